What follows belongs to an exercise in optimizing a design on an open flow for small area and a short achievable clock period; a production flow would make more cautious choices. Function was checked by simulation only, so behaviour that the tests miss may differ from the original. Order is by start time. A run may have started before the one above it ended, and the first run may already hold edits. Not every run is shown, and edits may drop behaviour that the tests do not exercise.

===== flow/config.mk =====
export PLATFORM = sky130hd
export DESIGN_NAME = metronome_top
export DESIGN_NICKNAME = metronome_top
export VERILOG_FILES = /design/flow/design.v
export SDC_FILE = /design/flow/constraint.sdc
export NUM_CORES = 4
export LEC_CHECK = 0
export CAP_MARGIN = 20
export CORE_MARGIN = 2
export CORE_UTILIZATION = 45
export SLEW_MARGIN = 20

===== flow/constraint.sdc =====
create_clock -name core_clock -period 140.0 [get_ports {i_clk}]
set_input_delay 28.0000 -clock core_clock [delete_from_list [all_inputs] [get_ports {i_clk}]]
set_output_delay 28.0000 -clock core_clock [all_outputs]
set_load 0.01 [all_outputs]

===== flow/design.v =====
module metronome_top #(
	parameter BTN_WAIT_WIDTH	= 10,	 
	parameter BTN_HOLD_WIDTH	= 12,	 
	parameter LED_HOLD_WIDTH	= 8,	 
	parameter LIFE_LED_WIDTH	= 10,	 
	parameter SSI_TIMER_WIDTH	= 6		 
)(
	input 			i_clk,
	input 			i_reset,
	input 			i_uart_rx,
	input	[3:0]	i_control_btns,
	output	[3:0]	o_led_n,
	output reg [6:0] o_ssi_segments,
	output reg [3:0] o_ssi_code
);
	localparam GW0 = (BTN_WAIT_WIDTH > LIFE_LED_WIDTH) ? BTN_WAIT_WIDTH : LIFE_LED_WIDTH;
	localparam GW  = (GW0 > SSI_TIMER_WIDTH + 2) ? GW0 : SSI_TIMER_WIDTH + 2;
	localparam [34:0] BEAT_N = 35'd12000000000;
	reg [GW-1:0] timer;
	always @(posedge i_clk, posedge i_reset)
		if (i_reset)	timer <= 0;
		else			timer <= timer + 1'b1;
	wire		btn_wait_end	= &timer[BTN_WAIT_WIDTH-1:0];
	wire		life_end		= &timer[LIFE_LED_WIDTH-1:0];
	wire [1:0]	ssi_sel			= timer[SSI_TIMER_WIDTH+1:SSI_TIMER_WIDTH];
	reg life_led_n;
	always @(posedge i_clk, posedge i_reset)
		if (i_reset)	life_led_n <= 1'b1;
		else			life_led_n <= life_led_n ^ life_end;
	reg [3:0] btn_d1, btn_d2, btn_lock, btn_act;
	wire [3:0] btn_edge = btn_d1 & ~btn_d2;
	always @(posedge i_clk, posedge i_reset)
		if (i_reset) begin
			btn_d1		<= 0;
			btn_d2		<= 0;
			btn_lock	<= 0;
			btn_act		<= 0;
		end else begin
			btn_d1		<= i_control_btns;
			btn_d2		<= btn_d1;
			btn_act		<= btn_edge & ~btn_lock;
			btn_lock	<= btn_wait_end ? 4'b0 : (btn_lock | btn_edge);
		end
	wire [1:0] hold_btn		= {btn_d1[3], btn_d1[1]};
	wire [1:0] hold_press	= {btn_act[3], btn_act[1]};
	reg  [1:0] hold_arm, hold_hit;
	reg  [BTN_HOLD_WIDTH-1:0] hold_cnt0, hold_cnt1;
	wire [1:0] hold_on		= hold_btn & hold_arm;
	wire [1:0] hold			= hold_btn & hold_hit;
	always @(posedge i_clk, posedge i_reset)
		if (i_reset) begin
			hold_arm	<= 0;
			hold_hit	<= 0;
		end else begin
			hold_arm	<= hold_press | hold_on;
			hold_hit	<= hold_on & {&hold_cnt1, &hold_cnt0};
		end
	always @(posedge i_clk) begin
		hold_cnt0	<= hold_on[0] ? hold_cnt0 + 1'b1 : {BTN_HOLD_WIDTH{1'b0}};
		hold_cnt1	<= hold_on[1] ? hold_cnt1 + 1'b1 : {BTN_HOLD_WIDTH{1'b0}};
	end
	localparam RX_IDLE = 3'd0, RX_START = 3'd1, RX_DATA = 3'd2, RX_STOP = 3'd3, RX_DONE = 3'd4;
	reg			rx_meta, rx_sync;
	reg [2:0]	rx_state;
	reg [6:0]	rx_cnt;
	reg [2:0]	rx_bit;
	reg [39:0]	rx_shift;	 
	wire rx_half	= rx_cnt == 7'd43;
	wire rx_full	= rx_cnt == 7'd86;
	wire rx_dv		= rx_state == RX_DONE;
	always @(posedge i_clk, posedge i_reset)
		if (i_reset) begin
			rx_meta		<= 1'b1;
			rx_sync		<= 1'b1;
			rx_state	<= RX_IDLE;
		end else begin
			rx_meta		<= i_uart_rx;
			rx_sync		<= rx_meta;
			case (rx_state)
				RX_IDLE:	if (~rx_sync) rx_state <= RX_START;
				RX_START:	if (rx_half) rx_state <= rx_sync ? RX_IDLE : RX_DATA;
				RX_DATA:	if (rx_full & (&rx_bit)) rx_state <= RX_STOP;
				RX_STOP:	if (rx_full) rx_state <= RX_DONE;
				default:	rx_state <= RX_IDLE;
			endcase
		end
	always @(posedge i_clk) begin
		rx_cnt	<= (((rx_state == RX_START) & ~rx_half) |
					(((rx_state == RX_DATA) | (rx_state == RX_STOP)) & ~rx_full)) ? rx_cnt + 1'b1 : 7'd0;
		rx_bit	<= (rx_state == RX_DATA) ? rx_bit + rx_full : 3'd0;
		if ((rx_state == RX_DATA) & rx_full)
			rx_shift <= {rx_sync, rx_shift[39:1]};
	end
	reg [2:0] msg_state;	 
	wire [7:0] rx_byte = rx_shift[39:32];
	always @(posedge i_clk, posedge i_reset)
		if (i_reset)
			msg_state <= 3'd0;
		else if (msg_state == 3'd0 || msg_state == 3'd2)
			msg_state <= 3'd1;
		else if (rx_dv)
			case (msg_state)
				3'd1:		msg_state <= (rx_byte == 8'h73) ? 3'd3 : 3'd0;
				3'd7:		msg_state <= (rx_byte == 8'h65) ? 3'd2 : 3'd0;
				default:	msg_state <= msg_state + 1'b1;
			endcase
	wire		uart_msg	= msg_state == 3'd2;
	wire [31:0]	uart_value	= {rx_shift[7:0], rx_shift[15:8], rx_shift[23:16], rx_shift[31:24]};
	reg [33:0]	bpm;
	reg			bpm_changed;
	wire p1 = btn_act[0], p5 = btn_act[1], p10 = hold[0];
	wire m1 = btn_act[2], m5 = btn_act[3], m10 = hold[1];
	wire		btn_any	= p1 | p5 | p10 | m1 | m5 | m10;
	wire		btn_sub	= ~(p1 | p5 | p10);
	wire [3:0]	step	= p1 ? 4'd1 : p5 ? 4'd5 : p10 ? 4'd10 : m1 ? 4'd1 : m5 ? 4'd5 : 4'd10;
	wire [34:0]	addend	= btn_sub ? {31'h7fffffff, ~step} : {31'd0, step};
	wire [34:0]	sum		= {1'b0, bpm} + addend + btn_sub;
	wire [33:0]	bpm_btn	= (btn_sub & sum[34]) ? 34'd0 : sum[33:0];
	always @(posedge i_clk, posedge i_reset)
		if (i_reset)			bpm <= 0;
		else if (uart_msg)		bpm <= {2'b00, uart_value};
		else if (btn_any)		bpm <= bpm_btn;
	always @(posedge i_clk)
		bpm_changed <= uart_msg | btn_any;
	reg [34:0]	beat_s;
	reg			beat_z, trig;
	wire		beat_hit	= beat_z ? ~beat_s[34] : beat_s[34];
	wire		zn			= (bpm == 34'd0) | (bpm > BEAT_N[33:0]);
	wire		reload		= beat_hit | bpm_changed;
	wire [34:0]	beat_a		= reload ? (zn ? (beat_hit ? 35'h400000000 : {35{1'b1}}) : BEAT_N) : beat_s;
	wire [34:0]	beat_t		= (reload & beat_hit) ? {bpm, 1'b0} : {1'b0, bpm};
	wire [34:0]	beat_b		= zn ? 35'd0 : ~beat_t;
	always @(posedge i_clk, posedge i_reset)
		if (i_reset) begin
			beat_s	<= 0;
			beat_z	<= 1'b1;
			trig	<= 1'b0;
		end else begin
			beat_s	<= beat_a + beat_b + 1'b1;
			beat_z	<= zn;
			trig	<= beat_hit;
		end
	reg							led_on, beat_led_n;
	reg [LED_HOLD_WIDTH-1:0]	led_cnt;
	wire						led_end = &led_cnt;
	always @(posedge i_clk, posedge i_reset)
		if (i_reset) begin
			led_on		<= 1'b0;
			beat_led_n	<= 1'b1;
		end else begin
			led_on		<= led_on ? ~led_end : trig;
			beat_led_n	<= ~(led_on & ~led_end);
		end
	always @(posedge i_clk)
		led_cnt <= led_on ? led_cnt + 1'b1 : {LED_HOLD_WIDTH{1'b0}};
	assign o_led_n = {beat_led_n, ~(bpm >= 34'd9999), ~(bpm >= 34'd600), life_led_n};
	reg [13:0]	d_n1;	 
	reg [10:0]	d_q1;	 
	reg [7:0]	d_q2;	 
	always @(posedge i_clk, posedge i_reset)
		if (i_reset) begin
			d_n1	<= 0;
			d_q1	<= 0;
			d_q2	<= 0;
		end else begin
			d_n1	<= bpm[13:0];
			d_q1	<= d_n1 / 4'd10;
			d_q2	<= d_q1 / 4'd10;
		end
	wire [3:0]	dig_1		= d_n1 % 4'd10;
	wire [3:0]	dig_10		= d_q1 % 4'd10;
	wire [3:0]	dig_100		= d_q2 % 4'd10;
	wire [3:0]	dig_1000	= d_q2 / 4'd10;
	wire		dig_big		= d_q2 >= 8'd100;
	reg [3:0] ssi_digit;
	reg [3:0] dig_sel;
	always @(*)
		case (ssi_sel)
			2'd0:		dig_sel = dig_1;
			2'd1:		dig_sel = dig_10;
			2'd2:		dig_sel = dig_100;
			default:	dig_sel = dig_1000;
		endcase
	always @(posedge i_clk, posedge i_reset)
		if (i_reset) begin
			o_ssi_code		<= 4'b0000;
			ssi_digit		<= 4'd0;
			o_ssi_segments	<= 7'b1000000;
		end else begin
			case (ssi_sel)
				2'd0:		o_ssi_code <= 4'b1110;
				2'd1:		o_ssi_code <= 4'b1101;
				2'd2:		o_ssi_code <= 4'b1011;
				default:	o_ssi_code <= 4'b0111;
			endcase
			ssi_digit <= dig_big ? 4'd9 : dig_sel;
			case (ssi_digit)
				4'd1:		o_ssi_segments <= 7'b1111001;
				4'd2:		o_ssi_segments <= 7'b0100100;
				4'd3:		o_ssi_segments <= 7'b0110000;
				4'd4:		o_ssi_segments <= 7'b0011001;
				4'd5:		o_ssi_segments <= 7'b0010010;
				4'd6:		o_ssi_segments <= 7'b0000010;
				4'd7:		o_ssi_segments <= 7'b1111000;
				4'd8:		o_ssi_segments <= 7'b0000000;
				4'd9:		o_ssi_segments <= 7'b0010000;
				default:	o_ssi_segments <= 7'b1000000;
			endcase
		end
endmodule

===== flow/run.sh =====
#!/bin/bash
# synth_recipe.tcl (not shown) runs the flow's synth.tcl, then flattens the netlist and writes it again
# the make line also repeats each setting of config.mk as NAME=value (left out here)
make -C /OpenROAD-flow-scripts/flow DESIGN_CONFIG=/design/flow/config.mk WORK_HOME=/design/flow/orfs CLKGATE_MAP_FILE= SYNTH_SCRIPT=/design/flow/synth_recipe.tcl finish

==> flow_summary.json, run 1 <==
{
  "status": "complete, no violations",
  "port_buffers": 21,
  "top_usage_layer": "met2",
  "layout_commonest_cell": "nor2_1",
  "n_antenna_cell": 0,
  "mostFrequentLayoutCells": "nor2_1 (181), nand2_1 (163), dfrtp_1 (154), o21ai_0 (116), a21oi_1 (101)",
  "drt_pass1_iterations": 5,
  "ctsResizeCount": 0,
  "fillCellCount": 3225,
  "worstPathRequired_ns": 112.00,
  "synthFlopType": "dfrtp_1",
  "fp-row-count": 68,
  "ctsHoldBuffers": 0,
  "seq_area_frac_synth": 0.3885,
  "critPathKind": "reg2out",
  "finalSetupViolCount": 0,
  "clk_pin_slew_ns": 0.06,
  "syn_area_um2": 15630,
  "fin_setup_tns_ns": 0,
  "use_met3": 0.02374,
  "drive_gt1_frac": 0.06162,
  "grt_first_pass_wirelength_um": 62000,
  "path_cells": "or4_1 > nor2_1 > and3_1 > and3_1 > and2_1 > a21boi_0 > clkdlybuf4s50_1",
  "yosysTopAreaCellShare": 0.2465,
  "worst_pin_slew_ns": 0.8737,
  "synth_top_cell_by_area": "dfrtp_1",
  "viasPerCell": 5.758,
  "core_um2": 34370,
  "route.detailed.drc": 0,
  "post-route-min-period_ns": 31.30,
  "critPathMaxStageDelay_ns": 0.62,
  "routed_wl_um": 37100,
  "gr-usage-met2": 0.3594,
  "crit_fanout": 5,
  "cp-start-kind": "flop",
  "gp_congestion": 0.8546,
  "chipWidth_um": 190.4,
  "worstHoldPathType": "reg2reg",
  "cts-root-buf": "clkbuf_16",
  "drt_iter0_markers": 915,
  "grt_overflow": 0,
  "synth_edf_count": 40,
  "yosys-top-cells-area": "dfrtp_1 (25%), edfxtp_1 (7.7%), ha_1 (7.4%)",
  "fin_skew_ns": 0.01553,
  "htree_levels": 1,
  "postSynthAreaPerCell_um2": 8.807,
  "cts_sinks": 243,
  "slowest_stage": "clkdlybuf4s50_1",
  "cp_common_cell": "and3_1",
  "final_max_slew_viol_count": 0,
  "first_global_vias": 12400,
  "cts_buffer_depth": 3,
  "grt_util_met1": 0.2674,
  "die-area_um2": 36250,
  "dr_total_vias": 12900,
  "netlist-cell-type-count": 97,
  "numCtsBuffers": 29,
  "boundaryPins": 22,
  "hold_viol_final": 0,
  "post-cts-setup-buffers": 0,
  "rsz0062_at_grt": "false",
  "finalNetCount": 1863,
  "period_share": 0.2235,
  "fmax_mhz": 31.95,
  "hpwlAfterDp_um": 25810,
  "grt_start_max_net_pins": 103,
  "max_cap_violations": 0,
  "ys_ff_latch": 243,
  "area_delta_synth_final_pct": 10.00,
  "wire_per_inst_um": 16.56,
  "worst_ep_arrival_time_ns": 3.30,
  "yosysWarnings": 1,
  "synth_cells": 1775,
  "insertion_delay_ns": 0.57,
  "cp_top_family": "simple AND/OR/NAND/NOR gates",
  "path_buf_inv": 1,
  "synth_nets": 1876,
  "grt_antenna_before_repair": 0,
  "fp.dieH_um": 190.4,
  "detail-route-antenna-nets": 0,
  "start_util": 0.4548,
  "slew_headroom": 0.4163,
  "synthArstFlopShare": 0.6584,
  "grt_usage": 0.2071,
  "setup.worst_path.end_class": "primary output",
  "cts_tree": "yes"
}
-- layout make-up --
| cell class | count | area (um^2) | area share |
|---|---|---|---|
| clock inverters | 16 | 160.2 | 0.009313 |
| inverters | 68 | 260.3 | 0.01513 |
| flip-flops and latches | 243 | 6073 | 0.3532 |
| well taps | 455 | 569.3 | 0.03311 |
| clock buffers | 38 | 802.0 | 0.04664 |
| multi-input cells | 1386 | 9006 | 0.5237 |
| repair buffers | 34 | 325.3 | 0.01892 |
-- per-stage QoR --
stage                     std cells  hold WS (ns)  utilization  worst slack (ns)  instance area, um^2
final                          2240        0.3576       0.5003            108.71                17200
after global routing           2240        0.3674       0.5003            108.62                17200
after CTS                      2238        0.3598       0.4993            108.68                17160
after detailed placement       2184        0.3507       0.4714            109.30                16200
after global placement         2184        0.3475       0.4714            109.25                16200
after floorplan                1775        0.3452            -            107.69                15630
-- synthesized netlist by cell type (all sizes together), types with 21 or more instances --
| cell type | count |
|---|---|
| a211oi | 21 |
| a21o | 29 |
| a21oi | 103 |
| a22oi | 34 |
| a31oi | 23 |
| and2 | 23 |
| and3 | 57 |
| clkbuf | 63 |
| dfrtp | 154 |
| dfxtp | 43 |
| edfxtp | 40 |
| ha | 92 |
| inv | 66 |
| nand2 | 163 |
| nand2b | 28 |
| nand3 | 51 |
| nor2 | 184 |
| nor2b | 31 |
| nor3 | 35 |
| o21a | 33 |
| o21ai | 123 |
| xnor2 | 72 |
| xor2 | 38 |
-- final timing paths --
kind / start / to / slack, ns / cells past startpoint
max: bpm[18] / o_led_n[1] / 108.71 / 7
min: rx_meta / rx_sync / 0.36 / 0
max reg2reg: bpm[18] / beat_s[33] / 131.66 / 30
min reg2reg: rx_meta / rx_sync / 0.36 / 0
max in group asynchronous: i_reset / beat_s[23] / 110.74 / 4
min in group asynchronous: i_reset / btn_d1[0] / 27.76 / 2
-- per-layer routing --
metal	part of all wire	routed length (um)
met1	0.45	16800
met4	0.030	1109
met5	0	0
met3	0.036	1347
met2	0.48	17850
-- cells by family after synthesis --
family                     Yosys count  synth area share
AOI/OAI and AO/OA                  497            0.2131
muxes                               19           0.01353
and+or+nand+nor                    664            0.2089
xor gates and xnor gates           110           0.06163
buffers and inverters              146           0.03682
adders and majority gates           96           0.07748
DFF                                243            0.3885
-- flip-flops by register name, summed over array words and instances (netlist names), 4 cells and up --
register        flops
beat_s             35
bpm                34
btn_act             4
btn_d1              4
btn_d2              4
btn_lock            4
d_n1               14
d_q1               11
d_q2                8
hold_cnt0          12
hold_cnt1          12
led_cnt             8
o_ssi_code          4
o_ssi_segments      7
rx_cnt              7
rx_shift           40
ssi_digit           4
timer              10
Power of run 1 is not shown: default switching activity piles up to over one toggle a cycle in this logic, so the estimate is an artifact.
==> inputs of run 2 (changes only) <==
==> flow/design.v (replaced) <==
module metronome_top #(
	parameter BTN_WAIT_WIDTH	= 10,	 
	parameter BTN_HOLD_WIDTH	= 12,	 
	parameter LED_HOLD_WIDTH	= 8,	 
	parameter LIFE_LED_WIDTH	= 10,	 
	parameter SSI_TIMER_WIDTH	= 6		 
)(
	input 			i_clk,
	input 			i_reset,
	input 			i_uart_rx,
	input	[3:0]	i_control_btns,
	output	[3:0]	o_led_n,
	output reg [6:0] o_ssi_segments,
	output reg [3:0] o_ssi_code
);
	localparam GW0 = (BTN_WAIT_WIDTH > LIFE_LED_WIDTH) ? BTN_WAIT_WIDTH : LIFE_LED_WIDTH;
	localparam GW  = (GW0 > SSI_TIMER_WIDTH + 2) ? GW0 : SSI_TIMER_WIDTH + 2;
	localparam [34:0] BEAT_N = 35'd12000000000;
	localparam [34:0] BEAT_K = 35'h7_FFFF_FFFF - BEAT_N;	 
	wire first = ~o_ssi_code[0] & ~o_ssi_code[1];
	reg [GW-1:0] timer;
	always @(posedge i_clk, posedge i_reset)
		if (i_reset)	timer <= 0;
		else			timer <= timer + 1'b1;
	wire		btn_wait_end	= &timer[BTN_WAIT_WIDTH-1:0];
	wire		life_end		= &timer[LIFE_LED_WIDTH-1:0];
	wire [1:0]	ssi_sel			= timer[SSI_TIMER_WIDTH+1:SSI_TIMER_WIDTH];
	reg life_led_n;
	always @(posedge i_clk, posedge i_reset)
		if (i_reset)	life_led_n <= 1'b1;
		else			life_led_n <= life_led_n ^ life_end;
	reg [3:0] btn_d1, btn_lock;
	reg [3:0] btn_d2, btn_act;
	wire [3:0] btn_edge = btn_d1 & ~btn_d2;
	always @(posedge i_clk, posedge i_reset)
		if (i_reset) begin
			btn_d1		<= 0;
			btn_lock	<= 0;
		end else begin
			btn_d1		<= i_control_btns;
			btn_lock	<= btn_wait_end ? 4'b0 : (btn_lock | btn_edge);
		end
	always @(posedge i_clk) begin
		btn_d2		<= btn_d1;
		btn_act		<= btn_edge & ~btn_lock;
	end
	wire [1:0] hold_btn		= {btn_d1[3], btn_d1[1]};
	wire [1:0] hold_press	= {btn_act[3], btn_act[1]};
	reg  [1:0] hold_arm;
	reg  [1:0] hold_hit;
	reg  [BTN_HOLD_WIDTH-1:0] hold_cnt0, hold_cnt1;
	wire [1:0] hold_on		= hold_btn & hold_arm;
	wire [1:0] hold			= hold_btn & hold_hit;
	always @(posedge i_clk, posedge i_reset)
		if (i_reset)	hold_arm <= 0;
		else			hold_arm <= hold_press | hold_on;
	always @(posedge i_clk) begin
		hold_hit	<= hold_on & {&hold_cnt1, &hold_cnt0};
		hold_cnt0	<= hold_on[0] ? hold_cnt0 + 1'b1 : {BTN_HOLD_WIDTH{1'b0}};
		hold_cnt1	<= hold_on[1] ? hold_cnt1 + 1'b1 : {BTN_HOLD_WIDTH{1'b0}};
	end
	localparam RX_IDLE = 3'd0, RX_START = 3'd1, RX_DATA = 3'd2, RX_STOP = 3'd3, RX_DONE = 3'd4;
	reg			rx_meta, rx_sync;
	reg [2:0]	rx_state;
	reg [6:0]	rx_cnt;
	reg [2:0]	rx_bit;
	wire rx_half	= rx_cnt == 7'd43;
	wire rx_full	= rx_cnt == 7'd86;
	wire rx_dv		= rx_state == RX_DONE;
	wire rx_sample	= (rx_state == RX_DATA) & rx_full;
	always @(posedge i_clk, posedge i_reset)
		if (i_reset) begin
			rx_meta		<= 1'b1;
			rx_state	<= RX_IDLE;
		end else begin
			rx_meta		<= i_uart_rx;
			case (rx_state)
				RX_IDLE:	if (~rx_sync) rx_state <= RX_START;
				RX_START:	if (rx_half) rx_state <= rx_sync ? RX_IDLE : RX_DATA;
				RX_DATA:	if (rx_full & (&rx_bit)) rx_state <= RX_STOP;
				RX_STOP:	if (rx_full) rx_state <= RX_DONE;
				default:	rx_state <= RX_IDLE;
			endcase
		end
	always @(posedge i_clk) begin
		rx_sync	<= rx_meta;
		rx_cnt	<= (((rx_state == RX_START) & ~rx_half) |
					(((rx_state == RX_DATA) | (rx_state == RX_STOP)) & ~rx_full)) ? rx_cnt + 1'b1 : 7'd0;
		rx_bit	<= (rx_state == RX_DATA) ? rx_bit + rx_full : 3'd0;
	end
	reg [2:0]	msg_state;	 
	reg			rx_match;	 
	reg [31:0]	rx_data;	 
	wire [7:0]	rx_expect	= (msg_state == 3'd1) ? 8'h73 : 8'h65;
	wire		msg_data	= msg_state[2] ? ~(msg_state[1] & msg_state[0]) : (msg_state[1] & msg_state[0]);
	always @(posedge i_clk) begin
		if (rx_sample)
			rx_match <= ((rx_bit == 3'd0) | rx_match) & (rx_sync == rx_expect[rx_bit]);
		if (rx_sample & msg_data)
			rx_data <= {rx_sync, rx_data[31:1]};
	end
	always @(posedge i_clk, posedge i_reset)
		if (i_reset)
			msg_state <= 3'd0;
		else if (msg_state == 3'd0 || msg_state == 3'd2)
			msg_state <= 3'd1;
		else if (rx_dv)
			case (msg_state)
				3'd1:		msg_state <= rx_match ? 3'd3 : 3'd0;
				3'd7:		msg_state <= rx_match ? 3'd2 : 3'd0;
				default:	msg_state <= msg_state + 1'b1;
			endcase
	wire		uart_msg	= msg_state == 3'd2;
	wire [31:0]	uart_value	= {rx_data[7:0], rx_data[15:8], rx_data[23:16], rx_data[31:24]};
	reg [33:0]	bpm;
	reg			bpm_changed;
	reg			led_600_n, led_9999_n;
	wire p1 = btn_act[0], p5 = btn_act[1], p10 = hold[0];
	wire m1 = btn_act[2], m5 = btn_act[3], m10 = hold[1];
	wire		btn_any	= p1 | p5 | p10 | m1 | m5 | m10;
	wire [4:0]	delta	= p1 ? 5'd1 : p5 ? 5'd5 : p10 ? 5'd10 : m1 ? 5'h1f : m5 ? 5'h1b : 5'h16;
	wire [33:0]	addend	= {{29{delta[4]}}, delta};
	wire [34:0]	bc;
	wire [33:0]	bsum;
	assign bc[0] = 1'b0;
	genvar i;
	generate for (i = 0; i < 34; i = i + 1) begin : bpm_add
		assign bsum[i]	= bpm[i] ^ addend[i] ^ bc[i];
		assign bc[i+1]	= (bpm[i] & addend[i]) | (bc[i] & (bpm[i] ^ addend[i]));
	end endgenerate
	wire [33:0]	bpm_btn		= (delta[4] & ~bc[34]) ? 34'd0 : bsum;
	wire [33:0]	bpm_next	= uart_msg ? {2'b00, uart_value} : btn_any ? bpm_btn : bpm;
	always @(posedge i_clk, posedge i_reset)
		if (i_reset) begin
			bpm			<= 0;
			led_600_n	<= 1'b1;
			led_9999_n	<= 1'b1;
		end else begin
			bpm			<= bpm_next;
			led_600_n	<= ~(bpm_next >= 34'd600);
			led_9999_n	<= ~(bpm_next >= 34'd9999);
		end
	always @(posedge i_clk)
		bpm_changed <= uart_msg | btn_any;
	reg [34:0]	beat_p;
	reg			trig;
	wire		beat_hit	= first | ~beat_p[34];
	wire		zn			= (bpm == 34'd0) | (bpm > BEAT_N[33:0]);
	wire		reload		= beat_hit | bpm_changed;
	wire [34:0]	beat_a		= reload ? (zn ? {beat_hit, 34'd0} : BEAT_K) : beat_p;
	wire [34:0]	beat_b		= zn ? 35'd0 : beat_hit ? {bpm, 1'b0} : {1'b0, bpm};
	wire [35:0]	pc;
	wire [34:0]	psum;
	assign pc[0] = zn & (beat_hit | ~bpm_changed);
	generate for (i = 0; i < 35; i = i + 1) begin : beat_add
		assign psum[i]	= beat_a[i] ^ beat_b[i] ^ pc[i];
		assign pc[i+1]	= (beat_a[i] & beat_b[i]) | (pc[i] & (beat_a[i] ^ beat_b[i]));
	end endgenerate
	always @(posedge i_clk)
		beat_p <= psum;
	always @(posedge i_clk, posedge i_reset)
		if (i_reset)	trig <= 1'b0;
		else			trig <= beat_hit;
	reg							led_on, beat_led_n;
	reg [LED_HOLD_WIDTH-1:0]	led_cnt;
	wire						led_end = &led_cnt;
	always @(posedge i_clk, posedge i_reset)
		if (i_reset) begin
			led_on		<= 1'b0;
			beat_led_n	<= 1'b1;
		end else begin
			led_on		<= led_on ? ~led_end : trig;
			beat_led_n	<= ~(led_on & ~led_end);
		end
	always @(posedge i_clk)
		led_cnt <= led_on ? led_cnt + 1'b1 : {LED_HOLD_WIDTH{1'b0}};
	assign o_led_n = {beat_led_n, led_9999_n, led_600_n, life_led_n};
	function [3:0] div10_step;
		input [3:0] r;
		reg q;
		begin
			q = r[3] | (r[2] & (r[1] | r[0]));
			div10_step = {q, (r[3] & r[0]) | (r[2] & ~r[1] & ~r[0]),
			                 (r[1] & (~r[2] | r[0])) | (r[3] & ~r[0]),
			                 r[0] ^ q};
		end
	endfunction
	function [17:0] div10;
		input [13:0] n;
		integer k;
		reg [3:0] r, t;
		reg [13:0] q;
		begin
			r = {1'b0, n[13:11]};
			q[13:11] = 3'd0;
			for (k = 10; k >= 0; k = k - 1) begin
				t = div10_step(r);
				q[k] = t[3];
				r = {t[2:0], n[k]};
			end
			div10 = {q, r};
		end
	endfunction
	reg  [13:0]	d_n1;	 
	reg  [10:0]	d_q1;	 
	reg  [7:0]	d_q2;	 
	wire [17:0]	d_s1 = div10(d_n1);
	wire [17:0]	d_s2 = div10({3'd0, d_q1});
	wire [17:0]	d_s3 = div10({6'd0, d_q2});
	always @(posedge i_clk) begin
		d_n1	<= bpm[13:0];
		d_q2	<= d_s2[11:4];
	end
	always @(posedge i_clk, posedge i_reset)
		if (i_reset)	d_q1 <= 0;
		else			d_q1 <= d_s1[14:4];
	wire		dig_big	= d_q2 >= 8'd100;
	reg  [3:0]	dig_sel;
	always @(*)
		case (ssi_sel)
			2'd0:		dig_sel = d_s1[3:0];
			2'd1:		dig_sel = d_s2[3:0];
			2'd2:		dig_sel = d_s3[3:0];
			default:	dig_sel = d_s3[7:4];
		endcase
	reg [3:0] ssi_digit;
	always @(posedge i_clk, posedge i_reset)
		if (i_reset) begin
			o_ssi_code		<= 4'b0000;
			ssi_digit		<= 4'd0;
			o_ssi_segments	<= 7'b1000000;
		end else begin
			case (ssi_sel)
				2'd0:		o_ssi_code <= 4'b1110;
				2'd1:		o_ssi_code <= 4'b1101;
				2'd2:		o_ssi_code <= 4'b1011;
				default:	o_ssi_code <= 4'b0111;
			endcase
			ssi_digit <= dig_big ? 4'd9 : dig_sel;
			case (ssi_digit)
				4'd1:		o_ssi_segments <= 7'b1111001;
				4'd2:		o_ssi_segments <= 7'b0100100;
				4'd3:		o_ssi_segments <= 7'b0110000;
				4'd4:		o_ssi_segments <= 7'b0011001;
				4'd5:		o_ssi_segments <= 7'b0010010;
				4'd6:		o_ssi_segments <= 7'b0000010;
				4'd7:		o_ssi_segments <= 7'b1111000;
				4'd8:		o_ssi_segments <= 7'b0000000;
				4'd9:		o_ssi_segments <= 7'b0010000;
				default:	o_ssi_segments <= 7'b1000000;
			endcase
		end
endmodule
==> run 2 against run 1 <==
- still clean on timing, DRC and antenna
- synthesized cell count shrank 19%
- register-to-register slack lost 8.1 ns
- critical path depth shrank 6
- fmax increased by 5.7%
- synthesized area shrank 15%
- largest cell class unchanged
- highest routed layer unchanged
==> flow_summary.json, run 2 <==
{
  "cp-start-kind": "flop",
  "synth_cells": 1430,
  "fin_skew_ns": 0.02736,
  "largest_reg_flops": 35,
  "mostFrequentLayoutCells": "nand2_1 (149), o21ai_0 (130), dfxtp_1 (111), inv_1 (105), nor2_1 (100)",
  "status": "complete, no violations",
  "post-route-min-period_ns": 29.61,
  "area_delta_synth_final_pct": 10.04,
  "period_share": 0.2115,
  "final_max_slew_viol_count": 0,
  "insertion_delay_ns": 0.55,
  "layout_commonest_cell": "nand2_1",
  "fmax_mhz": 33.78,
  "n_antenna_cell": 0,
  "drive_gt1_frac": 0.06399,
  "htree_levels": 1,
  "ctsResizeCount": 0,
  "synthFlopType": "dfxtp_1",
  "drt_pass1_iterations": 5,
  "rr_worst_depth": 44,
  "reg2reg_from": "bpm[23]",
  "largest_registers": "beat_p: 35 flops, bpm: 34 flops, rx_data: 32 flops",
  "max_cap_violations": 0,
  "fillCellCount": 2722,
  "yosysWarnings": 1,
  "hpwlAfterDp_um": 19110,
  "finalSetupViolCount": 0,
  "ctsHoldBuffers": 0,
  "hold_ws_ns": 0.3885,
  "clk_pin_slew_ns": 0.06,
  "reg2reg_setup_slack_ns": 123.55,
  "grt_antenna_before_repair": 0,
  "slew_headroom": 0.3356,
  "die-area_um2": 31080,
  "chipWidth_um": 176.3,
  "netlist-cell-type-count": 92,
  "start_util": 0.4543,
  "cts-root-buf": "clkbuf_16",
  "gp_congestion": 0.8113,
  "core_um2": 29400,
  "synth_edf_count": 33,
  "r2r_end": "beat_p[34]",
  "grt_usage": 0.1873,
  "viasPerCell": 5.600,
  "rsz0062_at_grt": "false",
  "dr_total_vias": 10150,
  "critPathMaxStageDelay_ns": 0.53,
  "synthArstFlopShare": 0.3924,
  "syn_area_um2": 13360,
  "numCtsBuffers": 27,
  "min_to": "btn_d2[0]",
  "whs_path_depth": 0,
  "path_buf_inv": 1,
  "worstPathRequired_ns": 112.00,
  "worst_ep_arrival_time_ns": 1.61,
  "synth_nets": 1522,
  "wire_per_inst_um": 15.59,
  "top_register": "beat_p",
  "cp_top_family": "flip-flops",
  "hold_viol_final": 0,
  "slowest_stage": "dfstp_2",
  "port_buffers": 21,
  "finish.utilization": 0.4999,
  "drt_iter0_markers": 568,
  "post-cts-setup-buffers": 0,
  "min_from": "btn_d1[0]",
  "fp.dieH_um": 176.3,
  "path_cells": "clkdlybuf4s50_1",
  "yosysMostFrequentCell": "nand2_1",
  "boundaryPins": 22,
  "seq_area_frac_synth": 0.4153,
  "synth_common_cells": "nand2_1 (149), o21ai_0 (130), dfxtp_1 (111)",
  "worst_pin_slew_ns": 0.9966,
  "cts_tree": "yes",
  "yosys-top-cells-area": "dfxtp_1 (17%), dfrtp_1 (16%), fa_1 (10%)",
  "routed_wl_um": 28250,
  "fp-row-count": 63,
  "setup.worst_path.end_class": "primary output",
  "yosysTopAreaCellShare": 0.1664,
  "ys_ff_latch": 237,
  "detail-route-antenna-nets": 0,
  "grt_overflow": 0,
  "route.detailed.drc": 0,
  "synth_top_cell_by_area": "dfxtp_1",
  "finalNetCount": 1493,
  "postSynthAreaPerCell_um2": 9.341,
  "crit_fanout": 2,
  "cts_buffer_depth": 3,
  "critPathKind": "reg2out",
  "grt_first_pass_wirelength_um": 48590,
  "grt_start_max_net_pins": 61,
  "fin_setup_tns_ns": 0,
  "cts_sinks": 237,
  "first_global_vias": 9678,
  "worstHoldPathType": "reg2reg"
}
==> run 2: final cells by class <==
class	instances	area, um^2	share of cell area
Clock inverter	11	171.4	0.01166
Clock buffer	39	802.0	0.05456
Sequential cell	237	5548	0.3774
Inverter	109	411.6	0.02800
Multi-Input combinational cell	996	7000	0.4763
Tap cell	390	488.0	0.03320
Timing Repair Buffer	30	277.8	0.01890
==> run 2: how the worst max path moves through the flow <==
stage / endpoint / cells after the start / slack, ns / from
6_report: o_led_n[0] / 1 / 110.39 / life_led_n
5_1_grt: o_led_n[0] / 1 / 110.35 / life_led_n
4_1_cts: o_led_n[0] / 1 / 110.37 / life_led_n
3_5_place_dp: led_on / 3 / 110.34 / i_reset
3_3_place_gp: led_on / 3 / 110.37 / i_reset
2_1_floorplan: bpm[0] / 1 / 109.59 / i_reset
==> run 2: cells by family after synthesis <==
family	count (synthesis)	share of synthesized area
and+or+nand+nor	483	0.1813
xor gates and xnor gates	53	0.03587
DFF	237	0.4153
buffers and inverters	197	0.06163
muxes	11	0.009273
AOI/OAI and AO/OA	362	0.1777
adders and majority gates	87	0.1189
==> run 2: metrics by stage <==
stage	area (um^2)	std cells	setup slack, ns
global route	14700	1812	110.35
CTS	14700	1812	110.37
global placement	13730	1762	110.37
detailed placement	13730	1762	110.34
floorplan	13360	1430	109.59
finish	14700	1812	110.39
==> run 2: per-layer routing <==
| metal | up-vias | routed length (um) | global-route usage |
|---|---|---|---|
| met1 | 4930 | 12900 | 0.2569 |
| met5 | - | 0 | 0 |
| li1 | 4973 | - | - |
| met4 | 0 | 703 | 0.05337 |
| met2 | 195 | 13460 | 0.3124 |
| met3 | 49 | 1179 | 0.02412 |
Power of run 2 is not shown: the default activity estimate is doubtful for this run.
==> inputs of run 3 (changes only) <==
--- a/flow/config.mk
+++ b/flow/config.mk
@@ -6,6 +6,8 @@
 export NUM_CORES = 4
 export LEC_CHECK = 0
+export ABC_AREA = 1
 export CAP_MARGIN = 20
 export CORE_MARGIN = 2
 export CORE_UTILIZATION = 45
+export CTS_BUF_LIST = sky130_fd_sc_hd__clkbuf_4 sky130_fd_sc_hd__clkbuf_8
 export SLEW_MARGIN = 20
==> run 3 against run 2 <==
- worst setup slack improved by 0.013 ns
- via count decreased by 17%
- global-route usage decreased by 2.5 points
- first-iteration DRC count decreased by 33%
- still clean on timing, DRC and antenna
- clock skew decreased by 0.0031 ns
- critical endpoint unchanged
- sequential cell count unchanged
- count of clock-buffer cells in the layout increased by 26
==> flow_summary.json, run 3 <==
{
  "status": "complete, no violations",
  "reg2reg_from": "bpm[12]",
  "cp_top_family": "flip-flops",
  "ctsHoldBuffers": 0,
  "clk_pin_slew_ns": 0.06,
  "layout_commonest_cell": "nand2_1",
  "drive_gt1_frac": 0.08677,
  "start_util": 0.4561,
  "cts-root-buf": "clkbuf_8",
  "netlist-cell-type-count": 52,
  "mostFrequentLayoutCells": "nand2_1 (304), inv_1 (228), dfxtp_1 (111), nor2_1 (91), dfrtp_1 (87)",
  "top_register": "beat_p",
  "worstHoldPathType": "reg2reg",
  "insertion_delay_ns": 0.53,
  "syn_area_um2": 11820,
  "synth_edf_count": 33,
  "max_cap_violations": 0,
  "slew_headroom": 0.3807,
  "crit_fanout": 2,
  "fmax_mhz": 33.79,
  "route.detailed.drc": 0,
  "path_buf_inv": 1,
  "chipWidth_um": 166.1,
  "grt_overflow": 0,
  "post-cts-setup-buffers": 0,
  "min_from": "btn_d1[2]",
  "finalNetCount": 1465,
  "hpwlAfterDp_um": 16040,
  "yosysMostFrequentCell": "nand2_1",
  "n_antenna_cell": 0,
  "post-route-min-period_ns": 29.59,
  "rsz0062_at_grt": "false",
  "critPathMaxStageDelay_ns": 0.54,
  "cp-start-kind": "flop",
  "core_um2": 25910,
  "cts_buffer_depth": 3,
  "synthFlopType": "dfxtp_1",
  "cts_tree": "yes",
  "synth_nets": 1423,
  "ys_ff_latch": 237,
  "area_delta_synth_final_pct": 12.26,
  "largest_reg_flops": 35,
  "crit_start": "life_led_n",
  "detail-route-antenna-nets": 0,
  "htree_levels": 2,
  "viasPerCell": 4.859,
  "synth_cells": 1331,
  "boundaryPins": 22,
  "fin_skew_ns": 0.02422,
  "grt_first_pass_wirelength_um": 37890,
  "finalSetupViolCount": 0,
  "path_cells": "clkdlybuf4s50_1",
  "wire_per_inst_um": 12.43,
  "grt_antenna_before_repair": 0,
  "fillCellCount": 2430,
  "fp-row-count": 59,
  "ctsResizeCount": 0,
  "final_max_slew_viol_count": 0,
  "worst_ep_arrival_time_ns": 1.59,
  "worst_pin_slew_ns": 0.9280,
  "worstPathRequired_ns": 112.00,
  "postSynthAreaPerCell_um2": 8.880,
  "gp_congestion": 0.9243,
  "largest_registers": "beat_p: 35 flops, bpm: 34 flops, rx_data: 32 flops",
  "first_global_vias": 8113,
  "setup.worst_path.end_class": "primary output",
  "slowest_stage": "dfstp_2",
  "numCtsBuffers": 41,
  "yosysWarnings": 1,
  "die-area_um2": 27580,
  "fp.dieH_um": 166.1,
  "yosys-top-cells-area": "dfxtp_1 (19%), dfrtp_1 (18%), fa_1 (11%)",
  "dr_total_vias": 8459,
  "grt_start_max_net_pins": 74,
  "synth_top_cell_by_area": "dfxtp_1",
  "hold_viol_final": 0,
  "seq_area_frac_synth": 0.4694,
  "fin_setup_tns_ns": 0,
  "cts_sinks": 237,
  "drt_pass1_iterations": 5,
  "period_share": 0.2114,
  "synthArstFlopShare": 0.3924,
  "grt_usage": 0.1626,
  "yosysTopAreaCellShare": 0.1880,
  "port_buffers": 21,
  "routed_wl_um": 21650,
  "synth_common_cells": "nand2_1 (305), inv_1 (229), dfxtp_1 (111)",
  "drt_iter0_markers": 382,
  "critPathKind": "reg2out"
}
-- run 3: cell count changes after synthesis, moves of 30 or more --
cell      before  now
a22oi_1       35    3
clkbuf_1      68   20
inv_1        106  229
nand2_1      149  305
o211ai_1       5   35
o21ai_0      130   46
-- run 3: path summary, 6_finish.rpt --
path                            cells past startpoint    endpoint  slack [ns]
worst max-delay path                                1  o_led_n[0]      110.41
max in group asynchronous                           3      led_on      111.04
worst min-delay path                                0   btn_d2[2]        0.37
min in group asynchronous                           2   btn_d1[2]       27.76
worst max register to register                     46  beat_p[34]      123.43
worst min register to register                      0   btn_d2[2]        0.37
-- run 3: routing by layer --
| layer | GRT usage | vias to the layer above | part of all wire |
|---|---|---|---|
| li1 | - | 4398 | - |
| met1 | 0.2320 | 3909 | 0.50 |
| met2 | 0.2553 | 112 | 0.44 |
| met3 | 0.02717 | 40 | 0.034 |
| met4 | 0.05180 | 0 | 0.023 |
| met5 | 0 | - | 0 |
-- run 3: through the flow --
stage	hold slack (ns)	util	std cells	cell area, um^2	worst slack [ns]
after floorplan	0.3472	-	1331	11820	109.59
after global placement	0.3544	0.4784	1665	12400	110.42
after detailed placement	0.3563	0.4784	1665	12400	110.40
after CTS	0.3751	0.5120	1741	13270	110.35
after global routing	0.3833	0.5120	1741	13270	110.34
final	0.3701	0.5120	1741	13270	110.41
-- run 3: layout make-up --
cell class,instances,area [um^2],share of cell area
clock inverter,11,65.06,0.004904
clock buffer,65,807.0,0.06083
tap,335,419.2,0.03159
timing repair buffer,28,262.8,0.01980
multi-input combinational,828,5274,0.3975
inverter,237,892.1,0.06724
sequential,237,5548,0.4181
-- run 3: cells by family after synthesis --
logic type                 after synthesis  share of synthesized area
and+or+nand+nor                        518                     0.1828
buffers and inverters                  266                    0.08638
DFF                                    237                     0.4694
AOI/OAI and AO/OA                      207                     0.1142
adders and majority gates               85                     0.1325
xor gates and xnor gates                18                    0.01461
Power of run 3 is not shown: the default activity estimate is doubtful for this run.
==> inputs of run 4 (changes only) <==
--- a/flow/design.v
+++ b/flow/design.v
@@ -50,13 +50,26 @@
 	reg  [1:0] hold_hit;
 	reg  [BTN_HOLD_WIDTH-1:0] hold_cnt0, hold_cnt1;
+	wire [BTN_HOLD_WIDTH-1:0] hold_inc0, hold_inc1;
+	wire [1:0] hold_end;
 	wire [1:0] hold_on		= hold_btn & hold_arm;
 	wire [1:0] hold			= hold_btn & hold_hit;
+	generate if (BTN_HOLD_WIDTH == 12) begin : hold_lfsr
+		wire z0 = hold_cnt0[10:0] == 11'd0;
+		wire z1 = hold_cnt1[10:0] == 11'd0;
+		assign hold_inc0 = {hold_cnt0[10:0], hold_cnt0[11] ^ hold_cnt0[5] ^ hold_cnt0[3] ^ hold_cnt0[0] ^ z0};
+		assign hold_inc1 = {hold_cnt1[10:0], hold_cnt1[11] ^ hold_cnt1[5] ^ hold_cnt1[3] ^ hold_cnt1[0] ^ z1};
+		assign hold_end = {hold_cnt1[11] & z1, hold_cnt0[11] & z0};
+	end else begin : hold_bin
+		assign hold_inc0 = hold_cnt0 + 1'b1;
+		assign hold_inc1 = hold_cnt1 + 1'b1;
+		assign hold_end = {&hold_cnt1, &hold_cnt0};
+	end endgenerate
 	always @(posedge i_clk, posedge i_reset)
 		if (i_reset)	hold_arm <= 0;
 		else			hold_arm <= hold_press | hold_on;
 	always @(posedge i_clk) begin
-		hold_hit	<= hold_on & {&hold_cnt1, &hold_cnt0};
-		hold_cnt0	<= hold_on[0] ? hold_cnt0 + 1'b1 : {BTN_HOLD_WIDTH{1'b0}};
-		hold_cnt1	<= hold_on[1] ? hold_cnt1 + 1'b1 : {BTN_HOLD_WIDTH{1'b0}};
+		hold_hit	<= hold_on & hold_end;
+		hold_cnt0	<= hold_on[0] ? hold_inc0 : {BTN_HOLD_WIDTH{1'b0}};
+		hold_cnt1	<= hold_on[1] ? hold_inc1 : {BTN_HOLD_WIDTH{1'b0}};
 	end
 	localparam RX_IDLE = 3'd0, RX_START = 3'd1, RX_DATA = 3'd2, RX_STOP = 3'd3, RX_DONE = 3'd4;
@@ -65,6 +78,7 @@
 	reg [6:0]	rx_cnt;
 	reg [2:0]	rx_bit;
-	wire rx_half	= rx_cnt == 7'd43;
-	wire rx_full	= rx_cnt == 7'd86;
+	wire rx_half	= rx_cnt == 7'b1010100;
+	wire rx_full	= rx_cnt == 7'b1101100;
+	wire [6:0] rx_cnt_inc = {rx_cnt[5:0], rx_cnt[6] ^ rx_cnt[5] ^ (rx_cnt[5:0] == 6'd0)};
 	wire rx_dv		= rx_state == RX_DONE;
 	wire rx_sample	= (rx_state == RX_DATA) & rx_full;
@@ -86,5 +100,5 @@
 		rx_sync	<= rx_meta;
 		rx_cnt	<= (((rx_state == RX_START) & ~rx_half) |
-					(((rx_state == RX_DATA) | (rx_state == RX_STOP)) & ~rx_full)) ? rx_cnt + 1'b1 : 7'd0;
+					(((rx_state == RX_DATA) | (rx_state == RX_STOP)) & ~rx_full)) ? rx_cnt_inc : 7'd0;
 		rx_bit	<= (rx_state == RX_DATA) ? rx_bit + rx_full : 3'd0;
 	end
@@ -119,5 +133,5 @@
 	wire m1 = btn_act[2], m5 = btn_act[3], m10 = hold[1];
 	wire		btn_any	= p1 | p5 | p10 | m1 | m5 | m10;
-	wire [4:0]	delta	= p1 ? 5'd1 : p5 ? 5'd5 : p10 ? 5'd10 : m1 ? 5'h1f : m5 ? 5'h1b : 5'h16;
+	wire [4:0]	delta	= p1 ? 5'd1 : p5 ? 5'd5 : p10 ? 5'd10 : m1 ? 5'h1f : m5 ? 5'h1b : m10 ? 5'h16 : 5'd0;
 	wire [33:0]	addend	= {{29{delta[4]}}, delta};
 	wire [34:0]	bc;
@@ -130,5 +144,5 @@
 	end endgenerate
 	wire [33:0]	bpm_btn		= (delta[4] & ~bc[34]) ? 34'd0 : bsum;
-	wire [33:0]	bpm_next	= uart_msg ? {2'b00, uart_value} : btn_any ? bpm_btn : bpm;
+	wire [33:0]	bpm_next	= uart_msg ? {2'b00, uart_value} : bpm_btn;
 	always @(posedge i_clk, posedge i_reset)
 		if (i_reset) begin
@@ -164,5 +178,14 @@
 	reg							led_on, beat_led_n;
 	reg [LED_HOLD_WIDTH-1:0]	led_cnt;
-	wire						led_end = &led_cnt;
+	wire [LED_HOLD_WIDTH-1:0]	led_inc;
+	wire						led_end;
+	generate if (LED_HOLD_WIDTH == 8) begin : led_lfsr
+		wire z = led_cnt[6:0] == 7'd0;
+		assign led_inc = {led_cnt[6:0], led_cnt[7] ^ led_cnt[5] ^ led_cnt[4] ^ led_cnt[3] ^ z};
+		assign led_end = led_cnt[7] & z;
+	end else begin : led_bin
+		assign led_inc = led_cnt + 1'b1;
+		assign led_end = &led_cnt;
+	end endgenerate
 	always @(posedge i_clk, posedge i_reset)
 		if (i_reset) begin
@@ -174,5 +197,5 @@
 		end
 	always @(posedge i_clk)
-		led_cnt <= led_on ? led_cnt + 1'b1 : {LED_HOLD_WIDTH{1'b0}};
+		led_cnt <= led_on ? led_inc : {LED_HOLD_WIDTH{1'b0}};
 	assign o_led_n = {beat_led_n, led_9999_n, led_600_n, life_led_n};
 	function [3:0] div10_step;
--- a/flow/config.mk
+++ b/flow/config.mk
@@ -9,5 +9,7 @@
 export CAP_MARGIN = 20
 export CORE_MARGIN = 2
-export CORE_UTILIZATION = 45
-export CTS_BUF_LIST = sky130_fd_sc_hd__clkbuf_4 sky130_fd_sc_hd__clkbuf_8
+export CORE_UTILIZATION = 60
+export CTS_BUF_LIST = sky130_fd_sc_hd__clkbuf_8
+export CTS_CLUSTER_DIAMETER = 60
+export CTS_CLUSTER_SIZE = 15
 export SLEW_MARGIN = 20
==> run 4 against run 3 <==
- first-iteration DRC count rose by 22%
- synthesized cell count fell by 3.2%
- global-route usage up 5.9 points
- final area shrank 5.9%
- fmax barely moved
- routed wire length down 2.6%
- critical path depth did not move
- hold slack improved by 0.025 ns
- clock skew shrank 0.0060 ns
- final cell count is 9.3% lower
- critical path type unchanged
- highest routed layer unchanged
==> flow_summary.json, run 4 <==
{
  "setup.worst_path.end_class": "primary output",
  "detail-route-antenna-nets": 0,
  "path_cells": "clkdlybuf4s50_1",
  "multi_input_area_um2": 4959,
  "hold_viol_final": 0,
  "seq_area_frac_synth": 0.4794,
  "rr_worst_depth": 46,
  "synth_edf_count": 33,
  "area_delta_synth_final_pct": 7.861,
  "core_um2": 18830,
  "cts_tree": "yes",
  "fp-row-count": 50,
  "period_share": 0.2115,
  "ys_ff_latch": 237,
  "yosysWarnings": 1,
  "worstHoldPathType": "reg2reg",
  "grt_first_pass_wirelength_um": 36660,
  "crit_cells": 1,
  "cp_top_family": "flip-flops",
  "top_register": "beat_p",
  "status": "complete, no violations",
  "ctsResizeCount": 0,
  "drt_pass1_iterations": 5,
  "cp-start-kind": "flop",
  "slew_headroom": 0.5043,
  "cts_sinks": 237,
  "grt_antenna_before_repair": 0,
  "rsz0062_at_grt": "false",
  "drt_iter0_markers": 465,
  "yosysTopAreaCellShare": 0.1920,
  "grt_usage": 0.2220,
  "synth_cells": 1288,
  "grt_start_max_net_pins": 67,
  "postSynthAreaPerCell_um2": 8.985,
  "routed_wl_um": 21090,
  "fmax_mhz": 33.78,
  "hpwlAfterDp_um": 15470,
  "mostFrequentLayoutCells": "nand2_1 (258), inv_1 (255), dfxtp_1 (111), nor2_1 (108), dfrtp_1 (87)",
  "clk_pin_slew_ns": 0.10,
  "fin_setup_tns_ns": 0,
  "post-route-min-period_ns": 29.61,
  "htree_levels": 1,
  "yosys-top-cells-area": "dfxtp_1 (19%), dfrtp_1 (19%), fa_1 (12%)",
  "synth_common_cells": "nand2_1 (258), inv_1 (246), dfxtp_1 (111)",
  "ctsHoldBuffers": 0,
  "slowest_stage": "dfstp_2",
  "n_antenna_cell": 0,
  "seqCellArea_um2": 5548,
  "synthFlopType": "dfxtp_1",
  "gp_congestion": 0.8548,
  "stdcell_count": 1579,
  "cts_buffer_depth": 3,
  "fp.dieH_um": 142.9,
  "start_util": 0.6146,
  "finalSetupViolCount": 0,
  "synth_top_cell_by_area": "dfxtp_1",
  "synthArstFlopShare": 0.3924,
  "layout_commonest_cell": "nand2_1",
  "largest_reg_flops": 35,
  "cts-root-buf": "clkbuf_8",
  "whs_path_depth": 0,
  "post-cts-setup-buffers": 0,
  "die-area_um2": 20410,
  "chipWidth_um": 142.9,
  "synth_nets": 1375,
  "drive_gt1_frac": 0.05155,
  "wire_per_inst_um": 13.36,
  "worst_ep_arrival_time_ns": 1.61,
  "boundaryPins": 22,
  "numCtsBuffers": 20,
  "netlist-cell-type-count": 51,
  "first_global_vias": 7706,
  "fin_skew_ns": 0.01822,
  "yosysMostFrequentCell": "nand2_1",
  "route.detailed.drc": 0,
  "critPathMaxStageDelay_ns": 0.55,
  "max_cap_violations": 0,
  "finalNetCount": 1392,
  "dr_total_vias": 8021,
  "grt_overflow": 0,
  "syn_area_um2": 11570,
  "fillCellCount": 1554,
  "critPathKind": "reg2out",
  "largest_registers": "beat_p: 35 flops, bpm: 34 flops, rx_data: 32 flops",
  "placed_cells": 1543,
  "crit_fanout": 2,
  "path_buf_inv": 1,
  "port_buffers": 21,
  "insertion_delay_ns": 0.54,
  "final_max_slew_viol_count": 0,
  "worst_pin_slew_ns": 0.7435,
  "worstPathRequired_ns": 112.00,
  "viasPerCell": 5.080
}
run 4: path summary, 6_finish.rpt:
path,from,end,slack (ns)
hold reg to reg,btn_d1[0],btn_d2[0],0.39
setup reg to reg,bpm[11],beat_p[34],123.91
setup / recovery,life_led_n,o_led_n[0],110.39
hold / removal,btn_d1[0],btn_d2[0],0.39
min in group asynchronous,i_reset,o_ssi_code[1],27.82
max in group asynchronous,i_reset,bpm[27],111.06
run 4: logic make-up after synthesis:
group                    Yosys count  synth area share
multiplexers                       1         0.0009730
AND/OR/NAND/NOR                  480            0.1736
adder cells (fa/ha/maj)           80            0.1300
XOR/XNOR                          29           0.02325
flip-flops                       237            0.4794
AO/OA/AOI/OAI                    176           0.09839
buffers and inverters            285           0.09439
run 4: area by class of cell:
type / instances / area share
Inverter: 251 / 0.07568
Sequential cell: 237 / 0.4445
Tap cell: 260 / 0.02606
Clock buffer: 22 / 0.02426
Clock inverter: 14 / 0.01063
Timing Repair Buffer: 29 / 0.02165
Multi-Input combinational cell: 766 / 0.3973
run 4: per-stage QoR:
stage,cell area (um^2),hold slack [ns],setup WS (ns),utilization
2_1_floorplan,11570,0.3472,109.59,-
3_3_place_gp,12050,0.3714,110.42,0.6397
3_5_place_dp,12050,0.3602,110.42,0.6397
4_1_cts,12480,0.4010,110.36,0.6629
5_1_grt,12480,0.4097,110.35,0.6629
6_report,12480,0.3947,110.39,0.6629
run 4: per-layer routing:
metal | GRT usage | share of wire | up-vias
met4 | 0.05576 | 0.020 | 0
li1 | - | - | 4088
met5 | 0 | 0 | -
met3 | 0.03856 | 0.052 | 37
met2 | 0.3419 | 0.44 | 144
met1 | 0.3304 | 0.49 | 3752
Power of run 4 is not shown: the default activity estimate is doubtful for this run.
==> inputs of run 5 (changes only) <==
--- a/flow/config.mk
+++ b/flow/config.mk
@@ -10,6 +10,6 @@
 export CORE_MARGIN = 2
 export CORE_UTILIZATION = 60
-export CTS_BUF_LIST = sky130_fd_sc_hd__clkbuf_8
-export CTS_CLUSTER_DIAMETER = 60
-export CTS_CLUSTER_SIZE = 15
+export CTS_BUF_LIST = sky130_fd_sc_hd__clkbuf_16
+export CTS_CLUSTER_DIAMETER = 80
+export CTS_CLUSTER_SIZE = 22
 export SLEW_MARGIN = 20
==> run 5 against run 4 <==
- critical path depth unchanged
- clock skew up 0.0040 ns
- final area about the same
- still clean on timing, DRC and antenna
- highest routed layer unchanged
- routed wire length down 1.2%
- hold slack worse by 0.016 ns
- via count down 0.22%
- sequential cell count unchanged
- synthesized cell count unchanged
- first-iteration DRC count up 1.7%
- fmax up 0.19%
- register-to-register slack worse by 0.03 ns
- synthesized area unchanged
==> flow_summary.json, run 5 <==
{
  "status": "complete, no violations",
  "seq_area_frac_synth": 0.4794,
  "detail-route-antenna-nets": 0,
  "whs_path_depth": 0,
  "synthFlopType": "dfxtp_1",
  "wire_per_inst_um": 13.28,
  "synth_common_cells": "nand2_1 (258), inv_1 (246), dfxtp_1 (111)",
  "syn_area_um2": 11570,
  "path_buf_inv": 1,
  "worstHoldPathType": "reg2reg",
  "dr_total_vias": 8003,
  "drive_gt1_frac": 0.04736,
  "synth_edf_count": 33,
  "yosys-top-cells-area": "dfxtp_1 (19%), dfrtp_1 (19%), fa_1 (12%)",
  "first_global_vias": 7652,
  "largest_reg_flops": 35,
  "slowest_stage": "dfstp_2",
  "top_register": "beat_p",
  "finish.utilization": 0.6633,
  "reg2reg_from": "bpm[28]",
  "worstPathRequired_ns": 112.00,
  "path_cells": "clkdlybuf4s50_1",
  "slew_headroom": 0.5082,
  "min_from": "btn_d1[2]",
  "cp-start-kind": "flop",
  "route.detailed.drc": 0,
  "drt_iter0_markers": 473,
  "boundaryPins": 22,
  "layout_commonest_cell": "nand2_1",
  "die-area_um2": 20410,
  "synth_top_cell_by_area": "dfxtp_1",
  "worst_pin_slew_ns": 0.7377,
  "yosysTopAreaCellShare": 0.1920,
  "grt_first_pass_wirelength_um": 36610,
  "ctsHoldBuffers": 0,
  "critPathMaxStageDelay_ns": 0.55,
  "critPathKind": "reg2out",
  "crit_fanout": 2,
  "fin_skew_ns": 0.02226,
  "core_um2": 18830,
  "gp_congestion": 0.8548,
  "post-route-min-period_ns": 29.55,
  "r2r_end": "beat_p[34]",
  "numCtsBuffers": 15,
  "ctsResizeCount": 0,
  "synth_nets": 1375,
  "synthArstFlopShare": 0.3924,
  "netlist-cell-type-count": 51,
  "crit_start": "life_led_n",
  "grt_usage": 0.2209,
  "placedInstanceArea_um2": 12050,
  "mostFrequentLayoutCells": "nand2_1 (258), inv_1 (251), dfxtp_1 (111), nor2_1 (108), dfrtp_1 (87)",
  "fp-row-count": 50,
  "synth_cells": 1288,
  "post-cts-setup-buffers": 0,
  "postSynthAreaPerCell_um2": 8.985,
  "grt_start_max_net_pins": 67,
  "fp.dieH_um": 142.9,
  "largest_registers": "beat_p: 35 flops, bpm: 34 flops, rx_data: 32 flops",
  "n_antenna_cell": 0,
  "ys_ff_latch": 237,
  "area_delta_synth_final_pct": 7.936,
  "chipWidth_um": 142.9,
  "setup.worst_path.end_class": "primary output",
  "grt_overflow": 0,
  "drt_pass1_iterations": 5,
  "hold_viol_final": 0,
  "final_max_slew_viol_count": 0,
  "cp_top_family": "flip-flops",
  "htree_levels": 1,
  "fmax_mhz": 33.84,
  "fillCellCount": 1548,
  "clk_pin_slew_ns": 0.09,
  "min_to": "btn_d2[2]",
  "viasPerCell": 5.101,
  "grt_antenna_before_repair": 0,
  "fin_setup_tns_ns": 0,
  "max_cap_violations": 0,
  "worst_ep_arrival_time_ns": 1.55,
  "rsz0062_at_grt": "false",
  "insertion_delay_ns": 0.49,
  "yosysWarnings": 1,
  "start_util": 0.6146,
  "yosysMostFrequentCell": "nand2_1",
  "fin_area_um2": 12490,
  "port_buffers": 21,
  "routed_wl_um": 20840,
  "cts_tree": "yes",
  "cts_sinks": 237,
  "reg2reg_setup_slack_ns": 123.88,
  "cts-root-buf": "clkbuf_16",
  "rr_worst_depth": 44,
  "period_share": 0.2111,
  "finalNetCount": 1387,
  "hpwlAfterDp_um": 15470,
  "finalSetupViolCount": 0,
  "cts_buffer_depth": 3
}
[run 5: cell counts after synthesis]
No cell type changed its count.
[run 5: final cells by class]
| cell class | count | area [um^2] | share of cell area |
|---|---|---|---|
| inverter | 251 | 944.7 | 0.07563 |
| timing repair buffer | 29 | 270.3 | 0.02164 |
| clock buffer | 15 | 375.4 | 0.03005 |
| sequential | 237 | 5548 | 0.4442 |
| multi-input combinational | 766 | 4959 | 0.3970 |
| tap | 260 | 325.3 | 0.02604 |
| clock inverter | 11 | 68.82 | 0.005509 |
[run 5: kinds of logic (layout without fill, tap and decap cells)]
logic type                 after synthesis  after routing  share of synthesized area
AOI/OAI and AO/OA                      176            176                    0.09839
xor gates and xnor gates                29             29                    0.02325
adders and majority gates               80             80                     0.1300
buffers and inverters                  285            306                    0.09439
DFF                                    237            237                     0.4794
muxes                                    1              1                  0.0009730
and+or+nand+nor                        480            480                     0.1736
[run 5: worst max path at each step]
stage	to	slack, ns	cells past startpoint
2_1_floorplan	bpm[0]	109.59	1
3_3_place_gp	bpm[18]	110.42	3
3_5_place_dp	bpm[18]	110.42	3
4_1_cts	o_led_n[0]	110.42	1
5_1_grt	o_led_n[0]	110.40	1
6_report	o_led_n[0]	110.45	1
[run 5: through the flow]
step	hold slack, ns	std cells	setup WS [ns]
2_1_floorplan	0.3472	1288	109.59
3_3_place_gp	0.3714	1543	110.42
3_5_place_dp	0.3602	1543	110.42
4_1_cts	0.3785	1569	110.42
5_1_grt	0.3916	1569	110.40
6_report	0.3784	1569	110.45
[run 5: per-layer routing]
metal / share of wire / up-vias / track usage
li1: - / 4086 / -
met1: 0.49 / 3738 / 0.3303
met2: 0.44 / 155 / 0.3429
met3: 0.050 / 24 / 0.03722
met4: 0.018 / 0 / 0.04794
met5: 0 / - / 0
Power of run 5 is not shown: the default activity estimate is doubtful for this run.
==> inputs of run 6 (changes only) <==
==> flow/flow/run.sh (new file) <==
#!/bin/bash
# The standard layout, with two changes:
#  - after the standard synthesis, the combinational logic is re-mapped by
#    flow/reopt.tcl with the ABC script flow/reopt.abc (flip-flops, adder
#    cells and their instance names are kept as they are);
#  - the port buffers are sky130_fd_sc_hd__buf_2.
set -euo pipefail
here=$(pwd)
echo 'export BUFFER_PORTS_ARGS = -buffer_cell sky130_fd_sc_hd__buf_2' >> config.mk
bash standard.sh synth > standard_synth.log 2>&1
res=$here/orfs/results/sky130hd/metronome_top/base
cp $res/1_2_yosys.v $here/standard_synth_netlist.v
REOPT_LIB=$FLOW_HOME/platforms/sky130hd/lib/sky130_fd_sc_hd__tt_025C_1v80.lib \
REOPT_IN=$here/standard_synth_netlist.v \
REOPT_TOP=$FLOW_TOP \
REOPT_ABC=$here/flow/reopt.abc \
REOPT_OUT=$res/1_2_yosys.v \
	yosys -c flow/reopt.tcl > reopt.log 2>&1
rm -f $res/1_synth.odb $res/1_synth.sdc
bash standard.sh finish > standard_finish.log 2>&1
==> flow/flow/reopt.abc (new file) <==
strash
dc2
resub -K 8
dc2
&get -n
&dch -f
&nf -a -R 1000
&put
&get -n
&dch -f
&nf -a -R 1000
&put
==> flow/flow/reopt.tcl (new file) <==
# Re-map the combinational logic of the standard synthesis netlist with a
# stronger ABC script.  Flip-flops, adder cells and tie cells stay as they are,
# with their instance names.
yosys -import
set lib $::env(REOPT_LIB)
set keep {sky130_fd_sc_hd__df* sky130_fd_sc_hd__edf* sky130_fd_sc_hd__sdf* sky130_fd_sc_hd__fa_* sky130_fd_sc_hd__ha_* sky130_fd_sc_hd__conb_*}
read_liberty -ignore_miss_func $lib
read_verilog $::env(REOPT_IN)
hierarchy -top $::env(REOPT_TOP)
foreach k $keep { setattr -mod -set keep_hierarchy 1 $k }
flatten
opt_clean -purge
abc -liberty $lib -script $::env(REOPT_ABC) -dont_use sky130_fd_sc_hd__probe_p_8 -dont_use sky130_fd_sc_hd__probec_p_8 -dont_use sky130_fd_sc_hd__lpflow_bleeder_1 -dont_use sky130_fd_sc_hd__lpflow_clkbufkapwr_1 -dont_use sky130_fd_sc_hd__lpflow_clkbufkapwr_16 -dont_use sky130_fd_sc_hd__lpflow_clkbufkapwr_2 -dont_use sky130_fd_sc_hd__lpflow_clkbufkapwr_4 -dont_use sky130_fd_sc_hd__lpflow_clkbufkapwr_8 -dont_use sky130_fd_sc_hd__lpflow_clkinvkapwr_1 -dont_use sky130_fd_sc_hd__lpflow_clkinvkapwr_16 -dont_use sky130_fd_sc_hd__lpflow_clkinvkapwr_2 -dont_use sky130_fd_sc_hd__lpflow_clkinvkapwr_4 -dont_use sky130_fd_sc_hd__lpflow_clkinvkapwr_8 -dont_use sky130_fd_sc_hd__lpflow_decapkapwr_12 -dont_use sky130_fd_sc_hd__lpflow_decapkapwr_3 -dont_use sky130_fd_sc_hd__lpflow_decapkapwr_4 -dont_use sky130_fd_sc_hd__lpflow_decapkapwr_6 -dont_use sky130_fd_sc_hd__lpflow_decapkapwr_8 -dont_use sky130_fd_sc_hd__lpflow_inputiso0n_1 -dont_use sky130_fd_sc_hd__lpflow_inputiso0p_1 -dont_use sky130_fd_sc_hd__lpflow_inputiso1n_1 -dont_use sky130_fd_sc_hd__lpflow_inputiso1p_1 -dont_use sky130_fd_sc_hd__lpflow_inputisolatch_1 -dont_use sky130_fd_sc_hd__lpflow_isobufsrc_1 -dont_use sky130_fd_sc_hd__lpflow_isobufsrc_16 -dont_use sky130_fd_sc_hd__lpflow_isobufsrc_2 -dont_use sky130_fd_sc_hd__lpflow_isobufsrc_4 -dont_use sky130_fd_sc_hd__lpflow_isobufsrc_8 -dont_use sky130_fd_sc_hd__lpflow_isobufsrckapwr_16 -dont_use sky130_fd_sc_hd__lpflow_lsbuf_lh_hl_isowell_tap_1 -dont_use sky130_fd_sc_hd__lpflow_lsbuf_lh_hl_isowell_tap_2 -dont_use sky130_fd_sc_hd__lpflow_lsbuf_lh_hl_isowell_tap_4 -dont_use sky130_fd_sc_hd__lpflow_lsbuf_lh_isowell_4 -dont_use sky130_fd_sc_hd__lpflow_lsbuf_lh_isowell_tap_1 -dont_use sky130_fd_sc_hd__lpflow_lsbuf_lh_isowell_tap_2 -dont_use sky130_fd_sc_hd__lpflow_lsbuf_lh_isowell_tap_4 
opt_clean -purge
setundef -zero
hilomap -singleton -hicell sky130_fd_sc_hd__conb_1 HI -locell sky130_fd_sc_hd__conb_1 LO
insbuf -buf sky130_fd_sc_hd__buf_4 A X
opt_clean -purge
foreach k $keep { blackbox $k }
stat -liberty $lib
write_verilog -noattr -nohex -nodec -selected $::env(REOPT_OUT)
==> flow/standard.sh (new file) <==
#!/bin/bash
# synth_recipe.tcl (not shown) runs the flow's synth.tcl, then flattens the netlist and writes it again
# the make line also repeats each setting of config.mk as NAME=value (left out here)
make -C /OpenROAD-flow-scripts/flow DESIGN_CONFIG=/design/flow/config.mk WORK_HOME=/design/flow/orfs CLKGATE_MAP_FILE= SYNTH_SCRIPT=/design/flow/synth_recipe.tcl "${@:-finish}"
--- a/flow/config.mk
+++ b/flow/config.mk
@@ -14,2 +14,3 @@
 export CTS_CLUSTER_SIZE = 22
 export SLEW_MARGIN = 20
+export BUFFER_PORTS_ARGS = -buffer_cell sky130_fd_sc_hd__buf_2
removed: flow/run.sh
==> run 6 against run 5 <==
- routed wire length shrank 6.0%
- clock skew decreased by 0.0037 ns
- count of clock-buffer cells in the layout grew 1
- non-clock buffer count up 1
- register-to-register slack worse by 0.19 ns
- critical path depth did not move
- via count decreased by 12%
- synthesized area decreased by 6.7%
- hold slack better by 0.015 ns
- sequential cell count stayed put
- fmax increased by 1.4%
- first-iteration DRC count decreased by 22%
- critical path type unchanged
- critical endpoint unchanged
- largest cell class unchanged
==> flow_summary.json, run 6 <==
{
  "status": "complete, no violations",
  "insertion_delay_ns": 0.49,
  "postSynthAreaPerCell_um2": 10.52,
  "chipWidth_um": 138.1,
  "placedInstanceArea_um2": 11220,
  "area_delta_synth_final_pct": 8.137,
  "route.detailed.drc": 0,
  "fin_area_um2": 11670,
  "die-area_um2": 19080,
  "yosysWarnings": 1,
  "fmax_mhz": 34.31,
  "reg2reg_from": "bpm[13]",
  "ctsHoldBuffers": 0,
  "grt_antenna_before_repair": 0,
  "path_buf_inv": 1,
  "worst_ep_arrival_time_ns": 1.14,
  "synth_cells": 1026,
  "period_share": 0.2082,
  "min_from": "btn_d1[2]",
  "routed_wl_um": 19580,
  "drt_iter0_markers": 369,
  "drive_gt1_frac": 0.05493,
  "path_cells": "buf_2",
  "final_max_slew_viol_count": 0,
  "largest_reg_flops": 35,
  "cts_sinks": 237,
  "r2r_end": "beat_p[34]",
  "n_antenna_cell": 0,
  "core_um2": 17780,
  "crit_fanout": 2,
  "worst_pin_slew_ns": 0.7047,
  "viasPerCell": 5.433,
  "finalSetupViolCount": 0,
  "hold_viol_final": 0,
  "gp_congestion": 0.8989,
  "mostFrequentLayoutCells": "nand2_1 (120), clkinv_1 (111), dfxtp_1 (111), dfrtp_1 (87), a21oi_1 (71)",
  "first_global_vias": 6951,
  "grt_usage": 0.2163,
  "grt_first_pass_wirelength_um": 34260,
  "post-cts-setup-buffers": 0,
  "fp.dieH_um": 138.1,
  "rr_worst_depth": 45,
  "cts_tree": "yes",
  "synth_nets": 1113,
  "drt_pass1_iterations": 5,
  "worstPathRequired_ns": 112.00,
  "numCtsBuffers": 15,
  "reg2reg_setup_slack_ns": 123.69,
  "clk_pin_slew_ns": 0.09,
  "slowest_stage": "dfstp_2",
  "largest_registers": "beat_p: 35 flops, bpm: 34 flops, rx_data: 32 flops",
  "finalNetCount": 1154,
  "cts-root-buf": "clkbuf_16",
  "critPathMaxStageDelay_ns": 0.54,
  "rsz0062_at_grt": "false",
  "ctsResizeCount": 0,
  "finish.utilization": 0.6565,
  "grt_start_max_net_pins": 64,
  "max_cap_violations": 0,
  "detail-route-antenna-nets": 0,
  "port_buffers": 21,
  "layout_commonest_cell": "nand2_1",
  "boundaryPins": 22,
  "hpwlAfterDp_um": 14460,
  "grt_overflow": 0,
  "worstHoldPathType": "reg2reg",
  "fp-row-count": 49,
  "cts_buffer_depth": 3,
  "dr_total_vias": 7079,
  "syn_area_um2": 10790,
  "top_register": "beat_p",
  "slew_headroom": 0.5252,
  "fin_skew_ns": 0.01853,
  "htree_levels": 1,
  "fin_setup_tns_ns": 0,
  "whs_path_depth": 0,
  "wire_per_inst_um": 15.03,
  "post-route-min-period_ns": 29.14,
  "setup.worst_path.end_class": "primary output",
  "start_util": 0.6071,
  "cp-start-kind": "flop",
  "cp_top_family": "flip-flops",
  "critPathKind": "reg2out",
  "min_to": "btn_d2[2]"
}
-- run 6: metal layers --
metal  global-route usage  vias up  share of wire
met5                    0        -              0
met4              0.04243        0          0.014
met3              0.02771       23          0.033
met2               0.3421      117           0.45
met1               0.3280     3358           0.50
li1                     -     3581              -
-- run 6: final cells by class --
class,instances,area (um^2)
Fill cell,1412,6107
Clock inverter,8,50.05
Multi-Input combinational cell,672,4796
Clock buffer,16,400.4
Sequential cell,237,5548
Tap cell,229,286.5
Inverter,111,419.2
Timing Repair Buffer,30,172.7
-- run 6: worst max path at each step --
stage	depth (start not counted)	to	slack [ns]	from
final	1	o_led_n[0]	110.86	life_led_n
after detailed placement	3	bpm[18]	110.79	i_reset
after floorplan	1	bpm[0]	110.44	i_reset
after global routing	1	o_led_n[0]	110.82	life_led_n
after CTS	1	o_led_n[0]	110.83	life_led_n
after global placement	3	bpm[17]	110.82	i_reset
-- run 6: metrics by stage --
| step | hold WS [ns] | setup WS (ns) | cells |
|---|---|---|---|
| CTS | 0.3968 | 110.83 | 1303 |
| global route | 0.4033 | 110.82 | 1303 |
| detailed placement | 0.3745 | 110.79 | 1279 |
| global placement | 0.3746 | 110.82 | 1279 |
| floorplan | 0.3602 | 110.44 | 1026 |
| finish | 0.3935 | 110.86 | 1303 |
Power of run 6 is not shown: the default activity estimate is doubtful for this run.
==> inputs of run 7 (changes only) <==
--- a/flow/design.v
+++ b/flow/design.v
@@ -11,5 +11,5 @@
 	input	[3:0]	i_control_btns,
 	output	[3:0]	o_led_n,
-	output reg [6:0] o_ssi_segments,
+	output	[6:0]	o_ssi_segments,
 	output reg [3:0] o_ssi_code
 );
@@ -26,8 +26,8 @@
 	wire		life_end		= &timer[LIFE_LED_WIDTH-1:0];
 	wire [1:0]	ssi_sel			= timer[SSI_TIMER_WIDTH+1:SSI_TIMER_WIDTH];
-	reg life_led_n;
-	always @(posedge i_clk, posedge i_reset)
-		if (i_reset)	life_led_n <= 1'b1;
-		else			life_led_n <= life_led_n ^ life_end;
+	reg life_led;
+	always @(posedge i_clk, posedge i_reset)
+		if (i_reset)	life_led <= 1'b0;
+		else			life_led <= life_led ^ life_end;
 	reg [3:0] btn_d1, btn_lock;
 	reg [3:0] btn_d2, btn_act;
@@ -129,5 +129,5 @@
 	reg [33:0]	bpm;
 	reg			bpm_changed;
-	reg			led_600_n, led_9999_n;
+	reg			led_600, led_9999;
 	wire p1 = btn_act[0], p5 = btn_act[1], p10 = hold[0];
 	wire m1 = btn_act[2], m5 = btn_act[3], m10 = hold[1];
@@ -148,10 +148,10 @@
 		if (i_reset) begin
 			bpm			<= 0;
-			led_600_n	<= 1'b1;
-			led_9999_n	<= 1'b1;
+			led_600		<= 1'b0;
+			led_9999	<= 1'b0;
 		end else begin
 			bpm			<= bpm_next;
-			led_600_n	<= ~(bpm_next >= 34'd600);
-			led_9999_n	<= ~(bpm_next >= 34'd9999);
+			led_600		<= bpm_next >= 34'd600;
+			led_9999	<= bpm_next >= 34'd9999;
 		end
 	always @(posedge i_clk)
@@ -176,5 +176,5 @@
 		if (i_reset)	trig <= 1'b0;
 		else			trig <= beat_hit;
-	reg							led_on, beat_led_n;
+	reg							led_on, beat_led;
 	reg [LED_HOLD_WIDTH-1:0]	led_cnt;
 	wire [LED_HOLD_WIDTH-1:0]	led_inc;
@@ -191,12 +191,12 @@
 		if (i_reset) begin
 			led_on		<= 1'b0;
-			beat_led_n	<= 1'b1;
+			beat_led	<= 1'b0;
 		end else begin
 			led_on		<= led_on ? ~led_end : trig;
-			beat_led_n	<= ~(led_on & ~led_end);
+			beat_led	<= led_on & ~led_end;
 		end
 	always @(posedge i_clk)
 		led_cnt <= led_on ? led_inc : {LED_HOLD_WIDTH{1'b0}};
-	assign o_led_n = {beat_led_n, led_9999_n, led_600_n, life_led_n};
+	assign o_led_n = ~{beat_led, led_9999, led_600, life_led};
 	function [3:0] div10_step;
 		input [3:0] r;
@@ -248,9 +248,11 @@
 		endcase
 	reg [3:0] ssi_digit;
+	reg [6:0] ssi_seg;	 
+	assign o_ssi_segments = ssi_seg ^ 7'b1000000;
 	always @(posedge i_clk, posedge i_reset)
 		if (i_reset) begin
 			o_ssi_code		<= 4'b0000;
 			ssi_digit		<= 4'd0;
-			o_ssi_segments	<= 7'b1000000;
+			ssi_seg			<= 7'b0000000;
 		end else begin
 			case (ssi_sel)
@@ -262,14 +264,14 @@
 			ssi_digit <= dig_big ? 4'd9 : dig_sel;
 			case (ssi_digit)
-				4'd1:		o_ssi_segments <= 7'b1111001;
-				4'd2:		o_ssi_segments <= 7'b0100100;
-				4'd3:		o_ssi_segments <= 7'b0110000;
-				4'd4:		o_ssi_segments <= 7'b0011001;
-				4'd5:		o_ssi_segments <= 7'b0010010;
-				4'd6:		o_ssi_segments <= 7'b0000010;
-				4'd7:		o_ssi_segments <= 7'b1111000;
-				4'd8:		o_ssi_segments <= 7'b0000000;
-				4'd9:		o_ssi_segments <= 7'b0010000;
-				default:	o_ssi_segments <= 7'b1000000;
+				4'd1:		ssi_seg <= 7'b0111001;
+				4'd2:		ssi_seg <= 7'b1100100;
+				4'd3:		ssi_seg <= 7'b1110000;
+				4'd4:		ssi_seg <= 7'b1011001;
+				4'd5:		ssi_seg <= 7'b1010010;
+				4'd6:		ssi_seg <= 7'b1000010;
+				4'd7:		ssi_seg <= 7'b0111000;
+				4'd8:		ssi_seg <= 7'b1000000;
+				4'd9:		ssi_seg <= 7'b1010000;
+				default:	ssi_seg <= 7'b0000000;
 			endcase
 		end
==> run 7 against run 6 <==
- register-to-register slack got worse by 0.41 ns
- first-iteration DRC count up 25%
- sequential cell count unchanged
- utilization rose by 0.25 points
- fmax is 0.31% higher
- die area up 1.6%
- final area up 1.4%
==> flow_summary.json, run 7 <==
{
  "status": "complete, no violations",
  "worstPathRequired_ns": 112.00,
  "multi_input_area_um2": 4927,
  "synth_cells": 1068,
  "crit_start": "life_led",
  "slew_headroom": 0.4474,
  "hpwlAfterDp_um": 14780,
  "fillCellCount": 1442,
  "drive_gt1_frac": 0.04839,
  "setup.worst_path.end_class": "primary output",
  "numCtsBuffers": 15,
  "placed_cells": 1319,
  "period_share": 0.2075,
  "syn_area_um2": 10970,
  "path_cells": "clkinv_1 > buf_2",
  "largest_registers": "beat_p: 35 flops, bpm: 34 flops, rx_data: 32 flops",
  "post-route-min-period_ns": 29.05,
  "route.detailed.drc": 0,
  "core_um2": 17960,
  "grt_overflow": 0,
  "seqCellArea_um2": 5542,
  "final_max_slew_viol_count": 0,
  "cts_sinks": 237,
  "cts-root-buf": "clkbuf_16",
  "post-cts-setup-buffers": 0,
  "dr_total_vias": 7386,
  "viasPerCell": 5.491,
  "finalNetCount": 1195,
  "n_antenna_cell": 0,
  "wire_per_inst_um": 15.08,
  "finalSetupViolCount": 0,
  "largest_reg_flops": 35,
  "start_util": 0.6106,
  "port_buffers": 21,
  "fin_setup_tns_ns": 0,
  "endpoint": "o_led_n[0]",
  "postSynthAreaPerCell_um2": 10.27,
  "max_cap_violations": 0,
  "yosysWarnings": 1,
  "fp-row-count": 49,
  "boundaryPins": 22,
  "fin_skew_ns": 0.02858,
  "routed_wl_um": 20290,
  "fmax_mhz": 34.42,
  "cts_buffer_depth": 3,
  "drt_pass1_iterations": 4,
  "first_global_vias": 7200,
  "grt_first_pass_wirelength_um": 35660,
  "detail-route-antenna-nets": 0,
  "rsz0062_at_grt": "false",
  "cp-start-kind": "flop",
  "htree_levels": 1,
  "chipWidth_um": 139.2,
  "insertion_delay_ns": 0.50,
  "critPathMaxStageDelay_ns": 0.33,
  "clk_pin_slew_ns": 0.09,
  "placedInstanceArea_um2": 11380,
  "crit_cells": 2,
  "gp_congestion": 0.8334,
  "die-area_um2": 19380,
  "fp.dieH_um": 139.2,
  "grt_usage": 0.2236,
  "top_register": "beat_p",
  "fin_area_um2": 11840,
  "worst_pin_slew_ns": 0.8290,
  "stdcell_count": 1345,
  "grt_antenna_before_repair": 0,
  "reg2reg_setup_slack_ns": 123.28,
  "area_delta_synth_final_pct": 7.916,
  "worstHoldPathType": "reg2reg",
  "ctsResizeCount": 0,
  "synth_nets": 1156,
  "critPathKind": "reg2out",
  "crit_fanout": 2,
  "path_buf_inv": 2,
  "r2r_end": "led_600",
  "reg2reg_from": "btn_d1[1]",
  "cp_top_family": "flip-flops",
  "slowest_stage": "dfrtp_1",
  "worst_ep_arrival_time_ns": 1.05,
  "mostFrequentLayoutCells": "clkinv_1 (120), nor2_1 (114), dfxtp_1 (111), a21oi_1 (96), nand2_1 (94)",
  "drt_iter0_markers": 461,
  "ctsHoldBuffers": 0,
  "rr_worst_depth": 48,
  "hold_viol_final": 0,
  "cts_tree": "yes",
  "layout_commonest_cell": "clkinv_1",
  "grt_start_max_net_pins": 65
}
run 7: worst min-delay path by stage:
stage / from / end / slack (ns) / cells past startpoint
floorplan: btn_d1[0] / btn_d2[0] / 0.36 / 0
global placement: btn_d1[2] / btn_d2[2] / 0.38 / 0
detailed placement: btn_d1[0] / btn_d2[0] / 0.38 / 0
CTS: rx_meta / rx_sync / 0.40 / 0
global route: rx_meta / rx_sync / 0.40 / 0
finish: btn_d1[2] / btn_d2[2] / 0.40 / 0
run 7: worst reg2reg max path, delay by kind of cell, from the launching register on:
family	cells	cell delay [ns]
adders and majority gates	33	12.53
and+or+nand+nor	9	2.62
buffers and inverters	5	0.68
DFF	1	0.54
AOI/OAI and AO/OA	1	0.21
run 7: cell type report:
class	count	area share
Clock buffer	16	0.03382
Clock inverter	10	0.005073
Inverter	119	0.03795
Multi-Input combinational cell	704	0.4162
Sequential cell	237	0.4681
Tap cell	229	0.02420
Timing Repair Buffer	30	0.01459
run 7: routing by layer:
metal | vias up | track usage | wire, um
met3 | 24 | 0.03097 | 723
met4 | 0 | 0.03828 | 303
met1 | 3560 | 0.3428 | 10070
met5 | - | 0 | 0
li1 | 3694 | - | -
met2 | 108 | 0.3503 | 9188
run 7: through the flow:
step,hold WS [ns],util,worst slack (ns)
after floorplan,0.3602,-,110.44
final,0.4009,0.6590,110.95
after global routing,0.4022,0.6590,110.90
after global placement,0.3780,0.6334,110.78
after detailed placement,0.3783,0.6334,110.77
after CTS,0.4014,0.6590,110.92
Power of run 7 is not shown: the default activity estimate is doubtful for this run.
==> inputs of run 8 (changes only) <==
==> flow/design.v: back to that of run 4 <==
--- a/flow/config.mk
+++ b/flow/config.mk
@@ -9,5 +9,5 @@
 export CAP_MARGIN = 20
 export CORE_MARGIN = 2
-export CORE_UTILIZATION = 60
+export CORE_UTILIZATION = 70
 export CTS_BUF_LIST = sky130_fd_sc_hd__clkbuf_16
 export CTS_CLUSTER_DIAMETER = 80
==> run 8 against run 7 <==
- via count shrank 1.4%
- global-route usage up 3.1 points
- count of clock-buffer cells in the layout is 1 lower
- synthesized cell count is 3.9% lower
- synthesized area decreased by 1.6%
- critical path type unchanged
- highest routed layer unchanged
==> flow_summary.json, run 8 <==
{
  "status": "complete, no violations",
  "port_buffers": 21,
  "largest_registers": "beat_p: 35 flops, bpm: 34 flops, rx_data: 32 flops",
  "drt_pass1_iterations": 5,
  "worst_ep_arrival_time_ns": 1.14,
  "finalNetCount": 1153,
  "wire_per_inst_um": 15.36,
  "fin_setup_tns_ns": 0,
  "top_register": "beat_p",
  "fin_skew_ns": 0.01313,
  "critPathMaxStageDelay_ns": 0.54,
  "first_global_vias": 7049,
  "max_cap_violations": 0,
  "layout_commonest_cell": "nand2_1",
  "slowest_stage": "dfstp_2",
  "route.detailed.drc": 0,
  "n_antenna_cell": 0,
  "gp_congestion": 0.9527,
  "drive_gt1_frac": 0.05307,
  "hold_viol_final": 0,
  "die-area_um2": 16430,
  "synth_cells": 1026,
  "slew_headroom": 0.4962,
  "mostFrequentLayoutCells": "nand2_1 (120), dfxtp_1 (111), clkinv_1 (110), dfrtp_1 (87), a21oi_1 (71)",
  "path_buf_inv": 1,
  "detail-route-antenna-nets": 0,
  "synth_nets": 1113,
  "cts_sinks": 237,
  "ctsResizeCount": 0,
  "final_max_slew_viol_count": 0,
  "critPathKind": "reg2out",
  "hpwlAfterDp_um": 14020,
  "fmax_mhz": 34.32,
  "worstHoldPathType": "reg2reg",
  "rr_worst_depth": 45,
  "start_util": 0.7127,
  "period_share": 0.2081,
  "setup.worst_path.end_class": "primary output",
  "grt_start_max_net_pins": 65,
  "grt_overflow": 0,
  "htree_levels": 1,
  "ctsHoldBuffers": 0,
  "area_delta_synth_final_pct": 7.303,
  "grt_antenna_before_repair": 0,
  "fillCellCount": 1033,
  "min_from": "btn_d1[0]",
  "dr_total_vias": 7284,
  "post-route-min-period_ns": 29.14,
  "grt_usage": 0.2542,
  "boundaryPins": 22,
  "reg2reg_from": "bpm[13]",
  "grt_first_pass_wirelength_um": 33550,
  "cts-root-buf": "clkbuf_16",
  "fp.dieH_um": 128.2,
  "cts_buffer_depth": 3,
  "viasPerCell": 5.772,
  "path_cells": "buf_2",
  "syn_area_um2": 10790,
  "reg2reg_setup_slack_ns": 123.54,
  "cp-start-kind": "flop",
  "post-cts-setup-buffers": 0,
  "rsz0062_at_grt": "false",
  "r2r_end": "beat_p[34]",
  "worstPathRequired_ns": 112.00,
  "insertion_delay_ns": 0.48,
  "chipWidth_um": 128.2,
  "clk_pin_slew_ns": 0.09,
  "numCtsBuffers": 14,
  "whs_path_depth": 0,
  "worst_pin_slew_ns": 0.7479,
  "cts_tree": "yes",
  "drt_iter0_markers": 409,
  "routed_wl_um": 19380,
  "cp_top_family": "flip-flops",
  "fp-row-count": 45,
  "yosysWarnings": 1,
  "min_to": "btn_d2[0]",
  "largest_reg_flops": 35,
  "finalSetupViolCount": 0,
  "core_um2": 15150,
  "crit_fanout": 2,
  "postSynthAreaPerCell_um2": 10.52
}
[run 8: final cells by class]
| class | count | area (um^2) | share of cell area |
|---|---|---|---|
| clock buffers | 15 | 375.4 | 0.03241 |
| clock inverters | 9 | 36.28 | 0.003133 |
| inverters | 111 | 419.2 | 0.03619 |
| multi-input cells | 672 | 4796 | 0.4141 |
| flip-flops and latches | 237 | 5548 | 0.4790 |
| well taps | 188 | 235.2 | 0.02031 |
| repair buffers | 30 | 172.7 | 0.01491 |
[run 8: per-layer routing]
metal  GRT usage  share of wire  vias up
li1            -              -     3571
met3     0.04174          0.048       32
met5           0              0        -
met4     0.06723          0.020        0
met2      0.4001           0.45      145
met1      0.3752           0.48     3536
[run 8: how the worst max path moves through the flow]
stage	start	end	slack [ns]	cells past startpoint
2_1_floorplan	i_reset	bpm[0]	110.44	1
5_1_grt	life_led_n	o_led_n[0]	110.82	1
4_1_cts	life_led_n	o_led_n[0]	110.84	1
3_3_place_gp	i_reset	bpm[18]	110.81	3
6_report	life_led_n	o_led_n[0]	110.86	1
3_5_place_dp	i_reset	bpm[17]	110.80	3
[run 8: stage by stage]
step                  util  cell area [um^2]  hold slack, ns  std cells  worst slack [ns]
global placement    0.7375             11170          0.3692       1238            110.81
finish              0.7647             11580          0.3882       1262            110.86
global route        0.7647             11580          0.4027       1262            110.82
floorplan                -             10790          0.3602       1026            110.44
CTS                 0.7647             11580          0.3910       1262            110.84
detailed placement  0.7375             11170          0.3720       1238            110.80
[run 8: worst reg2reg max path: cells and delay by family (launching register included)]
kind / cells / cell delay (ns)
AO/OA/AOI/OAI: 4 / 0.68
XOR/XNOR: 1 / 0.19
adder cells (fa/ha/maj): 34 / 13.69
buffers and inverters: 3 / 0.61
flip-flops: 1 / 0.44
AND/OR/NAND/NOR: 3 / 0.76
Power of run 8 is not shown: the default activity estimate is doubtful for this run.
==> inputs of run 9 (changes only) <==
--- a/flow/config.mk
+++ b/flow/config.mk
@@ -9,8 +9,8 @@
 export CAP_MARGIN = 20
 export CORE_MARGIN = 2
-export CORE_UTILIZATION = 70
-export CTS_BUF_LIST = sky130_fd_sc_hd__clkbuf_16
-export CTS_CLUSTER_DIAMETER = 80
-export CTS_CLUSTER_SIZE = 22
+export CORE_UTILIZATION = 60
+export CTS_BUF_LIST = sky130_fd_sc_hd__clkbuf_8
+export CTS_CLUSTER_DIAMETER = 60
+export CTS_CLUSTER_SIZE = 15
 export SLEW_MARGIN = 20
 export BUFFER_PORTS_ARGS = -buffer_cell sky130_fd_sc_hd__buf_2
==> run 9 against run 8 <==
- final cell count is 4.2% higher
- synthesized area is the same
- hold slack hardly changed
- die area up 16%
- sequential share of layout area hardly changed
- largest cell class unchanged
- via count decreased by 2.7%
- synthesized cell count did not move
- critical path depth unchanged
- utilization shrank 11 points
- still clean
- routed wire length shrank 0.29%
- global-route usage fell by 4.0 points
==> flow_summary.json, run 9 <==
{
  "status": "complete, no violations",
  "fin_setup_tns_ns": 0,
  "fillCellCount": 1427,
  "worstPathRequired_ns": 112.00,
  "seqCellArea_um2": 5548,
  "slowest_stage": "dfstp_2",
  "whs_path_depth": 0,
  "fp-row-count": 49,
  "reg2reg_from": "bpm[13]",
  "port_buffers": 21,
  "synth_cells": 1026,
  "grt_antenna_before_repair": 0,
  "drive_gt1_frac": 0.06169,
  "stdcell_count": 1315,
  "finalNetCount": 1159,
  "grt_overflow": 0,
  "period_share": 0.2084,
  "final_max_slew_viol_count": 0,
  "grt_first_pass_wirelength_um": 34020,
  "ctsResizeCount": 0,
  "postSynthAreaPerCell_um2": 10.52,
  "area_delta_synth_final_pct": 7.326,
  "r2r_end": "beat_p[34]",
  "min_to": "btn_d2[2]",
  "cts_sinks": 237,
  "max_cap_violations": 0,
  "synth_nets": 1113,
  "critPathMaxStageDelay_ns": 0.53,
  "cts_tree": "yes",
  "path_buf_inv": 1,
  "boundaryPins": 22,
  "first_global_vias": 6945,
  "htree_levels": 1,
  "slew_headroom": 0.5208,
  "cts-root-buf": "clkbuf_8",
  "clk_pin_slew_ns": 0.09,
  "die-area_um2": 19080,
  "reg2reg_setup_slack_ns": 123.75,
  "multi_input_area_um2": 4796,
  "worst_pin_slew_ns": 0.7113,
  "path_cells": "buf_2",
  "grt_start_max_net_pins": 64,
  "rr_worst_depth": 45,
  "insertion_delay_ns": 0.53,
  "drt_pass1_iterations": 4,
  "viasPerCell": 5.389,
  "top_register": "beat_p",
  "critPathKind": "reg2out",
  "ctsHoldBuffers": 0,
  "crit_fanout": 1,
  "detail-route-antenna-nets": 0,
  "grt_usage": 0.2146,
  "cts_buffer_depth": 3,
  "finalSetupViolCount": 0,
  "layout_commonest_cell": "nand2_1",
  "numCtsBuffers": 20,
  "core_um2": 17780,
  "syn_area_um2": 10790,
  "largest_reg_flops": 35,
  "yosysWarnings": 1,
  "post-route-min-period_ns": 29.18,
  "drt_iter0_markers": 353,
  "fin_skew_ns": 0.03095,
  "chipWidth_um": 138.1,
  "hold_viol_final": 0,
  "post-cts-setup-buffers": 0,
  "setup.worst_path.end_class": "primary output",
  "route.detailed.drc": 0,
  "n_antenna_cell": 0,
  "gp_congestion": 0.8989,
  "largest_registers": "beat_p: 35 flops, bpm: 34 flops, rx_data: 32 flops",
  "mostFrequentLayoutCells": "nand2_1 (120), dfxtp_1 (111), clkinv_1 (110), dfrtp_1 (87), a21oi_1 (71)",
  "wire_per_inst_um": 14.70,
  "hpwlAfterDp_um": 14460,
  "cp-start-kind": "flop",
  "routed_wl_um": 19330,
  "worst_ep_arrival_time_ns": 1.18,
  "start_util": 0.6071,
  "rsz0062_at_grt": "false",
  "cp_top_family": "flip-flops",
  "fp.dieH_um": 138.1,
  "worstHoldPathType": "reg2reg",
  "min_from": "btn_d1[2]",
  "fmax_mhz": 34.27,
  "dr_total_vias": 7086,
  "placed_cells": 1279
}
run 9: per-stage QoR:
step	instance area, um^2	setup WS, ns	utilization	hold WS, ns
CTS	11580	110.78	0.6516	0.3920
global placement	11220	110.82	0.6312	0.3746
detailed placement	11220	110.79	0.6312	0.3745
global route	11580	110.77	0.6516	0.4045
floorplan	10790	110.44	-	0.3602
finish	11580	110.82	0.6516	0.3886
run 9: cell type report:
cell class              instances  share of cell area
flip-flops and latches        237              0.4789
multi-input cells             672              0.4140
inverters                     111             0.03618
clock buffers                  22             0.02614
well taps                     229             0.02473
repair buffers                 30             0.01490
clock inverters                14            0.005184
run 9: worst max path at each step:
stage	start	slack, ns	end	cells after the start
2_1_floorplan	i_reset	110.44	bpm[0]	1
3_3_place_gp	i_reset	110.82	bpm[17]	3
3_5_place_dp	i_reset	110.79	bpm[18]	3
4_1_cts	life_led_n	110.78	o_led_n[0]	1
5_1_grt	led_9999_n	110.77	o_led_n[2]	1
6_report	led_9999_n	110.82	o_led_n[2]	1
run 9: routing by layer:
layer | wire length (um) | vias to the layer above | track usage
li1 | - | 3604 | -
met1 | 9731 | 3354 | 0.3267
met5 | 0 | - | 0
met4 | 355 | 0 | 0.04619
met3 | 566 | 28 | 0.02598
met2 | 8674 | 100 | 0.3372
run 9: worst reg2reg max path, delay by kind of cell (launching register included):
| kind | cells | cell delay, ns |
|---|---|---|
| fa+ha+maj | 34 | 13.57 |
| compound gates | 5 | 0.75 |
| simple gates | 3 | 0.73 |
| buf+inv | 2 | 0.46 |
| flops | 1 | 0.43 |
| xor+xnor | 1 | 0.19 |
Power of run 9 is not shown: the default activity estimate is doubtful for this run.
==> inputs of run 10 (changes only) <==
--- a/flow/config.mk
+++ b/flow/config.mk
@@ -9,8 +9,8 @@
 export CAP_MARGIN = 20
 export CORE_MARGIN = 2
-export CORE_UTILIZATION = 60
-export CTS_BUF_LIST = sky130_fd_sc_hd__clkbuf_8
-export CTS_CLUSTER_DIAMETER = 60
-export CTS_CLUSTER_SIZE = 15
+export CORE_UTILIZATION = 70
+export CTS_BUF_LIST = sky130_fd_sc_hd__clkbuf_4 sky130_fd_sc_hd__clkbuf_8
+export CTS_CLUSTER_DIAMETER = 40
+export CTS_CLUSTER_SIZE = 10
 export SLEW_MARGIN = 20
 export BUFFER_PORTS_ARGS = -buffer_cell sky130_fd_sc_hd__buf_2
==> run 10 against run 9 <==
- final area grew 3.6%
- register-to-register slack got worse by 0.12 ns
- largest cell class unchanged
- count of clock-buffer cells in the layout up 27
- critical path depth stayed put
- hold slack lost 0.0031 ns
- worst setup slack got worse by 0.0040 ns
==> flow_summary.json, run 10 <==
{
  "status": "complete, no violations",
  "drt_iter0_markers": 458,
  "fmax_mhz": 34.27,
  "hold_viol_final": 0,
  "insertion_delay_ns": 0.53,
  "cts_sinks": 237,
  "htree_levels": 2,
  "crit_fanout": 2,
  "cp_top_family": "flip-flops",
  "rsz0062_at_grt": "false",
  "port_buffers": 21,
  "syn_area_um2": 10790,
  "core_um2": 15150,
  "drive_gt1_frac": 0.09425,
  "top_register": "beat_p",
  "postSynthAreaPerCell_um2": 10.52,
  "fp-row-count": 45,
  "dr_total_vias": 7429,
  "drt_pass1_iterations": 6,
  "finalNetCount": 1174,
  "grt_start_max_net_pins": 65,
  "numCtsBuffers": 35,
  "slowest_stage": "dfstp_2",
  "cts_buffer_depth": 3,
  "post-route-min-period_ns": 29.18,
  "grt_first_pass_wirelength_um": 33960,
  "fillCellCount": 1010,
  "setup.worst_path.end_class": "primary output",
  "cts-root-buf": "clkbuf_8",
  "viasPerCell": 5.706,
  "path_cells": "buf_2",
  "hpwlAfterDp_um": 14020,
  "path_buf_inv": 1,
  "fin_setup_tns_ns": 0,
  "wire_per_inst_um": 15.27,
  "worstPathRequired_ns": 112.00,
  "synth_nets": 1113,
  "synth_cells": 1026,
  "chipWidth_um": 128.2,
  "layout_commonest_cell": "nand2_1",
  "yosysWarnings": 1,
  "critPathMaxStageDelay_ns": 0.54,
  "fin_skew_ns": 0.02027,
  "mostFrequentLayoutCells": "nand2_1 (120), dfxtp_1 (111), clkinv_1 (110), dfrtp_1 (87), a21oi_1 (71)",
  "detail-route-antenna-nets": 0,
  "final_max_slew_viol_count": 0,
  "gp_congestion": 0.9527,
  "start_util": 0.7127,
  "boundaryPins": 22,
  "worstHoldPathType": "reg2reg",
  "grt_usage": 0.2609,
  "n_antenna_cell": 0,
  "area_delta_synth_final_pct": 11.17,
  "max_cap_violations": 0,
  "routed_wl_um": 19880,
  "cts_tree": "yes",
  "grt_antenna_before_repair": 0,
  "post-cts-setup-buffers": 0,
  "cp-start-kind": "flop",
  "fp.dieH_um": 128.2,
  "ctsResizeCount": 0,
  "critPathKind": "reg2out",
  "slew_headroom": 0.4850,
  "clk_pin_slew_ns": 0.07,
  "grt_overflow": 0,
  "largest_registers": "beat_p: 35 flops, bpm: 34 flops, rx_data: 32 flops",
  "period_share": 0.2084,
  "first_global_vias": 7140,
  "worst_ep_arrival_time_ns": 1.18,
  "ctsHoldBuffers": 0,
  "largest_reg_flops": 35,
  "die-area_um2": 16430,
  "finalSetupViolCount": 0,
  "worst_pin_slew_ns": 0.7644,
  "route.detailed.drc": 0
}
run 10: final timing paths:
path | from | endpoint | slack [ns] | cells after the start
setup / recovery | life_led_n | o_led_n[0] | 110.82 | 1
hold / removal | btn_d1[0] | btn_d2[0] | 0.39 | 0
setup reg to reg | bpm[17] | beat_p[34] | 123.63 | 45
hold reg to reg | btn_d1[0] | btn_d2[0] | 0.39 | 0
max in group asynchronous | i_reset | bpm[20] | 111.42 | 3
min in group asynchronous | i_reset | timer[8] | 27.48 | 2
run 10: stage by stage:
step	utilization	hold WS (ns)	worst slack, ns	std cells	area (um^2)
2_1_floorplan	-	0.3602	110.44	1026	10790
3_3_place_gp	0.7375	0.3692	110.81	1238	11170
3_5_place_dp	0.7375	0.3720	110.80	1238	11170
4_1_cts	0.7923	0.3890	110.80	1302	12000
5_1_grt	0.7923	0.3982	110.77	1302	12000
6_report	0.7923	0.3854	110.82	1302	12000
run 10: cell type report:
type | instances | area (um^2) | area share
clock buffer | 49 | 611.8 | 0.05099
multi-input combinational | 672 | 4796 | 0.3996
inverter | 111 | 419.2 | 0.03493
tap | 188 | 235.2 | 0.01960
sequential | 237 | 5548 | 0.4623
timing repair buffer | 30 | 172.7 | 0.01439
clock inverter | 15 | 217.7 | 0.01814
run 10: per-layer routing:
layer | global-route usage | wire length (um) | vias to the layer above
met3 | 0.05467 | 906 | 35
li1 | - | - | 3631
met5 | 0 | 0 | -
met4 | 0.08016 | 431 | 0
met2 | 0.4115 | 9221 | 168
met1 | 0.3709 | 9317 | 3595
Power of run 10 is not shown: the default activity estimate is doubtful for this run.
==> inputs of run 11 (changes only) <==
--- a/flow/config.mk
+++ b/flow/config.mk
@@ -9,8 +9,8 @@
 export CAP_MARGIN = 20
 export CORE_MARGIN = 2
-export CORE_UTILIZATION = 70
-export CTS_BUF_LIST = sky130_fd_sc_hd__clkbuf_4 sky130_fd_sc_hd__clkbuf_8
-export CTS_CLUSTER_DIAMETER = 40
-export CTS_CLUSTER_SIZE = 10
+export CORE_UTILIZATION = 80
+export CTS_BUF_LIST = sky130_fd_sc_hd__clkbuf_8
+export CTS_CLUSTER_DIAMETER = 60
+export CTS_CLUSTER_SIZE = 15
 export SLEW_MARGIN = 20
 export BUFFER_PORTS_ARGS = -buffer_cell sky130_fd_sc_hd__buf_2
==> run 11 against run 10 <==
- still clean on timing, DRC and antenna
- hold slack better by 0.021 ns
- via count is 2.1% higher
- final area is 4.3% lower
- die area is 12% lower
==> flow_summary.json, run 11 <==
{
  "core_um2": 13190,
  "cp_top_family": "flip-flops",
  "critPathMaxStageDelay_ns": 0.54,
  "drt_pass1_iterations": 8,
  "ctsHoldBuffers": 0,
  "fillCellCount": 686,
  "fmax_mhz": 34.26,
  "viasPerCell": 6.025,
  "cp-start-kind": "flop",
  "worst_ep_arrival_time_ns": 1.19,
  "path_cells": "buf_2",
  "cts_buffer_depth": 3,
  "crit_fanout": 2,
  "setup.worst_path.end_class": "primary output",
  "largest_registers": "beat_p: 35 flops, bpm: 34 flops, rx_data: 32 flops",
  "insertion_delay_ns": 0.52,
  "syn_area_um2": 10790,
  "fin_skew_ns": 0.01241,
  "crit_start": "life_led_n",
  "finalSetupViolCount": 0,
  "cts_sinks": 237,
  "numCtsBuffers": 19,
  "r2r_end": "beat_p[34]",
  "hold_viol_final": 0,
  "layout_commonest_cell": "nand2_1",
  "final_max_slew_viol_count": 0,
  "status": "complete, no violations",
  "dr_total_vias": 7585,
  "finalNetCount": 1158,
  "chipWidth_um": 120.2,
  "first_global_vias": 7421,
  "synth_cells": 1026,
  "drive_gt1_frac": 0.05725,
  "cts_tree": "yes",
  "n_antenna_cell": 0,
  "htree_levels": 1,
  "grt_start_max_net_pins": 65,
  "grt_first_pass_wirelength_um": 35740,
  "endpoint": "o_led_n[0]",
  "hpwlAfterDp_um": 15300,
  "area_delta_synth_final_pct": 6.387,
  "period_share": 0.2085,
  "fp-row-count": 42,
  "placed_cells": 1226,
  "die-area_um2": 14440,
  "crit_cells": 1,
  "port_buffers": 21,
  "boundaryPins": 22,
  "routed_wl_um": 21200,
  "worstHoldPathType": "reg2reg",
  "synth_nets": 1113,
  "grt_antenna_before_repair": 0,
  "route.detailed.drc": 0,
  "hold_ws_ns": 0.4064,
  "cts-root-buf": "clkbuf_8",
  "detail-route-antenna-nets": 0,
  "fp.dieH_um": 120.2,
  "path_buf_inv": 1,
  "start_util": 0.8183,
  "largest_reg_flops": 35,
  "stdcell_count": 1259,
  "grt_usage": 0.3123,
  "grt_overflow": 0,
  "mostFrequentLayoutCells": "nand2_1 (120), dfxtp_1 (111), clkinv_1 (110), dfrtp_1 (87), a21oi_1 (71)",
  "post-cts-setup-buffers": 0,
  "rr_worst_depth": 44,
  "ctsResizeCount": 0,
  "rsz0062_at_grt": "false",
  "max_cap_violations": 0,
  "gp_congestion": 0.8949,
  "reg2reg_from": "bpm[19]",
  "yosysWarnings": 1,
  "wire_per_inst_um": 16.84,
  "reg2reg_setup_slack_ns": 123.36,
  "post-route-min-period_ns": 29.19,
  "clk_pin_slew_ns": 0.10,
  "postSynthAreaPerCell_um2": 10.52,
  "worstPathRequired_ns": 112.00,
  "critPathKind": "reg2out",
  "top_register": "beat_p",
  "fin_setup_tns_ns": 0,
  "slew_headroom": 0.4370,
  "slowest_stage": "dfstp_2",
  "drt_iter0_markers": 533,
  "worst_pin_slew_ns": 0.8357
}
## run 11: changes by cell type in the layout (fill, tap and decap cells not counted)
cell / change
inv_1: +12
clkinv_2: -4
inv_4: -1
clkbuf_4: -10
clkbuf_8: -19
inv_6: -3
bufinv_16: -5
clkinvlp_4: -1
## run 11: cell type report
type                    instances  area (um^2)  share of cell area
clock buffers                  20        275.3             0.02397
clock inverters                13        52.55            0.004576
inverters                     111        419.2             0.03650
multi-input cells             672         4796              0.4176
flip-flops and latches        237         5548              0.4831
well taps                     176        220.2             0.01918
repair buffers                 30        172.7             0.01504
## run 11: worst min path at each step
stage	startpoint	end	slack, ns	depth (start not counted)
5_1_grt	rx_meta	rx_sync	0.41	0
3_3_place_gp	btn_d1[2]	btn_d2[2]	0.37	0
3_5_place_dp	btn_d1[2]	btn_d2[2]	0.39	0
2_1_floorplan	btn_d1[0]	btn_d2[0]	0.36	0
6_report	rx_meta	rx_sync	0.41	0
4_1_cts	rx_meta	rx_sync	0.41	0
## run 11: metal layers
metal,global-route usage,share of wire
met1,0.4352,0.42
met2,0.5192,0.49
met3,0.05703,0.067
met4,0.07500,0.025
met5,0,0
## run 11: through the flow
step | worst slack [ns] | util | instance area [um^2]
after CTS | 110.80 | 0.8706 | 11480
after detailed placement | 110.85 | 0.8458 | 11160
after global routing | 110.77 | 0.8706 | 11480
final | 110.81 | 0.8706 | 11480
after global placement | 110.86 | 0.8458 | 11160
after floorplan | 110.44 | - | 10790
Power of run 11 is not shown: the default activity estimate is doubtful for this run.
==> inputs of run 12 (changes only) <==
--- a/flow/config.mk
+++ b/flow/config.mk
@@ -9,8 +9,8 @@
 export CAP_MARGIN = 20
 export CORE_MARGIN = 2
-export CORE_UTILIZATION = 80
+export CORE_UTILIZATION = 70
 export CTS_BUF_LIST = sky130_fd_sc_hd__clkbuf_8
-export CTS_CLUSTER_DIAMETER = 60
-export CTS_CLUSTER_SIZE = 15
+export CTS_CLUSTER_DIAMETER = 70
+export CTS_CLUSTER_SIZE = 18
 export SLEW_MARGIN = 20
 export BUFFER_PORTS_ARGS = -buffer_cell sky130_fd_sc_hd__buf_2
==> run 12 against run 11 <==
- critical path depth is the same
- global-route usage shrank 6.4 points
- sequential share of layout area is essentially flat
- routed wire length shrank 11%
- hold slack lost 0.029 ns
- die area grew 14%
- non-clock buffer count is the same
- sequential cell count is the same
- final cell count grew 0.71%
- critical endpoint unchanged
- synthesized cell count is the same
- via count shrank 4.2%
- still clean on timing, DRC and antenna
- utilization shrank 11 points
==> flow_summary.json, run 12 <==
{
  "htree_levels": 1,
  "fillCellCount": 1056,
  "drt_iter0_markers": 465,
  "first_global_vias": 6872,
  "cts-root-buf": "clkbuf_8",
  "grt_start_max_net_pins": 65,
  "final_max_slew_viol_count": 0,
  "largest_reg_flops": 35,
  "mostFrequentLayoutCells": "nand2_1 (120), dfxtp_1 (111), clkinv_1 (110), dfrtp_1 (87), a21oi_1 (71)",
  "cp-start-kind": "flop",
  "critPathKind": "reg2out",
  "drive_gt1_frac": 0.05741,
  "cp_top_family": "flip-flops",
  "cts_sinks": 237,
  "placedInstanceArea_um2": 11170,
  "fin_setup_tns_ns": 0,
  "detail-route-antenna-nets": 0,
  "crit_fanout": 2,
  "rsz0062_at_grt": "false",
  "gp_congestion": 0.9527,
  "rr_worst_depth": 45,
  "finalNetCount": 1156,
  "post-cts-setup-buffers": 0,
  "post-route-min-period_ns": 29.18,
  "grt_usage": 0.2481,
  "slowest_stage": "dfstp_2",
  "numCtsBuffers": 17,
  "fin_skew_ns": 0.03185,
  "largest_registers": "beat_p: 35 flops, bpm: 34 flops, rx_data: 32 flops",
  "area_delta_synth_final_pct": 6.456,
  "cts_tree": "yes",
  "viasPerCell": 5.728,
  "whs_path_depth": 0,
  "grt_overflow": 0,
  "max_cap_violations": 0,
  "period_share": 0.2084,
  "postSynthAreaPerCell_um2": 10.52,
  "synth_nets": 1113,
  "insertion_delay_ns": 0.53,
  "crit_cells": 1,
  "fmax_mhz": 34.27,
  "clk_pin_slew_ns": 0.11,
  "cts_buffer_depth": 3,
  "multi_input_area_um2": 4796,
  "fp.dieH_um": 128.2,
  "grt_first_pass_wirelength_um": 32740,
  "n_antenna_cell": 0,
  "fin_area_um2": 11490,
  "worst_ep_arrival_time_ns": 1.18,
  "wire_per_inst_um": 14.95,
  "dr_total_vias": 7263,
  "top_register": "beat_p",
  "ctsHoldBuffers": 0,
  "layout_commonest_cell": "nand2_1",
  "yosysWarnings": 1,
  "fp-row-count": 45,
  "setup.worst_path.end_class": "primary output",
  "seqCellArea_um2": 5548,
  "boundaryPins": 22,
  "worstHoldPathType": "reg2reg",
  "worstPathRequired_ns": 112.00,
  "syn_area_um2": 10790,
  "drt_pass1_iterations": 5,
  "synth_cells": 1026,
  "die-area_um2": 16430,
  "hold_viol_final": 0,
  "finalSetupViolCount": 0,
  "port_buffers": 21,
  "ctsResizeCount": 0,
  "worst_pin_slew_ns": 0.7601,
  "path_cells": "buf_2",
  "critPathMaxStageDelay_ns": 0.55,
  "status": "complete, no violations",
  "grt_antenna_before_repair": 0,
  "path_buf_inv": 1,
  "routed_wl_um": 18960,
  "core_um2": 15150,
  "start_util": 0.7127,
  "slew_headroom": 0.4879,
  "hpwlAfterDp_um": 14020,
  "route.detailed.drc": 0,
  "chipWidth_um": 128.2
}
==> run 12: worst paths after layout <==
| check | startpoint | slack (ns) | end |
|---|---|---|---|
| setup / recovery | life_led_n | 110.82 | o_led_n[0] |
| hold reg to reg | btn_d1[0] | 0.38 | btn_d2[0] |
| setup reg to reg | bpm[13] | 123.69 | beat_p[34] |
| hold / removal | btn_d1[0] | 0.38 | btn_d2[0] |
| min in group asynchronous | i_reset | 27.48 | timer[6] |
| max in group asynchronous | i_reset | 111.43 | rx_state[0] |
==> run 12: layout make-up <==
| cell class | count | area share |
|---|---|---|
| Clock inverter | 13 | 0.007513 |
| Inverter | 111 | 0.03648 |
| Sequential cell | 237 | 0.4828 |
| Clock buffer | 17 | 0.02036 |
| Tap cell | 188 | 0.02047 |
| Multi-Input combinational cell | 672 | 0.4174 |
| Timing Repair Buffer | 30 | 0.01503 |
==> run 12: metrics by stage <==
stage	utilization	instances	worst slack [ns]	hold WS [ns]
floorplan	-	1026	110.44	0.3602
global placement	0.7375	1238	110.81	0.3692
CTS	0.7587	1268	110.79	0.3839
finish	0.7587	1268	110.82	0.3770
detailed placement	0.7375	1238	110.80	0.3720
global route	0.7587	1268	110.77	0.3911
==> run 12: layer usage <==
layer / wire length, um / part of all wire / up-vias / GRT usage
met3: 673 / 0.036 / 34 / 0.03464
met5: 0 / 0 / - / 0.01238
met1: 9243 / 0.49 / 3513 / 0.3736
met4: 450 / 0.024 / 0 / 0.06464
li1: - / - / 3583 / -
met2: 8589 / 0.45 / 133 / 0.3860
Power of run 12 is not shown: the default activity estimate is doubtful for this run.
==> inputs of run 13 (changes only) <==
--- a/flow/config.mk
+++ b/flow/config.mk
@@ -11,6 +11,6 @@
 export CORE_UTILIZATION = 70
 export CTS_BUF_LIST = sky130_fd_sc_hd__clkbuf_8
-export CTS_CLUSTER_DIAMETER = 70
-export CTS_CLUSTER_SIZE = 18
+export CTS_CLUSTER_DIAMETER = 60
+export CTS_CLUSTER_SIZE = 15
 export SLEW_MARGIN = 20
 export BUFFER_PORTS_ARGS = -buffer_cell sky130_fd_sc_hd__buf_2
==> run 13 against run 12 <==
- hold slack improved by 0.0069 ns
- register-to-register slack barely moved
- first-iteration DRC count shrank 0.22%
- worst setup slack improved by 0.019 ns
- fmax about the same
- final area stayed put
- non-clock buffer count is the same
- synthesized cell count unchanged
- clock skew fell by 0.010 ns
- sequential cell count did not move
- largest cell class unchanged
==> flow_summary.json, run 13 <==
{
  "fmax_mhz": 34.29,
  "crit_fanout": 2,
  "port_buffers": 21,
  "max_cap_violations": 0,
  "area_delta_synth_final_pct": 6.456,
  "final_max_slew_viol_count": 0,
  "seqCellArea_um2": 5548,
  "path_cells": "buf_2",
  "mostFrequentLayoutCells": "nand2_1 (120), dfxtp_1 (111), clkinv_1 (110), dfrtp_1 (87), a21oi_1 (71)",
  "start_util": 0.7127,
  "grt_usage": 0.2444,
  "slowest_stage": "dfstp_2",
  "fillCellCount": 1056,
  "hpwlAfterDp_um": 14020,
  "yosysWarnings": 1,
  "worstHoldPathType": "reg2reg",
  "placed_cells": 1238,
  "fp-row-count": 45,
  "cts_tree": "yes",
  "fin_setup_tns_ns": 0,
  "cp_top_family": "flip-flops",
  "detail-route-antenna-nets": 0,
  "critPathKind": "reg2out",
  "status": "complete, no violations",
  "synth_nets": 1113,
  "finalNetCount": 1158,
  "hold_viol_final": 0,
  "slew_headroom": 0.4865,
  "wire_per_inst_um": 14.79,
  "routed_wl_um": 18790,
  "ctsResizeCount": 0,
  "gp_congestion": 0.9527,
  "boundaryPins": 22,
  "path_buf_inv": 1,
  "cts_sinks": 237,
  "drt_pass1_iterations": 5,
  "multi_input_area_um2": 4796,
  "cp-start-kind": "flop",
  "core_um2": 15150,
  "post-cts-setup-buffers": 0,
  "ctsHoldBuffers": 0,
  "syn_area_um2": 10790,
  "numCtsBuffers": 19,
  "worstPathRequired_ns": 112.00,
  "grt_antenna_before_repair": 0,
  "clk_pin_slew_ns": 0.09,
  "layout_commonest_cell": "nand2_1",
  "route.detailed.drc": 0,
  "finalSetupViolCount": 0,
  "fin_skew_ns": 0.02142,
  "drive_gt1_frac": 0.05638,
  "drt_iter0_markers": 464,
  "stdcell_count": 1270,
  "critPathMaxStageDelay_ns": 0.54,
  "postSynthAreaPerCell_um2": 10.52,
  "top_register": "beat_p",
  "largest_registers": "beat_p: 35 flops, bpm: 34 flops, rx_data: 32 flops",
  "setup.worst_path.end_class": "primary output",
  "rsz0062_at_grt": "false",
  "fp.dieH_um": 128.2,
  "first_global_vias": 6837,
  "cts-root-buf": "clkbuf_8",
  "chipWidth_um": 128.2,
  "period_share": 0.2083,
  "htree_levels": 1,
  "cts_buffer_depth": 3,
  "worst_pin_slew_ns": 0.7621,
  "viasPerCell": 5.662,
  "dr_total_vias": 7191,
  "die-area_um2": 16430,
  "worst_ep_arrival_time_ns": 1.16,
  "grt_overflow": 0,
  "largest_reg_flops": 35,
  "synth_cells": 1026,
  "grt_first_pass_wirelength_um": 32370,
  "n_antenna_cell": 0,
  "post-route-min-period_ns": 29.16,
  "insertion_delay_ns": 0.51,
  "grt_start_max_net_pins": 65
}
==> run 13: cell count changes in the layout (fill, tap and decap cells not counted) <==
| cell | change |
|---|---|
| clkbuf_8 | +3 |
| inv_1 | +3 |
| bufinv_16 | -1 |
| clkinv_4 | -1 |
| clkinvlp_4 | -1 |
| inv_4 | -1 |
==> run 13: metrics by stage <==
stage / area, um^2 / setup WS, ns / util / hold slack (ns)
2_1_floorplan: 10790 / 110.44 / - / 0.3602
3_3_place_gp: 11170 / 110.81 / 0.7375 / 0.3692
3_5_place_dp: 11170 / 110.80 / 0.7375 / 0.3720
4_1_cts: 11490 / 110.81 / 0.7587 / 0.3886
5_1_grt: 11490 / 110.78 / 0.7587 / 0.3936
6_report: 11490 / 110.84 / 0.7587 / 0.3839
==> run 13: layout make-up <==
cell class,instances,area share
multi-input combinational,672,0.4174
clock buffer,20,0.02395
inverter,111,0.03648
timing repair buffer,30,0.01503
sequential,237,0.4828
clock inverter,12,0.003920
tap,188,0.02047
==> run 13: path summary, 6_finish.rpt <==
kind                            start  slack (ns)          end  cells past startpoint
hold / removal              btn_d1[0]        0.38    btn_d2[0]                      0
hold reg to reg             btn_d1[0]        0.38    btn_d2[0]                      0
max in group asynchronous     i_reset      111.41  rx_state[0]                      3
setup / recovery           life_led_n      110.84   o_led_n[0]                      1
setup reg to reg              bpm[13]      123.69   beat_p[34]                     45
min in group asynchronous     i_reset       27.50     timer[8]                      2
==> run 13: layer usage <==
metal,part of all wire,global-route usage,vias to the layer above
met4,0.021,0.06141,0
li1,-,-,3585
met3,0.042,0.03715,30
met1,0.49,0.3670,3454
met2,0.45,0.3816,122
met5,0,0,-
Power of run 13 is not shown: the default activity estimate is doubtful for this run.
==> inputs of run 14 (changes only) <==
==> flow/design.v: back to that of run 7 <==
==> run 14 against run 13 <==
- count of clock-buffer cells in the layout did not move
- sequential share of layout area decreased by 0.86 points
- sequential cell count is the same
- final cell count increased by 5.1%
==> flow_summary.json, run 14 <==
{
  "r2r_end": "led_600",
  "wire_per_inst_um": 15.07,
  "detail-route-antenna-nets": 0,
  "rsz0062_at_grt": "false",
  "reg2reg_setup_slack_ns": 123.11,
  "boundaryPins": 22,
  "min_to": "rx_sync",
  "max_cap_violations": 0,
  "fmax_mhz": 34.39,
  "final_max_slew_viol_count": 0,
  "stdcell_count": 1335,
  "finalNetCount": 1199,
  "drive_gt1_frac": 0.04982,
  "synth_nets": 1156,
  "grt_usage": 0.2575,
  "use_met3": 0.03964,
  "hpwlAfterDp_um": 14710,
  "grt_overflow": 0,
  "slowest_stage": "dfrtp_1",
  "fin_skew_ns": 0.02541,
  "whs_path_depth": 0,
  "grt_start_max_net_pins": 65,
  "mostFrequentLayoutCells": "clkinv_1 (118), nor2_1 (114), dfxtp_1 (111), a21oi_1 (96), nand2_1 (94)",
  "post-route-min-period_ns": 29.08,
  "first_global_vias": 7158,
  "chipWidth_um": 129.2,
  "worstHoldPathType": "reg2reg",
  "cts_sinks": 237,
  "insertion_delay_ns": 0.53,
  "route.detailed.drc": 0,
  "fin_setup_tns_ns": 0,
  "postSynthAreaPerCell_um2": 10.27,
  "hold_viol_final": 0,
  "placed_cells": 1301,
  "cts-root-buf": "clkbuf_8",
  "viasPerCell": 5.652,
  "numCtsBuffers": 19,
  "area_delta_synth_final_pct": 6.536,
  "hold_ws_ns": 0.4000,
  "ctsResizeCount": 0,
  "drt_pass1_iterations": 5,
  "slew_headroom": 0.4768,
  "placedInstanceArea_um2": 11350,
  "setup.worst_path.end_class": "primary output",
  "fp-row-count": 45,
  "finalSetupViolCount": 0,
  "worstPathRequired_ns": 112.00,
  "gp_congestion": 0.9377,
  "worst_pin_slew_ns": 0.7848,
  "fp.dieH_um": 129.2,
  "routed_wl_um": 20110,
  "post-cts-setup-buffers": 0,
  "top_usage_layer": "met2",
  "drt_iter0_markers": 589,
  "gr-usage-met2": 0.4031,
  "clk_pin_slew_ns": 0.09,
  "port_buffers": 21,
  "core_um2": 15260,
  "ctsHoldBuffers": 0,
  "htree_levels": 1,
  "min_from": "rx_meta",
  "n_antenna_cell": 0,
  "status": "complete, no violations",
  "yosysWarnings": 1,
  "crit_fanout": 2,
  "largest_reg_flops": 35,
  "reg2reg_from": "btn_d1[1]",
  "critPathMaxStageDelay_ns": 0.34,
  "rr_worst_depth": 48,
  "fin_area_um2": 11690,
  "worst_ep_arrival_time_ns": 1.08,
  "path_cells": "clkinv_1 > buf_2",
  "grt_first_pass_wirelength_um": 34440,
  "grt_util_met1": 0.3843,
  "syn_area_um2": 10970,
  "critPathKind": "reg2out",
  "die-area_um2": 16690,
  "grt_antenna_before_repair": 0,
  "cts_tree": "yes",
  "layout_commonest_cell": "clkinv_1",
  "top_register": "beat_p",
  "largest_registers": "beat_p: 35 flops, bpm: 34 flops, rx_data: 32 flops",
  "period_share": 0.2077,
  "dr_total_vias": 7546,
  "cp-start-kind": "flop",
  "start_util": 0.7189,
  "synth_cells": 1068,
  "cts_buffer_depth": 3
}
run 14: critical path: cells and delay by family (launching register included):
family   cells  cell delay [ns]
flops        1             0.34
buf+inv      2             0.21
run 14: through the flow:
| step | util | worst slack (ns) |
|---|---|---|
| 2_1_floorplan | - | 110.44 |
| 3_3_place_gp | 0.7442 | 110.80 |
| 3_5_place_dp | 0.7442 | 110.79 |
| 5_1_grt | 0.7659 | 110.87 |
| 4_1_cts | 0.7659 | 110.89 |
| 6_report | 0.7659 | 110.92 |
run 14: layer usage:
metal,routed length [um],share of wire
met3,1043,0.052
met1,9517,0.47
met5,0,0
met2,9141,0.45
met4,412,0.020
run 14: layout make-up:
cell class	count	area (um^2)
Clock inverter	14	56.30
Tap cell	211	264.0
Sequential cell	237	5542
Clock buffer	20	275.3
Timing Repair Buffer	30	172.7
Inverter	119	449.2
Fill cell	1084	3572
Multi-Input combinational cell	704	4927
run 14: worst max path at each step:
stage / startpoint / endpoint / cells after the start
final: life_led / o_led_n[0] / 2
after global routing: life_led / o_led_n[0] / 2
after CTS: life_led / o_led_n[0] / 2
after detailed placement: i_reset / bpm[21] / 3
after global placement: i_reset / rx_state[0] / 3
after floorplan: i_reset / beat_led / 1
Power of run 14 is not shown: the default activity estimate is doubtful for this run.
==> inputs of run 15 (changes only) <==
==> flow/design.v: back to that of run 4 <==
--- a/flow/flow/run.sh
+++ b/flow/flow/run.sh
@@ -4,8 +4,8 @@
 #    flow/reopt.tcl with the ABC script flow/reopt.abc (flip-flops, adder
 #    cells and their instance names are kept as they are);
-#  - the port buffers are sky130_fd_sc_hd__buf_2.
+#  - the port buffers are sky130_fd_sc_hd__buf_1.
 set -euo pipefail
 here=$(pwd)
-echo 'export BUFFER_PORTS_ARGS = -buffer_cell sky130_fd_sc_hd__buf_2' >> config.mk
+echo 'export BUFFER_PORTS_ARGS = -buffer_cell sky130_fd_sc_hd__buf_1' >> config.mk
 bash standard.sh synth > standard_synth.log 2>&1
 res=$here/orfs/results/sky130hd/metronome_top/base
--- a/flow/config.mk
+++ b/flow/config.mk
@@ -14,3 +14,3 @@
 export CTS_CLUSTER_SIZE = 15
 export SLEW_MARGIN = 20
-export BUFFER_PORTS_ARGS = -buffer_cell sky130_fd_sc_hd__buf_2
+export BUFFER_PORTS_ARGS = -buffer_cell sky130_fd_sc_hd__buf_1
==> run 15 against run 14 <==
- final cell count is 4.7% lower
- still clean on timing, DRC and antenna
- via count is 5.1% lower
- clock skew is 0.0097 ns higher
- hold slack worse by 0.013 ns
- sequential share of layout area is 0.92 points higher
==> flow_summary.json, run 15 <==
{
  "crit_start": "life_led_n",
  "post-place-ws_ns": 110.79,
  "final_max_slew_viol_count": 0,
  "first_global_vias": 6802,
  "fmax_mhz": 34.21,
  "path_cells": "buf_1",
  "reg2reg_from": "bpm[13]",
  "rsz0062_at_grt": "false",
  "fp-row-count": 45,
  "multi_input_area_um2": 4796,
  "status": "complete, no violations",
  "drive_gt1_frac": 0.03782,
  "numCtsBuffers": 19,
  "post-route-min-period_ns": 29.23,
  "post-cts-setup-buffers": 0,
  "path_buf_inv": 1,
  "layout_commonest_cell": "nand2_1",
  "stdcell_count": 1272,
  "seqCellArea_um2": 5548,
  "n_antenna_cell": 0,
  "critPathKind": "reg2out",
  "worst_pin_slew_ns": 0.8085,
  "port_buffers": 21,
  "cts_tree": "yes",
  "timing.final.ws_setup_ns": 110.77,
  "cp_top_family": "flip-flops",
  "syn_area_um2": 10790,
  "grt_first_pass_wirelength_um": 32720,
  "fin_setup_tns_ns": 0,
  "detail-route-antenna-nets": 0,
  "routed_wl_um": 19050,
  "wire_per_inst_um": 14.98,
  "chipWidth_um": 128.2,
  "synth_nets": 1113,
  "largest_reg_flops": 35,
  "mostFrequentLayoutCells": "nand2_1 (120), dfxtp_1 (111), clkinv_1 (110), dfrtp_1 (87), a21oi_1 (71)",
  "ctsResizeCount": 0,
  "slew_headroom": 0.4553,
  "grt_antenna_before_repair": 0,
  "worst_ep_arrival_time_ns": 1.23,
  "largest_registers": "beat_p: 35 flops, bpm: 34 flops, rx_data: 32 flops",
  "fin_area_um2": 11480,
  "placed_cells": 1238,
  "grt_usage": 0.2505,
  "postSynthAreaPerCell_um2": 10.52,
  "drt_pass1_iterations": 5,
  "core_um2": 15150,
  "hpwlAfterDp_um": 14110,
  "finalSetupViolCount": 0,
  "insertion_delay_ns": 0.54,
  "hold_viol_final": 0,
  "viasPerCell": 5.631,
  "yosysWarnings": 1,
  "worstPathRequired_ns": 112.00,
  "max_cap_violations": 0,
  "route.detailed.drc": 0,
  "die-area_um2": 16430,
  "slowest_stage": "dfstp_2",
  "drt_iter0_markers": 507,
  "top_register": "beat_p",
  "cts_sinks": 237,
  "worstHoldPathType": "reg2reg",
  "dr_total_vias": 7163,
  "min_from": "rx_meta",
  "gp_congestion": 0.9250,
  "start_util": 0.7127,
  "area_delta_synth_final_pct": 6.317,
  "ctsHoldBuffers": 0,
  "fillCellCount": 1089,
  "finalNetCount": 1158,
  "setup.worst_path.end_class": "primary output",
  "critPathMaxStageDelay_ns": 0.55,
  "clk_pin_slew_ns": 0.10,
  "cts_buffer_depth": 3,
  "grt_start_max_net_pins": 65,
  "period_share": 0.2088,
  "fin_skew_ns": 0.03516,
  "htree_levels": 1,
  "synth_cells": 1026,
  "cp-start-kind": "flop",
  "placedInstanceArea_um2": 11140,
  "cts-root-buf": "clkbuf_8",
  "crit_fanout": 2,
  "boundaryPins": 22,
  "grt_overflow": 0,
  "fp.dieH_um": 128.2
}
[run 15: layout make-up]
cell class                 count  share of cell area
tap                          188             0.02050
clock buffer                  20             0.02399
sequential                   237              0.4834
clock inverter                14            0.004906
timing repair buffer          30             0.01276
inverter                     111             0.03652
multi-input combinational    672              0.4179
[run 15: worst paths after layout]
kind                                    end  slack, ns  cells after the start
worst max-delay path             o_led_n[0]     110.77                      1
worst min-delay path                rx_sync       0.39                      0
worst max register to register   beat_p[34]     123.90                     44
min in group asynchronous          timer[5]      27.45                      2
worst min register to register      rx_sync       0.39                      0
max in group asynchronous       rx_state[2]     111.44                      3
[run 15: metal layers]
layer	wire length, um	track usage	vias to the layer above
met5	0	0	-
met4	446	0.06464	0
met3	792	0.03965	36
met2	8441	0.3831	131
met1	9369	0.3820	3409
li1	-	-	3587
[run 15: through the flow]
step                hold WS [ns]    util
global placement          0.3880  0.7358
floorplan                 0.3602       -
detailed placement        0.3827  0.7358
global route              0.3869  0.7577
finish                    0.3866  0.7577
CTS                       0.3779  0.7577
Power of run 15 is not shown: the default activity estimate is doubtful for this run.

[static timing again, ports no longer ideal]
The results above use ideal ports. As a check the final layouts listed here were re-extracted and re-timed, cells and wires unchanged. Step 1: set_driving_cell puts a clkbuf_16 on i_clk and a buf_2 on each other input, an assumption about the parent block. Step 2 adds t to the input delays and takes it off the output delays; t is the mean of the earliest and latest rising clock arrival at the registers after step 1. Input paths then give back, and output paths get back, about the clock's delay inside the block. Slacks: ideal ports / drivers / drivers and shift; pairs: ideal ports / drivers.
| run | t (ns) | setup slack, ns | worst register clock-pin slew, ns | cell pins on the clock port's net |
|---|---|---|---|---|
| run 1 | 0.622 | 108.705 / 108.649 / 109.271 | 0.06 / 0.06 | 1 |
| run 2 | 0.591 | 110.394 / 110.340 / 110.443 | 0.06 / 0.06 | 1 |
| run 3 | 0.564 | 110.407 / 110.367 / 110.493 | 0.06 / 0.06 | 1 |
| run 4 | 0.569 | 110.394 / 110.354 / 110.506 | 0.10 / 0.10 | 1 |
| run 5 | 0.519 | 110.449 / 110.405 / 110.508 | 0.09 / 0.09 | 1 |
| run 6 | 0.522 | 110.857 / 110.811 / 110.884 | 0.09 / 0.09 | 1 |
| run 7 | 0.527 | 110.948 / 110.905 / 110.874 | 0.09 / 0.09 | 1 |
| run 8 | 0.518 | 110.861 / 110.818 / 110.891 | 0.09 / 0.09 | 1 |
| run 9 | 0.555 | 110.823 / 110.782 / 110.898 | 0.10 / 0.10 | 1 |
| run 10 | 0.558 | 110.819 / 110.780 / 110.884 | 0.07 / 0.07 | 1 |
| run 11 | 0.550 | 110.814 / 110.780 / 110.904 | 0.10 / 0.10 | 1 |
| run 12 | 0.550 | 110.819 / 110.781 / 110.904 | 0.11 / 0.11 | 1 |
| run 13 | 0.536 | 110.838 / 110.800 / 110.896 | 0.10 / 0.10 | 1 |
| run 14 | 0.554 | 110.924 / 110.884 / 110.880 | 0.10 / 0.10 | 1 |
| run 15 | 0.564 | 110.768 / 110.729 / 110.889 | 0.11 / 0.11 | 1 |
After both steps every run listed still meets setup and hold. The setup slack of run 7, which loses most, moves by -0.043 ns with the drivers and by -0.074 ns with both steps. The worst setup slack also covers recovery checks on asynchronous resets.
